From an optimization exercise on the open Yosys and OpenROAD flow, aimed at small area; shortcuts taken in it are not production practice. Where RTL was checked, it was by simulation tests only, not by an equivalence proof against the original. The runs stand in the order in which they began. Some may have run side by side, so a run need not build on the results above it, and the first need not be the original design. The series may have gaps, and a smaller design here may also do less where the tests do not look. For runs 2 to 5, only the layout was checked, not whether the RTL still works. Power figures rest on the tool's default switching activity, not on a simulated workload.

$ cat flow/config.mk
export PLATFORM = sky130hd
export DESIGN_NAME = PipelinedProcessor
export DESIGN_NICKNAME = PipelinedProcessor
export VERILOG_FILES = /design/flow/design.v
export SDC_FILE = /design/flow/constraint.sdc
export NUM_CORES = 4
export LEC_CHECK = 0
export CAP_MARGIN = 20
export CORE_MARGIN = 2
export CORE_UTILIZATION = 40
export SLEW_MARGIN = 20
$ cat flow/constraint.sdc
create_clock -name core_clock -period 5.0 [get_ports {clk}]
set_input_delay 1.0000 -clock core_clock [delete_from_list [all_inputs] [get_ports {clk}]]
set_output_delay 1.0000 -clock core_clock [all_outputs]
set_load 0.01 [all_outputs]
$ cat flow/design.v
module PipelinedProcessor(
    input clk, reset,
    input [31:0] instruction_in,  
    input [31:0] data_in,         
    output reg [31:0] data_out,   
    output reg [31:0] address_out  
);
    reg [31:0] IF_ID_instr, IF_ID_pc;
    reg [31:0] ID_EX_regA, ID_EX_regB, ID_EX_instr;
    reg [31:0] EX_MEM_alu_out, EX_MEM_instr;
    reg [31:0] MEM_WB_data, MEM_WB_alu_out, MEM_WB_instr;
    reg IF_ID_valid, ID_EX_valid, EX_MEM_valid, MEM_WB_valid;
    reg [31:0] register_file[0:15];  
    reg [31:0] pc;
    wire [3:0] opcode = IF_ID_instr[31:28];
    wire [3:0] rs = IF_ID_instr[27:24];
    wire [3:0] rt = IF_ID_instr[23:20];
    wire [3:0] rd = IF_ID_instr[19:16];
    wire [15:0] imm = IF_ID_instr[15:0];
    wire [3:0] ex_opcode = ID_EX_instr[31:28];
    wire [3:0] mem_opcode = EX_MEM_instr[31:28];
    wire [3:0] wb_opcode = MEM_WB_instr[31:28];
    wire [3:0] wb_rd = MEM_WB_instr[19:16];
    wire wb_write = MEM_WB_valid && (wb_opcode == 4'b0000 || wb_opcode == 4'b0001 ||
                                     wb_opcode == 4'b0010 || wb_opcode == 4'b1000);
    reg [31:0] alu_out;
    always @(posedge clk or posedge reset) begin
        if (reset) begin
            pc <= 0;
            IF_ID_instr <= 0;
            IF_ID_pc <= 0;
            IF_ID_valid <= 0;
        end else begin
            IF_ID_instr <= instruction_in;
            IF_ID_pc <= pc;
            IF_ID_valid <= 1'b1;
            pc <= pc + 4;
        end
    end
    always @(posedge clk or posedge reset) begin
        if (reset) begin
            ID_EX_instr <= 0;
            ID_EX_regA <= 0;
            ID_EX_regB <= 0;
            ID_EX_valid <= 0;
        end else begin
            ID_EX_instr <= IF_ID_instr;
            ID_EX_valid <= IF_ID_valid;
            ID_EX_regA <= register_file[rs];
            ID_EX_regB <= opcode == 4'b1000 ? {16'b0, imm} : register_file[rt];  
        end
    end
    always @(*) begin
        if (!ID_EX_valid)
            alu_out = 0;
        else
            case (ex_opcode)
                4'b0000: alu_out = ID_EX_regA + ID_EX_regB;  
                4'b0001: alu_out = ID_EX_regA - ID_EX_regB;  
                4'b0010: alu_out = ID_EX_regA & ID_EX_regB;  
                4'b1000: alu_out = ID_EX_regA + ID_EX_regB;  
                default: alu_out = 0;
            endcase
    end
    always @(posedge clk or posedge reset) begin
        if (reset) begin
            EX_MEM_alu_out <= 0;
            EX_MEM_instr <= 0;
            EX_MEM_valid <= 0;
        end else begin
            EX_MEM_alu_out <= alu_out;
            EX_MEM_instr <= ID_EX_instr;
            EX_MEM_valid <= ID_EX_valid;
        end
    end
    always @(posedge clk or posedge reset) begin
        if (reset) begin
            MEM_WB_data <= 0;
            MEM_WB_alu_out <= 0;
            MEM_WB_instr <= 0;
            MEM_WB_valid <= 0;
        end else begin
            if (EX_MEM_valid && mem_opcode == 4'b1000) begin
                MEM_WB_data <= data_in;  
            end else begin
                MEM_WB_alu_out <= EX_MEM_alu_out;  
            end
            MEM_WB_instr <= EX_MEM_instr;
            MEM_WB_valid <= EX_MEM_valid;
        end
    end
    always @(posedge clk) begin
        if (wb_write)
            register_file[wb_rd] <= (wb_opcode == 4'b1000) ? MEM_WB_data : MEM_WB_alu_out;
    end
    always @(*) begin
        data_out = MEM_WB_data;
        address_out = EX_MEM_alu_out;
    end
endmodule
$ cat flow/run.sh
#!/bin/bash
# synth_recipe.tcl (not shown) runs the flow's synth.tcl, then flattens the netlist and writes it again
# the make line also repeats each setting of config.mk as NAME=value (left out here)
make -C /OpenROAD-flow-scripts/flow DESIGN_CONFIG=/design/flow/config.mk WORK_HOME=/design/flow/orfs CLKGATE_MAP_FILE= SYNTH_SCRIPT=/design/flow/synth_recipe.tcl finish
==> results of run 1 <==
## state kept, by name, summed over array words and instances (netlist names)
name and count:
IF_ID_instr 32, EX_MEM_instr 8, ID_EX_instr 8, MEM_WB_instr 8, ID_EX_regA 32, IF_ID_valid 1
register_file 512, MEM_WB_valid 1, MEM_WB_data 32, ID_EX_valid 1, EX_MEM_alu_out 32, ID_EX_regB 32
MEM_WB_alu_out 32, EX_MEM_valid 1
## layout make-up
| class | instances | share of cell area |
|---|---|---|
| Tap cell | 1060 | 0.0348 |
| Multi-Input combinational cell | 846 | 0.302 |
| Inverter | 15 | 0.00157 |
| Clock inverter | 34 | 0.00751 |
| Sequential cell | 732 | 0.548 |
| Clock buffer | 114 | 0.0584 |
| Timing Repair Buffer | 185 | 0.0478 |
## layout by cell type, fill, tap and decap left out, types with 4 or more instances in the layout
master and instances:
nor3_1 6, clkbuf_16 82, buf_4 47, nor3_2 6
clkinv_2 12, nand3_1 21, a21oi_1 36, mux4_2 320
dfrtp_1 212, nor2_4 12, a21o_1 10, nor2b_1 28
clkinv_1 11, dfrtp_4 4, o31ai_1 12, clkbuf_1 26
dfrtp_2 4, o21a_1 5, inv_1 14, o21bai_1 6
nor2_1 24, and3_1 4, clkdlybuf4s50_1 129, clkbuf_8 5
xor2_1 21, a31oi_1 4, edfxtp_1 512, clkinvlp_4 4
a32oi_1 12, xnor2_1 33, nand2_1 41, nand2b_1 5
mux2_2 113, ha_1 38, bufinv_16 4, buf_12 9
o21ai_0 24
## report_power, final
| part | internal [W] | total [W] | switching (W) |
|---|---|---|---|
| Sequential | 0.00677 | 0.00699 | 0.000227 |
| Clock | 0.00331 | 0.00566 | 0.00235 |
| Combinational | 0.000853 | 0.00175 | 0.000902 |
| Total | 0.0109 | 0.0144 | 0.00348 |
## worst max path at each step
stage / from / to / cells after the start
floorplan: MEM_WB_instr[31] / register_file[0][0] / 4
global placement: ID_EX_regB[6] / EX_MEM_alu_out[25] / 16
detailed placement: ID_EX_regB[12] / EX_MEM_alu_out[25] / 14
CTS: ID_EX_regB[12] / EX_MEM_alu_out[23] / 14
global route: ID_EX_regB[6] / EX_MEM_alu_out[23] / 16
finish: ID_EX_regB[12] / EX_MEM_alu_out[23] / 14
## metrics by stage
stage	power [W]	utilization
floorplan	0.00817	-
global placement	0.00884	0.442
detailed placement	0.00887	0.442
CTS	0.0146	0.473
global route	0.0150	0.473
finish	0.0144	0.473
## layer usage
| metal | share of wire | vias up | GRT usage |
|---|---|---|---|
| met5 | 0.00030 | - | 0 |
| met4 | 0.024 | 4 | 0.0567 |
| met3 | 0.060 | 144 | 0.0317 |
| met2 | 0.50 | 642 | 0.340 |
| met1 | 0.42 | 9549 | 0.285 |
| li1 | - | 7331 | - |
## cells by family after synthesis
group	synth area share
AO/OA/AOI/OAI	0.0287
XOR/XNOR	0.0145
AND/OR/NAND/NOR	0.0294
buffers and inverters	0.0132
other	0.000115
adder cells (fa/ha/maj)	0.0155
multiplexers	0.260
flip-flops	0.639
==> metrics.md, run 1 <==
| Metric | Value |
|---|---|
| Total CTS buffers | 80 |
| Final nets | 1,965 |
| Die Y | 290 um |
| Top cells by count, synth | edfxtp_1, mux4_2, dfrtp_1 |
| Antenna-violating nets left | 0 |
| Vias in the first global route | 18,800 |
| Arr. time, crit path | 4.73 ns |
| Slew Viols, Final | 0 |
| F_max | 0.237 GHz |
| Worst reg2reg path depth | 14 |
| DP HPWL | 53,600 um |
| Synth Flop Type | edfxtp_1 |
| FP Rows | 104 |
| CTS Hold Bufs | 0 |
| Cell count after synthesis | 1,687 |
| Post-synthesis cell area | 32,700 sq um |
| DIE AREA | 84,000 sq um |
| First-pass GRT wire length | 126,000 um |
| Initial antenna violation count | 4 |
| Setup WS pre-CTS | 0.878 ns |
| Final Critical Period | 4.21 ns |
| Setup Viol. Count Final | 0 |
| Pleak | 13.2 nW |
| Io pins | 130 |
| Number of warnings issued by yosys | 1 |
| Hold WS | 0.343 ns |
| Largest area contributor in the synthesized netlist | edfxtp_1 |
| Top-count cell post-synth | edfxtp_1 |
| DR vias/cell | 5.92 |
| CTS resizes | 0 |
| Buffers on Ports | 129 |
| Placed Area | 35,600 sq um |
| Ant. Diodes | 0 |
| Final WS setup | 0.789 ns |
| Final Cell Area | 38,100 sq um |
| Type of the worst setup path | reg -> reg |
| Slowest CP cell | nor4_1 |
| RSZ-0062 raised after global routing | no |
| CP Capture Type | flip-flop |
| TNS Setup | 0 ns |
| Crit start category | flip-flop |
| DP Cell Count | 2,838 |
| Largest buffer count on any clock path | 3 |
| Avg WL per Cell | 28.7 um |
| Hold Crit Class | reg -> reg |
| Synth-to-Final Area Change | 16.7% |
| Worst Skew | 0.0283 ns |
| Hold path cells | 0 |
| Grt ovf | 0 |
| Cells along the critical path | or3_4, nor3_2, nor3b_2, nand2_1, o31ai_1, xnor2_1, ha_1, nand2_1, nor4_1, nand3_2, a21boi_0, a21oi_1, xor2_1, o21ai_0 |
| Post-CTS Setup Bufs | 0 |
| CTS tree | done |
| Worst Path Buf+Inv | 0 |
| Kind of cell adding the most delay to the critical path | simple AND/OR/NAND/NOR gates |
| Most used cell, CP | nand2_1 |
| Core ar. | 80,700 sq um |
| Fraction of layout cells with a size suffix above 1 | 0.335 |
| Initial core utilization | 0.405 |
| H-tree depth | 3 |
| GPL Wtd Cong | 0.828 |
| Vias | 17,700 |
| Drt initial violations | 1,712 |
| Cell variety after synth | 68 |
| Status | complete, no violations |
| Ys async rst share | 0.301 |
| Worst reg2reg setup slack | 0.79 ns |
| Reg area | 20,900 sq um |
| Die X | 290 um |
| CP required | 5.52 ns |
| Total track usage | 0.206 |
| TritonRoute pass-1 iters | 5 |
| Root Buffer | clkbuf_16 |
| Later-pin clock latency in the skew report | 0.63 ns |
| Post-Layout Cell Count | 2,986 |
| DRC violations left | 0 |
| Largest net degree at the start of global routing | 76 |
| Power Dens Cells | 378 nW/um^2 |
| Hold Crit Endpoint | EX_MEM_instr[17] |
| Reg clk slew, reported paths | 0.06 ns |
| Worst path max stage delay | 0.57 ns |
| Critical hold path startpoint | ID_EX_instr[17] |
| Final-report hold violation count | 0 |
| Fillers | 6,684 |
| Post-synth EDFFs | 512 |
| Relative slew slack | 0.246 |
| Area of the multi-input gates | 11,500 sq um |
| Maximum vdd drop | 0.212 mV |
| Top area cells in the synthesized netlist | edfxtp_1, mux4_2, dfrtp_1 |
| Slew @ Worst Pin | 1.13 ns |
| Mapped Nets | 1,792 |
| Sequential fraction of the synthesis area | 0.639 |
| Top-area cell type share of the netlist area | 0.470 |
| Fin crit share | 0.842 |
| CTS Sinks | 732 |
| Syn Area/Cell | 19.4 sq um |
| Worst R2R End | EX_MEM_alu_out[23] |
| Routed wire length | 85,700 um |
| #FFs+latches synth | 732 |
| RR Startpoint | ID_EX_regB[12] |
| Max-Cap Viols | 0 |
| Critical Path Fanout Max | 5 |
==> inputs of run 2 (changes only) <==
==> flow/design.v (replaced) <==
module PipelinedProcessor(
    input clk, reset,
    input [31:0] instruction_in,  
    input [31:0] data_in,         
    output reg [31:0] data_out,   
    output reg [31:0] address_out  
);
    reg [31:0] register_file[0:15];
    wire [3:0] opcode = instruction_in[31:28];
    wire [3:0] rs = instruction_in[27:24];
    wire [3:0] rt = instruction_in[23:20];
    wire [3:0] rd = instruction_in[19:16];
    wire [15:0] imm = instruction_in[15:0];
    wire op_add  = opcode == 4'b0000;
    wire op_sub  = opcode == 4'b0001;
    wire op_and  = opcode == 4'b0010;
    wire op_load = opcode == 4'b1000;
    wire [15:0] sel_a = 16'b1 << rs;
    wire [15:0] sel_b = 16'b1 << rt;
    reg [31:0] a, rb;
    integer i;
    always @(*) begin
        a = 0;
        rb = 0;
        for (i = 0; i < 16; i = i + 1) begin
            a = a | ({32{sel_a[i]}} & register_file[i]);
            rb = rb | ({32{sel_b[i]}} & register_file[i]);
        end
    end
    wire [31:0] b = op_load ? {16'b0, imm} : rb;
    reg [31:0] alu_out;
    always @(*) begin
        if (op_add || op_load)
            alu_out = a + b;
        else if (op_sub)
            alu_out = a - b;
        else if (op_and)
            alu_out = a & b;
        else
            alu_out = 0;
    end
    reg [31:0] s1_res, s2_res;
    reg s1_wr, s2_wr, s3_wr;        
    reg s1_ld, s2_ld, s3_ld;        
    reg [3:0] s1_rd, s2_rd, s3_rd;
    always @(posedge clk or posedge reset) begin
        if (reset) begin
            s1_res <= 0; s2_res <= 0; address_out <= 0;
            s1_wr <= 0; s2_wr <= 0; s3_wr <= 0;
            s1_ld <= 0; s2_ld <= 0; s3_ld <= 0;
            data_out <= 0;
        end else begin
            s1_res <= alu_out;
            s2_res <= s1_res;
            address_out <= s2_res;
            s1_wr <= op_add | op_sub | op_and | op_load;
            s2_wr <= s1_wr;
            s3_wr <= s2_wr;
            s1_ld <= op_load;
            s2_ld <= s1_ld;
            s3_ld <= s2_ld;
            if (s3_ld)
                data_out <= data_in;
        end
    end
    always @(posedge clk) begin
        s1_rd <= rd;
        s2_rd <= s1_rd;
        s3_rd <= s2_rd;
    end
    always @(posedge clk) begin
        if (s3_wr)
            register_file[s3_rd] <= s3_ld ? data_in : address_out;
    end
endmodule
==> run 2 against run 1 <==
- final cell count increased by 28%
- count of clock-buffer cells in the layout decreased by 26
- critical path type is now in -> reg
- sequential power decreased by 4.6%
- largest power group unchanged
- still clean on timing, DRC and antenna
- flip-flop and latch count decreased by 74
- largest cell class unchanged
- routed wire length increased by 34%
- power increased by 5.6%
- critical path depth increased by 8
==> metrics.md, run 2 <==
| Metric | Value |
|---|---|
| Status | complete, no violations |
| Post-synthesis cell area | 29,500 sq um |
| Drt initial violations | 3,837 |
| Arr. time, crit path | 5.26 ns |
| Maximum vdd drop | 0.385 mV |
| Fraction of layout cells with a size suffix above 1 | 0.258 |
| Final Critical Period | 4.81 ns |
| FP Rows | 99 |
| First-pass GRT wire length | 164,000 um |
| DR vias/cell | 6.50 |
| Reg clk slew, reported paths | 0.06 ns |
| Comb pwr share | 0.219 |
| Max FFs per register | 512 |
| Fillers | 6,034 |
| Die X | 276 um |
| TNS Setup | 0 ns |
| Tot Pwr | 0.0152 W |
| Antenna-violating nets left | 0 |
| TritonRoute pass-1 iters | 8 |
| Total track usage | 0.299 |
| Sequential fraction of the synthesis area | 0.643 |
| Commonest non-fill, non-tap cell in the layout | edfxtp_1 |
| Final nets | 2,944 |
| Pleak | 14.5 nW |
| Mapped Nets | 2,392 |
| CTS tree | done |
| Vias | 24,900 |
| Setup Viol. Count Final | 0 |
| Synth Flop Type | edfxtp_1 |
| Critical Path Fanout Max | 8 |
| Simple-gate portion of the synthesized area | 0.0686 |
| CP required | 5.45 ns |
| Flop pwr share | 0.438 |
| H-tree depth | 3 |
| GPL Wtd Cong | 1.00 |
| Relative slew slack | 0.254 |
| Reg area | 19,000 sq um |
| Routed wire length | 115,000 um |
| Vias in the first global route | 24,200 |
| Largest buffer count on any clock path | 3 |
| Io pins | 130 |
| Top-count cell post-synth | edfxtp_1 |
| Sw power | 0.00422 W |
| Syn Area/Cell | 13.1 sq um |
| Die Y | 276 um |
| Clock share of power | 0.343 |
| DRC violations left | 0 |
| Main combinational cell family by area after synthesis | compound AO/OA/AOI/OAI gates |
| Worst Skew | 0.0171 ns |
| Hold Crit Class | reg -> reg |
| Initial antenna violation count | 3 |
| Type of the worst setup path | in -> reg |
| Final-report hold violation count | 0 |
| RSZ-0062 raised after global routing | no |
| Total CTS buffers | 72 |
| Internal Dissipation | 0.0110 W |
| F_max | 0.208 GHz |
| Root Buffer | clkbuf_16 |
| Core ar. | 73,000 sq um |
| Max-Cap Viols | 0 |
| Synth Area in Compound Gates | 0.221 |
| Fin crit share | 0.962 |
| Post-synthesis mux area share | 0.000678 |
| Top area cells in the synthesized netlist | edfxtp_1, dfrtp_1, a22o_1 |
| Power Dens Cells | 395 nW/um^2 |
| Slew Viols, Final | 0 |
| Cell count after synthesis | 2,261 |
| CP Capture Type | flip-flop |
| Number of warnings issued by yosys | 1 |
| DIE AREA | 76,000 sq um |
| Ys async rst share | 0.204 |
| Synth-to-Final Area Change | 30.4% |
| DP HPWL | 77,700 um |
| Slew @ Worst Pin | 1.12 ns |
| Post-synth EDFFs | 512 |
| Xor/xnor share of the synthesized area | 0.00148 |
| Largest net degree at the start of global routing | 104 |
| CTS Sinks | 658 |
| Crit start category | input port |
| Biggest register | register_file |
| Top cells by count, synth | edfxtp_1, a22o_1, a221oi_1, a22oi_1, dfrtp_1 |
| Grt ovf | 0 |
| Later-pin clock latency in the skew report | 0.61 ns |
| Largest area contributor in the synthesized netlist | edfxtp_1 |
| Top-area cell type share of the netlist area | 0.521 |
| Adder-Cell Fraction of Synth Area | 0.0281 |
| Cell variety after synth | 81 |
| Commonest cells after routing, fill and taps aside | edfxtp_1, buf_4, a22o_1 |
| Avg WL per Cell | 30.1 um |
| Area of the multi-input gates | 10,100 sq um |
| Switching Share | 0.277 |
| Hold WS | 0.326 ns |
| Buffers on Ports | 129 |
| #FFs+latches synth | 658 |
| Fin util | 0.528 |
| Initial core utilization | 0.405 |
## run 2: routing by layer
metal | track usage | share of wire | vias to the layer above
li1 | - | - | 10300
met1 | 0.397 | 0.38 | 12100
met2 | 0.459 | 0.44 | 2078
met3 | 0.0843 | 0.13 | 474
met4 | 0.125 | 0.050 | 2
met5 | 0 | 0.000061 | -
## run 2: path summary, 6_finish.rpt
path | from | endpoint | depth (start not counted) | slack, ns
min in group asynchronous | reset | s2_res[22] | 2 | 0.92
setup reg to reg | register_file[0][0] | s1_res[18] | 19 | 0.65
setup / recovery | instruction_in[20] | s1_res[31] | 22 | 0.19
hold / removal | s2_rd[0] | s3_rd[0] | 0 | 0.33
hold reg to reg | s2_rd[0] | s3_rd[0] | 0 | 0.33
max in group asynchronous | reset | address_out[19] | 3 | 3.25
## run 2: per-stage QoR
stage	worst slack (ns)	area, sq um	std cells
4_1_cts	-0.0161	38200	3821
2_1_floorplan	0.0112	29500	2261
3_3_place_gp	-1.21	35700	3683
6_report	0.192	38500	3830
5_1_grt	0.0113	38500	3827
3_5_place_dp	-1.27	35700	3683
## run 2: power groups by stage
stage                     combinational [W]  clock, W  sequential (W)
after floorplan                     0.00140         0         0.00681
after global placement              0.00311         0         0.00677
after detailed placement            0.00315         0         0.00678
after CTS                           0.00321   0.00528         0.00667
after global routing                0.00357   0.00550         0.00670
final                               0.00333   0.00522         0.00667
## run 2: logic make-up after synthesis
| kind of cell | Yosys count |
|---|---|
| buf+inv | 275 |
| compound gates | 841 |
| fa+ha+maj | 65 |
| mux | 2 |
| xor+xnor | 5 |
| simple gates | 415 |
| flops | 658 |
## run 2: layout make-up
| cell class | count | area share |
|---|---|---|
| Clock inverter | 41 | 0.00949 |
| Sequential cell | 658 | 0.493 |
| Timing Repair Buffer | 627 | 0.142 |
| Antenna cell | 3 | 0.000195 |
| Clock buffer | 88 | 0.0500 |
| Multi-Input combinational cell | 1329 | 0.262 |
| Inverter | 125 | 0.0123 |
| Tap cell | 959 | 0.0312 |
## run 2: worst max-delay path, stage by stage
cell and delay [ns]:
dlymetal6s2s_1 0.17, nand2b_1 0.19, buf_4 0.18, nor2_4 0.10, buf_4 0.15, a221oi_1 0.29
and3_1 0.21, nand4_1 0.31, o21a_1 0.27, ha_4 0.28, inv_1 0.07, a21oi_2 0.07
o31ai_2 0.26, a221oi_1 0.12, buf_4 0.16, o41ai_4 0.32, buf_6 0.18, a21oi_4 0.07
o31ai_4 0.34, a41oi_2 0.16, xnor2_1 0.18, o221ai_1 0.14
## run 2: what timing repair did
item	4_1_cts	5_1_grt
gates resized for setup	32	47
endpoints found under the hold margin	0	0
hold buffers	0	0
gates cloned	1	0
pin swaps	11	18
setup endpoints to repair	14	21
setup buffers	8	6
==> inputs of run 3 (changes only) <==
--- a/flow/design.v
+++ b/flow/design.v
@@ -5,6 +5,8 @@
     output reg [31:0] data_out,   
     output reg [31:0] address_out  
 );
+    localparam K = 16;
+    localparam H = 32 - K;
     reg [31:0] register_file[0:15];
     wire [3:0] opcode = instruction_in[31:28];
     wire [3:0] rs = instruction_in[27:24];
@@ -28,45 +30,54 @@
         end
     end
     wire [31:0] b = op_load ? {16'b0, imm} : rb;
-    reg [31:0] alu_out;
-    always @(*) begin
-        if (op_add || op_load)
-            alu_out = a + b;
-        else if (op_sub)
-            alu_out = a - b;
-        else if (op_and)
-            alu_out = a & b;
-        else
-            alu_out = 0;
-    end
-    reg [31:0] s1_res, s2_res;
+    wire [K-1:0] b_lo = op_sub ? ~b[K-1:0] : b[K-1:0];
+    wire [K:0] sum_lo = {1'b0, a[K-1:0]} + {1'b0, b_lo} + {{K{1'b0}}, op_sub};
+    wire [K-1:0] res_lo = op_and ? (a[K-1:0] & b[K-1:0]) : sum_lo[K-1:0];
+    reg [K-1:0] s1_lo;
+    reg [H-1:0] s1_ahi, s1_bhi;
+    reg s1_c;
+    reg s1_arith, s1_sub, s1_and;   
     reg s1_wr, s2_wr, s3_wr;        
     reg s1_ld, s2_ld, s3_ld;        
     reg [3:0] s1_rd, s2_rd, s3_rd;
+    reg [31:0] s2_res;
+    reg s2_alu;
+    wire [H-1:0] bhi = s1_sub ? ~s1_bhi : s1_bhi;
+    wire [H-1:0] sum_hi = s1_ahi + bhi + {{(H-1){1'b0}}, s1_c};
+    wire [H-1:0] res_hi = s1_and ? (s1_ahi & s1_bhi) : sum_hi;
+    always @(posedge clk) begin
+        s1_lo <= res_lo;
+        s1_c <= sum_lo[K];
+        s1_ahi <= a[31:K];
+        s1_bhi <= b[31:K];
+        s1_rd <= rd;
+        s2_rd <= s1_rd;
+        s3_rd <= s2_rd;
+        s2_res <= {res_hi, s1_lo};
+    end
     always @(posedge clk or posedge reset) begin
         if (reset) begin
-            s1_res <= 0; s2_res <= 0; address_out <= 0;
+            s1_arith <= 0; s1_sub <= 0; s1_and <= 0;
             s1_wr <= 0; s2_wr <= 0; s3_wr <= 0;
             s1_ld <= 0; s2_ld <= 0; s3_ld <= 0;
+            s2_alu <= 0;
+            address_out <= 0;
             data_out <= 0;
         end else begin
-            s1_res <= alu_out;
-            s2_res <= s1_res;
-            address_out <= s2_res;
+            s1_arith <= op_add | op_load;
+            s1_sub <= op_sub;
+            s1_and <= op_and;
             s1_wr <= op_add | op_sub | op_and | op_load;
             s2_wr <= s1_wr;
             s3_wr <= s2_wr;
             s1_ld <= op_load;
             s2_ld <= s1_ld;
             s3_ld <= s2_ld;
+            s2_alu <= s1_arith | s1_sub | s1_and;
+            address_out <= s2_alu ? s2_res : 32'b0;
             if (s3_ld)
                 data_out <= data_in;
         end
-    end
-    always @(posedge clk) begin
-        s1_rd <= rd;
-        s2_rd <= s1_rd;
-        s3_rd <= s2_rd;
     end
     always @(posedge clk) begin
         if (s3_wr)
==> flow/flow/run.sh (new file) <==
#!/bin/bash
# The standard layout (standard.sh) with three changes to how it is made:
#  - port buffers use the smallest buffer, sky130_fd_sc_hd__buf_1;
#  - clock tree synthesis inserts no dummy loads and builds the tree from
#    clkbuf_8 cells with larger sink clusters.
# Everything else, synthesis included, is the standard flow.
set -euo pipefail
export BUFFER_PORTS_ARGS="-buffer_cell sky130_fd_sc_hd__buf_1"
export CTS_ARGS="-sink_clustering_enable -repair_clock_nets -dont_use_dummy_load -buf_list sky130_fd_sc_hd__clkbuf_8 -sink_clustering_size 16 -sink_clustering_max_diameter 60"
bash standard.sh > standard_make.log 2>&1
==> flow/standard.sh (new file) <==
#!/bin/bash
# synth_recipe.tcl (not shown) runs the flow's synth.tcl, then flattens the netlist and writes it again
# the make line also repeats each setting of config.mk as NAME=value (left out here)
make -C /OpenROAD-flow-scripts/flow DESIGN_CONFIG=/design/flow/config.mk WORK_HOME=/design/flow/orfs CLKGATE_MAP_FILE= SYNTH_SCRIPT=/design/flow/synth_recipe.tcl "${@:-finish}"
--- a/flow/config.mk
+++ b/flow/config.mk
@@ -5,7 +5,8 @@
 export SDC_FILE = /design/flow/constraint.sdc
 export NUM_CORES = 4
 export LEC_CHECK = 0
-export CAP_MARGIN = 20
+export CAP_MARGIN = 0
 export CORE_MARGIN = 2
-export CORE_UTILIZATION = 40
-export SLEW_MARGIN = 20
+export CORE_UTILIZATION = 65
+export GPL_TIMING_DRIVEN = 0
+export SLEW_MARGIN = 0
removed: flow/run.sh
==> run 3 against run 2 <==
- now fails the layout checks on setup timing
- final cell count is 25% lower
- power is 27% lower
- sequential share of layout area is 11 points higher
- first-iteration DRC count grew 45%
- synthesized cell count is 10% lower
- clock power decreased by 49%
- die area down 41%
- routed wire length decreased by 8.1%
- worst setup slack got worse by 0.20 ns
- largest power group unchanged
==> metrics.md, run 3 <==
| Metric | Value |
|---|---|
| Io pins | 130 |
| Worst Skew | 0.0563 ns |
| CTS tree | done |
| Drt initial violations | 5,556 |
| Arr. time, crit path | 5.59 ns |
| Sw power | 0.00306 W |
| Status | finished with violations |
| Hold Crit Class | reg -> reg |
| Comb pwr share | 0.161 |
| Top area cells in the synthesized netlist | edfxtp_1, dfxtp_1, dfrtp_1 |
| Hold Crit Endpoint | s2_res[5] |
| Synth Flop Type | edfxtp_1 |
| Power Dens Cells | 354 nW/um^2 |
| Antenna-violating nets left | 0 |
| Reg clk slew, reported paths | 0.10 ns |
| Biggest register | register_file |
| RR Startpoint | s1_sub |
| Final-report hold violation count | 0 |
| Final nets | 2,382 |
| CTS Hold Bufs | 0 |
| Worst reg2reg setup slack | 0.88 ns |
| Crit start category | input port |
| Ys async rst share | 0.109 |
| Die Y | 212 um |
| Met3 wire length | 21,400 um |
| Largest net degree at the start of global routing | 75 |
| Slew Viols, Final | 0 |
| Hold path cells | 0 |
| CP required | 5.59 ns |
| Largest area contributor in the synthesized netlist | edfxtp_1 |
| Fin util | 0.732 |
| Relative slew slack | 0.0868 |
| Buffers on Ports | 127 |
| Maximum vdd drop | 0.344 mV |
| Critical hold path startpoint | s1_lo[5] |
| Met2 routed WL | 41,700 um |
| Vias | 22,700 |
| Later-pin clock latency in the skew report | 0.72 ns |
| Max Used Layer | met5 |
| Setup Viol. Count Final | 1 |
| Vias in the first global route | 21,000 |
| Setup WS pre-CTS | -2.31 ns |
| Clock share of power | 0.239 |
| WL met1 | 34,500 um |
| Synth-to-Final Area Change | 11.5% |
| Syn Area/Cell | 13.9 sq um |
| Layout Check Failures | setup timing |
| Number of warnings issued by yosys | 1 |
| Largest buffer count on any clock path | 3 |
| Pleak | 10.8 nW |
| CTS Sinks | 679 |
| First-pass GRT wire length | 146,000 um |
| Avg WL per Cell | 36.9 um |
| Cell variety after synth | 67 |
| Total CTS buffers | 52 |
| Initial antenna violation count | 5 |
| Root Buffer | clkbuf_8 |
| Fraction of layout cells with a size suffix above 1 | 0.112 |
| DP HPWL | 68,100 um |
| Max-Cap Viols | 0 |
| TNS Setup | -0.00543 ns |
| Commonest cells after routing, fill and taps aside | edfxtp_1, a22o_1, a221oi_1 |
| Slew @ Worst Pin | 1.37 ns |
| Post-synthesis cell area | 28,200 sq um |
| GPL Wtd Cong | 0.999 |
| Top cells by count, synth | edfxtp_1, a221oi_1, a22o_1 |
| Internal Dissipation | 0.00810 W |
| Fin crit share | 1.00 |
| Sequential fraction of the synthesis area | 0.676 |
| Max FFs per register | 512 |
| Cell count after synthesis | 2,035 |
| Commonest non-fill, non-tap cell in the layout | edfxtp_1 |
| FP Rows | 76 |
| Final Critical Period | 5.01 ns |
| Routed wire length | 106,000 um |
| Flop pwr share | 0.600 |
| #FFs+latches synth | 679 |
| Top-count cell post-synth | edfxtp_1 |
| Switching Share | 0.274 |
| Type of the worst setup path | in -> reg |
| DIE AREA | 45,100 sq um |
| Critical Path Fanout Max | 10 |
| Die X | 212 um |
| Post-synth EDFFs | 512 |
| CP Capture Type | flip-flop |
| TritonRoute pass-1 iters | 8 |
| Initial core utilization | 0.657 |
| Core ar. | 43,000 sq um |
| Final WS setup | -0.00543 ns |
| Total track usage | 0.469 |
| Grt ovf | 0 |
| Worst R2R End | s2_res[28] |
| DRC violations left | 0 |
| F_max | 0.200 GHz |
| Mapped Nets | 2,133 |
| Worst reg2reg path depth | 15 |
| DR vias/cell | 7.90 |
| H-tree depth | 2 |
| Top-area cell type share of the netlist area | 0.545 |
-- run 3: cell types whose count changed after synthesis, moves of 39 or more --
cell	change
a21oi_1	-40
a22oi_1	-81
dfrtp_1	-60
dfxtp_1	+81
inv_1	-39
nor2_1	-48
-- run 3: worst max-delay path by stage --
| stage | from | to | slack (ns) | depth (start not counted) |
|---|---|---|---|---|
| final | instruction_in[22] | s1_lo[13] | -0.005 | 19 |
| after floorplan | instruction_in[23] | s1_lo[14] | 0.24 | 20 |
| after global placement | s3_wr | register_file[0][0] | -2.35 | 2 |
| after CTS | instruction_in[20] | s1_lo[14] | -0.02 | 19 |
| after global routing | instruction_in[22] | s1_lo[13] | -0.04 | 19 |
| after detailed placement | instruction_in[20] | s1_lo[14] | -2.31 | 19 |
-- run 3: worst max-delay path, cell delays in order --
cell and delay [ns]:
buf_1 0.11, buf_2 0.24, nand2b_2 0.30, nor2_1 0.42
buf_2 0.43, buf_4 0.42, a221oi_1 0.15, a41oi_2 0.51
xnor2_1 0.13, ha_1 0.40, a21o_1 0.20, a21o_1 0.18
a21o_1 0.17, a21oi_1 0.15, o211ai_1 0.10, a31oi_1 0.31
a21oi_2 0.13, xnor2_1 0.14, o21ai_1 0.06
-- run 3: power groups by stage --
stage	sequential, W	combinational [W]	clock (W)
after floorplan	0.00685	0.000940	0
after global routing	0.00674	0.00189	0.00280
after detailed placement	0.00683	0.00166	0
after global placement	0.00684	0.00151	0
after CTS	0.00670	0.00168	0.00262
final	0.00670	0.00180	0.00266
-- run 3: layout make-up --
cell class                      count  area (sq um)
Sequential cell                   679         19100
Fill cell                        2835         11500
Multi-Input combinational cell   1138          8600
Timing Repair Buffer              196          1350
Tap cell                          585           732
Clock buffer                       52           716
Buffer                            132           666
Inverter                           85           322
Antenna cell                        4          10.0
-- run 3: stage by stage --
stage               hold slack, ns  std cells  total power, W  cell area, sq um
finish                       0.317       2871          0.0112             31500
global route                 0.327       2867          0.0114             31500
CTS                          0.323       2862          0.0110             31300
detailed placement           0.312       2810         0.00848             30400
global placement             0.311       2747         0.00834             29400
floorplan                    0.310       2035         0.00779             28200
-- run 3: logic make-up after synthesis --
| kind of cell | synth area share |
|---|---|
| compound gates | 0.195 |
| simple gates | 0.0648 |
| mux | 0.00421 |
| fa+ha+maj | 0.0150 |
| buf+inv | 0.0294 |
| xor+xnor | 0.0152 |
| flops | 0.676 |
-- run 3: what timing repair did --
| action | CTS | global route |
|---|---|---|
| pin swaps | 1 | 5 |
| gates resized for setup | 90 | 93 |
| setup endpoints to repair | 15 | 8 |
| gates cloned | 0 | 0 |
| buffers inserted | 1 | 5 |
-- run 3: per-layer routing --
metal / vias to the layer above / track usage
met5: - / 0
met2: 2622 / 0.641
met4: 10 / 0.258
met1: 10600 / 0.597
li1: 8711 / -
met3: 713 / 0.251
==> inputs of run 4 (changes only) <==
==> flow/design.v (replaced) <==
module PipelinedProcessor(
    input clk, reset,
    input [31:0] instruction_in,  
    input [31:0] data_in,         
    output reg [31:0] data_out,   
    output reg [31:0] address_out  
);
    reg [31:0] register_file[0:15];
    reg [3:0] d_rs, d_rt, d_rd;
    reg [15:0] d_imm;
    reg d_sub, d_and, d_ld;         
    reg d_wr;                       
    wire [3:0] opcode = instruction_in[31:28];
    always @(posedge clk) begin
        d_rs <= instruction_in[27:24];
        d_rt <= instruction_in[23:20];
        d_rd <= instruction_in[19:16];
        d_imm <= instruction_in[15:0];
        d_sub <= opcode == 4'b0001;
        d_and <= opcode == 4'b0010;
    end
    always @(posedge clk or posedge reset) begin
        if (reset) begin
            d_wr <= 0;
            d_ld <= 0;
        end else begin
            d_wr <= opcode == 4'b0000 || opcode == 4'b0001 ||
                    opcode == 4'b0010 || opcode == 4'b1000;
            d_ld <= opcode == 4'b1000;
        end
    end
    wire [15:0] sel_a = 16'b1 << d_rs;
    wire [15:0] sel_b = 16'b1 << d_rt;
    reg [31:0] a, rb;
    integer i;
    always @(*) begin
        a = 0;
        rb = 0;
        for (i = 0; i < 16; i = i + 1) begin
            a = a | ({32{sel_a[i]}} & register_file[i]);
            rb = rb | ({32{sel_b[i]}} & register_file[i]);
        end
    end
    wire [31:0] b = d_ld ? {16'b0, d_imm} : rb;
    localparam K = 12;
    localparam H = 32 - K;
    wire [K-1:0] b_lo = d_sub ? ~b[K-1:0] : b[K-1:0];
    wire [K:0] sum_lo = {1'b0, a[K-1:0]} + {1'b0, b_lo} + {{K{1'b0}}, d_sub};
    wire [K-1:0] res_lo = d_and ? (a[K-1:0] & b[K-1:0]) : sum_lo[K-1:0];
    reg [K-1:0] e_lo;
    reg [H-1:0] e_ahi, e_bhi;
    reg e_c, e_sub, e_and;
    reg [31:0] w_res;
    reg [3:0] e_rd, m_rd, w_rd;
    reg e_wr, m_wr, w_wr;
    reg e_ld, m_ld, w_ld;
    wire [H-1:0] bhi = e_sub ? ~e_bhi : e_bhi;
    wire [H-1:0] sum_hi = e_ahi + bhi + {{(H-1){1'b0}}, e_c};
    wire [H-1:0] res_hi = e_and ? (e_ahi & e_bhi) : sum_hi;
    always @(posedge clk) begin
        e_lo <= res_lo;
        e_c <= sum_lo[K];
        e_ahi <= a[31:K];
        e_bhi <= b[31:K];
        e_sub <= d_sub;
        e_and <= d_and;
        w_res <= address_out;
        e_rd <= d_rd;
        m_rd <= e_rd;
        w_rd <= m_rd;
    end
    always @(posedge clk or posedge reset) begin
        if (reset) begin
            e_wr <= 0; m_wr <= 0; w_wr <= 0;
            e_ld <= 0; m_ld <= 0; w_ld <= 0;
            address_out <= 0;
            data_out <= 0;
        end else begin
            e_wr <= d_wr;
            m_wr <= e_wr;
            w_wr <= m_wr;
            e_ld <= d_ld;
            m_ld <= e_ld;
            w_ld <= m_ld;
            address_out <= e_wr ? {res_hi, e_lo} : 32'b0;
            if (m_ld)
                data_out <= data_in;
        end
    end
    always @(posedge clk) begin
        if (w_wr)
            register_file[w_rd] <= w_ld ? data_out : w_res;
    end
endmodule
==> run 4 against run 3 <==
- clock power is 2% higher
- via count fell by 4.0%
- critical path type is now reg -> reg
- count of clock-buffer cells in the layout grew 1
- die area up 1.7%
- utilization down 1.4 points
- worst setup slack lost 0.049 ns
- routed wire length down 3.1%
- non-clock buffer count is 37 lower
- the layout still fails its checks (setup timing)
- critical endpoint is now e_lo[10]
- register-to-register slack got worse by 0.93 ns
- first-iteration DRC count down 11%
==> metrics.md, run 4 <==
| Metric | Value |
|---|---|
| DP HPWL | 66,800 um |
| Max-Cap Viols | 0 |
| Avg WL per Cell | 37.4 um |
| Biggest register | register_file |
| Total CTS buffers | 53 |
| Sequential fraction of the synthesis area | 0.688 |
| Slew @ Worst Pin | 1.38 ns |
| CTS Hold Bufs | 0 |
| Antenna-violating nets left | 0 |
| Synth-to-Final Area Change | 9.94% |
| Total track usage | 0.444 |
| Ys async rst share | 0.101 |
| Worst reg2reg setup slack | -0.05 ns |
| Syn Area/Cell | 14.9 sq um |
| DIE AREA | 45,900 sq um |
| Top cells by count, synth | edfxtp_1, a221oi_1, a22o_1 |
| #FFs+latches synth | 713 |
| H-tree depth | 2 |
| Die Y | 214 um |
| Hold Crit Endpoint | w_rd[3] |
| DR vias/cell | 7.93 |
| Post-synthesis cell area | 28,700 sq um |
| Largest area contributor in the synthesized netlist | edfxtp_1 |
| Arr. time, crit path | 5.62 ns |
| Reg clk slew, reported paths | 0.10 ns |
| Fraction of layout cells with a size suffix above 1 | 0.122 |
| Final nets | 2,248 |
| Mapped Nets | 2,031 |
| GPL Wtd Cong | 0.997 |
| Initial core utilization | 0.654 |
| Critical path startpoint | d_rs[2] |
| Vias in the first global route | 20,400 |
| Post-Layout Cell Count | 2,746 |
| Worst reg2reg path depth | 18 |
| Critical hold path startpoint | m_rd[3] |
| Final Critical Period | 5.05 ns |
| RSZ-0062 raised after global routing | yes |
| Number of warnings issued by yosys | 1 |
| Io pins | 130 |
| Setup Viol. Count Final | 1 |
| Routed wire length | 103,000 um |
| DP Cell Count | 2,685 |
| Worst Skew | 0.0860 ns |
| Top-area cell type share of the netlist area | 0.535 |
| Commonest cells after routing, fill and taps aside | edfxtp_1, a22o_1, a221oi_1 |
| Commonest non-fill, non-tap cell in the layout | edfxtp_1 |
| TritonRoute pass-1 iters | 12 |
| Final-report hold violation count | 0 |
| Top area cells in the synthesized netlist | edfxtp_1, dfxtp_1, a221oi_1 |
| Hold WS | 0.313 ns |
| Cell count after synthesis | 1,933 |
| CP Capture Type | flip-flop |
| Fin crit share | 1.01 |
| Hold path cells | 0 |
| Largest buffer count on any clock path | 3 |
| Critical Path Fanout Max | 10 |
| Max FFs per register | 512 |
| Die X | 214 um |
| Type of the worst setup path | reg -> reg |
| Buffers on Ports | 129 |
| Later-pin clock latency in the skew report | 0.73 ns |
| Core ar. | 43,900 sq um |
| FP Rows | 77 |
| Top-count cell post-synth | edfxtp_1 |
| DRC violations left | 0 |
| GRT Max-Usage Layer | met2 |
| CTS tree | done |
| Tot Pwr | 0.0113 W |
| Reg area | 19,800 sq um |
| Relative slew slack | 0.0772 |
| Synth Flop Type | edfxtp_1 |
| CTS Sinks | 713 |
| RR Startpoint | d_rs[2] |
| Cell variety after synth | 65 |
| First-pass GRT wire length | 144,000 um |
| Hold Crit Class | reg -> reg |
| Met3 Usage GRT | 0.222 |
| Maximum vdd drop | 0.365 mV |
| Vias | 21,800 |
| Initial antenna violation count | 2 |
| GR Util met2 | 0.614 |
| Root Buffer | clkbuf_8 |
| Status | finished with violations |
| Fillers | 2,928 |
| Area of the multi-input gates | 8620 sq um |
| GR Util met1 | 0.585 |
| Layout Check Failures | setup timing |
| Final WS setup | -0.0543 ns |
| Drt initial violations | 4,929 |
| Power Dens Cells | 359 nW/um^2 |
| F_max | 0.198 GHz |
| CP required | 5.56 ns |
| TNS Setup | -0.0543 ns |
| Post-synth EDFFs | 512 |
| Setup WS pre-CTS | -0.672 ns |
| Grt ovf | 0 |
| Slew Viols, Final | 0 |
| Crit start category | flip-flop |
| Worst R2R End | e_lo[10] |
| Largest net degree at the start of global routing | 73 |
| Pleak | 10.7 nW |
[run 4: per-stage QoR]
stage	util	instance area (sq um)
floorplan	-	28700
finish	0.719	31600
global route	0.718	31600
detailed placement	0.696	30600
global placement	0.681	29900
CTS	0.716	31500
[run 4: cells by family after synthesis]
kind of cell,Yosys count,share of synthesized area
AO/OA/AOI/OAI,630,0.178
XOR/XNOR,52,0.0159
adder cells (fa/ha/maj),33,0.0151
buffers and inverters,153,0.0204
flip-flops,713,0.688
multiplexers,80,0.0317
AND/OR/NAND/NOR,272,0.0512
[run 4: layout make-up]
cell class | count | share of cell area
diodes | 6 | 0.000476
plain buffers | 129 | 0.0184
repair buffers | 162 | 0.0325
flip-flops and latches | 713 | 0.626
inverters | 24 | 0.00297
multi-input cells | 1067 | 0.273
well taps | 592 | 0.0235
clock buffers | 53 | 0.0231
[run 4: repair_timing]
item / in CTS / in global routing
resized for setup: 61 / 48
pin swaps: 2 / 4
buffers inserted: 0 / 2
setup endpoints to repair: 6 / 7
[run 4: routing by layer]
| metal | share of wire | wire length (um) |
|---|---|---|
| met5 | 0.00075 | 77 |
| met4 | 0.066 | 6730 |
| met3 | 0.20 | 20300 |
| met2 | 0.40 | 41300 |
| met1 | 0.33 | 34200 |
[run 4: worst max-delay path by stage]
stage | to | slack (ns) | depth (start not counted)
after global placement | register_file[0][25] | -1.83 | 2
after detailed placement | e_lo[10] | -0.67 | 19
final | e_lo[10] | -0.05 | 18
after CTS | e_lo[10] | 0.01 | 19
after global routing | e_lo[10] | -0.13 | 17
after floorplan | e_lo[10] | 0.91 | 20
[run 4: where the power goes]
| group | switching [W] | internal (W) |
|---|---|---|
| sequential | 0.000156 | 0.00679 |
| combinational | 0.00110 | 0.000572 |
| clock | 0.00178 | 0.000947 |
[run 4: critical path, stage by stage, from the launching register on]
cell and delay [ns]:
dfxtp_1 0.31, clkbuf_1 0.35, clkbuf_2 0.32, nand2b_1 0.17, nor2_1 0.57, clkbuf_2 0.53
a221oi_1 0.17, nand4_1 0.34, ha_1 0.35, nor2b_1 0.15, o21ai_0 0.24, a21oi_1 0.14
o21ai_0 0.22, a21boi_1 0.12, o21ai_0 0.21, a21oi_1 0.13, o21ai_0 0.24, a211oi_1 0.12
a221o_1 0.29
==> inputs of run 5 (changes only) <==
--- a/flow/design.v
+++ b/flow/design.v
@@ -6,14 +6,17 @@
     output reg [31:0] address_out  
 );
     reg [31:0] register_file[0:15];
-    reg [3:0] d_rs, d_rt, d_rd;
+    reg [3:0] d_rd;
+    reg [3:0] d_rs_lo, d_rs_hi, d_rt_lo, d_rt_hi;
     reg [15:0] d_imm;
     reg d_sub, d_and, d_ld;         
     reg d_wr;                       
     wire [3:0] opcode = instruction_in[31:28];
     always @(posedge clk) begin
-        d_rs <= instruction_in[27:24];
-        d_rt <= instruction_in[23:20];
+        d_rs_lo <= 4'b1 << instruction_in[25:24];
+        d_rs_hi <= 4'b1 << instruction_in[27:26];
+        d_rt_lo <= 4'b1 << instruction_in[21:20];
+        d_rt_hi <= 4'b1 << instruction_in[23:22];
         d_rd <= instruction_in[19:16];
         d_imm <= instruction_in[15:0];
         d_sub <= opcode == 4'b0001;
@@ -29,8 +32,13 @@
             d_ld <= opcode == 4'b1000;
         end
     end
-    wire [15:0] sel_a = 16'b1 << d_rs;
-    wire [15:0] sel_b = 16'b1 << d_rt;
+    reg [15:0] sel_a, sel_b;
+    integer k;
+    always @(*)
+        for (k = 0; k < 16; k = k + 1) begin
+            sel_a[k] = d_rs_hi[k / 4] & d_rs_lo[k % 4];
+            sel_b[k] = d_rt_hi[k / 4] & d_rt_lo[k % 4];
+        end
     reg [31:0] a, rb;
     integer i;
     always @(*) begin
@@ -42,29 +50,26 @@
         end
     end
     wire [31:0] b = d_ld ? {16'b0, d_imm} : rb;
-    localparam K = 12;
+    localparam K = 8;
     localparam H = 32 - K;
     wire [K-1:0] b_lo = d_sub ? ~b[K-1:0] : b[K-1:0];
     wire [K:0] sum_lo = {1'b0, a[K-1:0]} + {1'b0, b_lo} + {{K{1'b0}}, d_sub};
     wire [K-1:0] res_lo = d_and ? (a[K-1:0] & b[K-1:0]) : sum_lo[K-1:0];
     reg [K-1:0] e_lo;
     reg [H-1:0] e_ahi, e_bhi;
-    reg e_c, e_sub, e_and;
+    reg e_c;
     reg [31:0] w_res;
     reg [3:0] e_rd, m_rd, w_rd;
     reg e_wr, m_wr, w_wr;
     reg e_ld, m_ld, w_ld;
-    wire [H-1:0] bhi = e_sub ? ~e_bhi : e_bhi;
-    wire [H-1:0] sum_hi = e_ahi + bhi + {{(H-1){1'b0}}, e_c};
-    wire [H-1:0] res_hi = e_and ? (e_ahi & e_bhi) : sum_hi;
+    wire [H-1:0] res_hi = e_ahi + e_bhi + {{(H-1){1'b0}}, e_c};
     always @(posedge clk) begin
         e_lo <= res_lo;
-        e_c <= sum_lo[K];
-        e_ahi <= a[31:K];
-        e_bhi <= b[31:K];
-        e_sub <= d_sub;
-        e_and <= d_and;
+        e_c <= sum_lo[K] & ~d_and;
+        e_ahi <= d_and ? (a[31:K] & b[31:K]) : a[31:K];
+        e_bhi <= d_and ? {H{1'b0}} : d_sub ? ~b[31:K] : b[31:K];
         w_res <= address_out;
+        address_out <= e_wr ? {res_hi, e_lo} : 32'b0;
         e_rd <= d_rd;
         m_rd <= e_rd;
         w_rd <= m_rd;
@@ -73,7 +78,6 @@
         if (reset) begin
             e_wr <= 0; m_wr <= 0; w_wr <= 0;
             e_ld <= 0; m_ld <= 0; w_ld <= 0;
-            address_out <= 0;
             data_out <= 0;
         end else begin
             e_wr <= d_wr;
@@ -82,7 +86,6 @@
             e_ld <= d_ld;
             m_ld <= e_ld;
             w_ld <= m_ld;
-            address_out <= e_wr ? {res_hi, e_lo} : 32'b0;
             if (m_ld)
                 data_out <= data_in;
         end
--- a/flow/config.mk
+++ b/flow/config.mk
@@ -9,4 +9,5 @@
 export CORE_MARGIN = 2
 export CORE_UTILIZATION = 65
 export GPL_TIMING_DRIVEN = 0
+export SETUP_SLACK_MARGIN = 0.15
 export SLEW_MARGIN = 0
==> run 5 against run 4 <==
- fails the layout checks on capacitance limit, slew limit, setup timing
- count of clock-buffer cells in the layout shrank 1
- synthesized area grew 1.3%
- power grew 1.1%
- via count grew 4.8%
- final cell count grew 3.0%
- die area grew 1.3%
- sequential share of layout area shrank 0.29 points
- utilization is essentially flat
- critical path type unchanged
- critical endpoint is now e_lo[7]
- largest cell class unchanged
- largest power group unchanged
==> metrics.md, run 5 <==
| Metric | Value |
|---|---|
| Syn Area/Cell | 14.4 sq um |
| Die Y | 216 um |
| Total track usage | 0.481 |
| Synth-to-Final Area Change | 9.20% |
| Largest net degree at the start of global routing | 41 |
| Pleak | 10.7 nW |
| Most used cell, CP | clkbuf_1 |
| #FFs+latches synth | 723 |
| Worst reg2reg path depth | 10 |
| Vias | 22,800 |
| DR vias/cell | 8.06 |
| Tot Pwr | 0.0115 W |
| Worst R2R End | e_lo[7] |
| FP Rows | 77 |
| Maximum vdd drop | 0.326 mV |
| Io pins | 130 |
| Initial core utilization | 0.658 |
| Worst Skew | 0.0904 ns |
| Sequential fraction of the synthesis area | 0.680 |
| Arr. time, crit path | 5.64 ns |
| Cell variety after synth | 73 |
| Worst path max stage delay | 1.11 ns |
| Die X | 216 um |
| Fraction of layout cells with a size suffix above 1 | 0.0986 |
| Root Buffer | clkbuf_8 |
| DP HPWL | 73,400 um |
| Power Dens Cells | 361 nW/um^2 |
| CTS Hold Bufs | 0 |
| Largest area contributor in the synthesized netlist | edfxtp_1 |
| Setup Viol. Count Final | 3 |
| Mapped Nets | 2,118 |
| CP endpoint | e_lo[7] |
| Top cells by count, synth | edfxtp_1, a22oi_1, dfxtp_1 |
| Max-Cap Viols | 9 |
| Core ar. | 44,200 sq um |
| Commonest non-fill, non-tap cell in the layout | edfxtp_1 |
| Reg clk slew, reported paths | 0.10 ns |
| Final WS setup | -0.0471 ns |
| Cell count after synthesis | 2,020 |
| RR Startpoint | d_rs_hi[0] |
| Initial antenna violation count | 8 |
| Slowest CP cell | clkbuf_1 |
| Max FFs per register | 512 |
| First-pass GRT wire length | 154,000 um |
| Hold path cells | 1 |
| Critical path startpoint | d_rs_hi[0] |
| Routed wire length | 112,000 um |
| Final nets | 2,331 |
| Post-synth EDFFs | 512 |
| Total CTS buffers | 52 |
| Crit start category | flip-flop |
| Post-Layout Cell Count | 2,828 |
| Status | finished with violations |
| DIE AREA | 46,500 sq um |
| Drt initial violations | 5,656 |
| Worst reg2reg setup slack | -0.05 ns |
| Commonest cells after routing, fill and taps aside | edfxtp_1, a22oi_1, dfxtp_1 |
| Critical Path Fanout Max | 10 |
| Slew Viols, Final | 100 |
| RSZ-0062 raised after global routing | no |
| Final-report hold violation count | 0 |
| Hold WS | 0.329 ns |
| GPL Wtd Cong | 1.03 |
| Buffers on Ports | 129 |
| Slew @ Worst Pin | 1.73 ns |
| Synth Flop Type | edfxtp_1 |
| CTS tree | done |
| Layout Check Failures | capacitance limit, slew limit, setup timing |
| Number of warnings issued by yosys | 1 |
| Fin crit share | 1.01 |
| TritonRoute pass-1 iters | 12 |
| Later-pin clock latency in the skew report | 0.77 ns |
| Type of the worst setup path | reg -> reg |
| Hold Crit Class | in -> reg |
| Largest buffer count on any clock path | 3 |
| Biggest register | register_file |
| CTS Sinks | 723 |
| Top-count cell post-synth | edfxtp_1 |
| Post-synthesis cell area | 29,100 sq um |
| Cells along the critical path | and2_0, clkbuf_1, clkbuf_1, a221oi_1, nand4_1, ha_1, and3_2, a211o_1, o21a_1, o311ai_1 |
| Antenna-violating nets left | 0 |
| Grt ovf | 0 |
| Avg WL per Cell | 39.7 um |
| Top area cells in the synthesized netlist | edfxtp_1, dfxtp_1, a22oi_1 |
| Final Critical Period | 5.05 ns |
| Top-area cell type share of the netlist area | 0.528 |
| Post-CTS Setup Bufs | 0 |
| Relative slew slack | -0.156 |
| Vias in the first global route | 21,200 |
| DRC violations left | 0 |
| CP required | 5.59 ns |
| H-tree depth | 2 |
| Ys async rst share | 0.0553 |
| CP Capture Type | flip-flop |
| DP Cell Count | 2,774 |
| F_max | 0.198 GHz |
run 5: cell types whose count changed in the layout (fill, tap and decap cells not counted), sizes merged, moves of 15 or more:
cell / previous run / this run
dfxtp: 129 / 171
o21ai: 29 / 50
xor2: 32 / 10
a221oi: 214 / 139
buf: 203 / 186
nand2: 25 / 10
dfrtp: 72 / 40
and2: 15 / 60
nand3: 25 / 80
nand4: 51 / 36
a22oi: 69 / 219
a22o: 214 / 142
a31oi: 33 / 6
clkbuf: 141 / 156
run 5: layer usage:
metal | part of all wire | global-route usage | wire [um] | vias to the layer above
met2 | 0.39 | 0.652 | 44200 | 2789
li1 | - | - | - | 8608
met4 | 0.085 | 0.301 | 9590 | 18
met3 | 0.20 | 0.281 | 22400 | 828
met1 | 0.32 | 0.586 | 35800 | 10600
met5 | 0.0019 | 0.00938 | 217 | -
run 5: worst max-delay path: cells and delay by family (launching register included):
family                   cells  cell delay [ns]
AO/OA/AOI/OAI                4             1.09
adder cells (fa/ha/maj)      1             0.32
buffers and inverters        2             1.95
flip-flops                   1             0.47
AND/OR/NAND/NOR              3             1.07
run 5: worst min path at each step:
stage / endpoint / slack [ns] / start
floorplan: e_rd[0] / 0.31 / d_rd[0]
global route: m_rd[3] / 0.33 / e_rd[3]
global placement: e_rd[3] / 0.31 / d_rd[3]
detailed placement: w_rd[0] / 0.31 / m_rd[0]
CTS: m_rd[3] / 0.33 / e_rd[3]
finish: d_rd[2] / 0.33 / instruction_in[18]
run 5: layout make-up:
type,instances,area (sq um)
plain buffers,128,529
flip-flops and latches,723,19800
fillers,2956,12400
diodes,5,12.5
repair buffers,162,1080
clock buffers,52,716
inverters,17,63.8
well taps,592,741
multi-input cells,1149,8830
run 5: through the flow:
step	setup slack, ns	utilization	setup TNS [ns]	cell area (sq um)
2_1_floorplan	1.48	-	0	29100
3_3_place_gp	-2.00	0.686	-227.34	30300
3_5_place_dp	-0.150	0.702	-0.374	31000
4_1_cts	0.164	0.718	0	31800
5_1_grt	0.164	0.718	0	31800
6_report	-0.0471	0.719	-0.0802	31800
run 5: kinds of logic after synthesis:
| family | after synthesis | synth area share |
|---|---|---|
| adders and majority gates | 33 | 0.0149 |
| xor gates and xnor gates | 32 | 0.00963 |
| DFF | 723 | 0.680 |
| AOI/OAI and AO/OA | 668 | 0.179 |
| buffers and inverters | 148 | 0.0197 |
| muxes | 78 | 0.0300 |
| and+or+nand+nor | 338 | 0.0661 |
run 5: power by group:
part           internal, W  switching (W)
logic             0.000568        0.00112
registers          0.00687       0.000144
clock network     0.000929        0.00183
run 5: what timing repair did:
item                                   4_1_cts  5_1_grt
setup endpoints to repair                    4        4
resized for setup                           10       37
endpoints found under the hold margin        0        0
==> inputs of run 6 (changes only) <==
--- a/flow/design.v
+++ b/flow/design.v
@@ -50,26 +50,19 @@
         end
     end
     wire [31:0] b = d_ld ? {16'b0, d_imm} : rb;
-    localparam K = 8;
-    localparam H = 32 - K;
-    wire [K-1:0] b_lo = d_sub ? ~b[K-1:0] : b[K-1:0];
-    wire [K:0] sum_lo = {1'b0, a[K-1:0]} + {1'b0, b_lo} + {{K{1'b0}}, d_sub};
-    wire [K-1:0] res_lo = d_and ? (a[K-1:0] & b[K-1:0]) : sum_lo[K-1:0];
-    reg [K-1:0] e_lo;
-    reg [H-1:0] e_ahi, e_bhi;
+    reg [31:0] e_a, e_b;
     reg e_c;
     reg [31:0] w_res;
     reg [3:0] e_rd, m_rd, w_rd;
     reg e_wr, m_wr, w_wr;
     reg e_ld, m_ld, w_ld;
-    wire [H-1:0] res_hi = e_ahi + e_bhi + {{(H-1){1'b0}}, e_c};
+    wire [31:0] res = e_a + e_b + {31'b0, e_c};
     always @(posedge clk) begin
-        e_lo <= res_lo;
-        e_c <= sum_lo[K] & ~d_and;
-        e_ahi <= d_and ? (a[31:K] & b[31:K]) : a[31:K];
-        e_bhi <= d_and ? {H{1'b0}} : d_sub ? ~b[31:K] : b[31:K];
+        e_a <= d_and ? (a & b) : a;
+        e_b <= d_and ? 32'b0 : d_sub ? ~b : b;
+        e_c <= d_sub;
         w_res <= address_out;
-        address_out <= e_wr ? {res_hi, e_lo} : 32'b0;
+        address_out <= e_wr ? res : 32'b0;
         e_rd <= d_rd;
         m_rd <= e_rd;
         w_rd <= m_rd;
==> flow/flow/run.sh (replaced) <==
#!/bin/bash
# The standard layout (standard.sh, synthesis included) with these changes to
# how it is made:
#  - port buffers use the smallest buffer, sky130_fd_sc_hd__buf_1;
#  - clock tree synthesis inserts no dummy loads and builds the tree from
#    clkbuf_8 cells with sink clusters of up to 16 flip-flops;
#  - after global routing, cells on paths with slack are downsized
#    (repair_timing -recover_power).
# The make output goes to standard_make.log; each step's log is under orfs/logs.
set -euo pipefail
export BUFFER_PORTS_ARGS="-buffer_cell sky130_fd_sc_hd__buf_1"
export CTS_ARGS="-sink_clustering_enable -repair_clock_nets -dont_use_dummy_load -buf_list sky130_fd_sc_hd__clkbuf_8 -sink_clustering_size 16 -sink_clustering_max_diameter 60"
export RECOVER_POWER=100
bash standard.sh > standard_make.log 2>&1
==> flow/config.mk (replaced) <==
export PLATFORM = sky130hd
export DESIGN_NAME = PipelinedProcessor
export DESIGN_NICKNAME = PipelinedProcessor
export VERILOG_FILES = /design/flow/design.v
export SDC_FILE = /design/flow/constraint.sdc
export NUM_CORES = 4
export LEC_CHECK = 0
export CAP_MARGIN = 20
export CORE_MARGIN = 2
export CORE_UTILIZATION = 55
export GPL_TIMING_DRIVEN = 0
export SETUP_SLACK_MARGIN = 0
export SLEW_MARGIN = 20
==> run 6 against run 5 <==
- critical path type unchanged
- power is 2.1% higher
- count of clock-buffer cells in the layout increased by 2
- fails the layout checks on capacitance limit, slew limit
- largest cell class unchanged
- sequential power rose by 0.9%
- register-to-register slack better by 0.24 ns
- clock skew is 0.034 ns lower
- die area is 19% higher
- utilization is 11 points lower
- combinational power increased by 4%
==> metrics.md, run 6 <==
| Metric | Value |
|---|---|
| Status | finished with violations |
| Layout Check Failures | capacitance limit, slew limit |
| Die X | 235 um |
| CTS resizes | 0 |
| Avg WL per Cell | 41.4 um |
| Pleak | 10.6 nW |
| Post-synthesis cell area | 29,300 sq um |
| Post-CTS Setup Bufs | 0 |
| Largest net degree at the start of global routing | 35 |
| Power Dens Cells | 369 nW/um^2 |
| Top area cells in the synthesized netlist | edfxtp_1, dfxtp_1, a22oi_1 |
| Largest buffer count on any clock path | 3 |
| Largest area contributor in the synthesized netlist | edfxtp_1 |
| Commonest cells after routing, fill and taps aside | edfxtp_1, a22oi_1, dfxtp_1 |
| Worst Skew | 0.0564 ns |
| Number of warnings issued by yosys | 1 |
| Synth Flop Type | edfxtp_1 |
| GPL Wtd Cong | 1.03 |
| Worst R2R End | e_a[20] |
| DP HPWL | 82,600 um |
| Fillers | 4,189 |
| Drt initial violations | 4,987 |
| Final-report hold violation count | 0 |
| Sw power | 0.00325 W |
| Buffers on Ports | 129 |
| Syn Area/Cell | 14.3 sq um |
| F_max | 0.208 GHz |
| CTS tree | done |
| Later-pin clock latency in the skew report | 0.75 ns |
| Crit start category | flip-flop |
| Post-synth EDFFs | 512 |
| Switching Share | 0.278 |
| Final nets | 2,387 |
| Sequential fraction of the synthesis area | 0.682 |
| Vias | 23,000 |
| CP Capture Type | flip-flop |
| Hold Crit Class | in -> async |
| Internal Dissipation | 0.00846 W |
| Flop pwr share | 0.605 |
| Final Cell Area | 31,700 sq um |
| Total track usage | 0.437 |
| Initial core utilization | 0.557 |
| Die Y | 235 um |
| Relative slew slack | -0.307 |
| Worst reg2reg path depth | 8 |
| Arr. time, crit path | 5.40 ns |
| Fraction of layout cells with a size suffix above 1 | 0.0691 |
| Vias in the first global route | 21,300 |
| RR Startpoint | d_rt_hi[0] |
| Maximum vdd drop | 0.253 mV |
| Mapped Nets | 2,147 |
| RSZ-0062 raised after global routing | no |
| Ys async rst share | 0.0547 |
| Max-Cap Viols | 16 |
| Critical path startpoint | d_rt_hi[0] |
| First-pass GRT wire length | 166,000 um |
| Cell count after synthesis | 2,049 |
| Comb pwr share | 0.151 |
| Initial antenna violation count | 10 |
| #FFs+latches synth | 731 |
| TritonRoute pass-1 iters | 9 |
| Reg clk slew, reported paths | 0.09 ns |
| Top cells by count, synth | edfxtp_1, a22oi_1, dfxtp_1 |
| Cell variety after synth | 60 |
| CTS Sinks | 731 |
| Root Buffer | clkbuf_8 |
| CTS Hold Bufs | 0 |
| Routed wire length | 124,000 um |
| Slew Viols, Final | 199 |
| Total CTS buffers | 54 |
| DR vias/cell | 7.70 |
| Commonest non-fill, non-tap cell in the layout | edfxtp_1 |
| DRC violations left | 0 |
| Type of the worst setup path | reg -> reg |
| Final Critical Period | 4.81 ns |
| Max FFs per register | 512 |
| Clock share of power | 0.244 |
| Top-area cell type share of the netlist area | 0.525 |
| Io pins | 130 |
| Core ar. | 52,600 sq um |
| Top-count cell post-synth | edfxtp_1 |
| FP Rows | 84 |
| Biggest register | register_file |
| DIE AREA | 55,100 sq um |
| Critical Path Fanout Max | 10 |
| Antenna-violating nets left | 0 |
| Setup Viol. Count Final | 0 |
| Synth-to-Final Area Change | 8.37% |
| Grt ovf | 0 |
| Slew @ Worst Pin | 1.95 ns |
| H-tree depth | 2 |
| Fin crit share | 0.962 |
| Tot Pwr | 0.0117 W |
| Placed Area | 31,700 sq um |
| CP required | 5.59 ns |
| CP endpoint | e_a[20] |
| Worst reg2reg setup slack | 0.19 ns |
## run 6: how the worst min path moves through the flow
stage              endpoint
2_1_floorplan       e_rd[0]
3_3_place_gp        m_rd[2]
3_5_place_dp        e_rd[1]
4_1_cts        data_out[26]
5_1_grt        data_out[26]
6_report               w_wr
## run 6: power by group through the flow
stage	sequential [W]	combinational (W)	clock (W)
after global routing	0.00712	0.00185	0.00302
after detailed placement	0.00722	0.00172	0
final	0.00708	0.00176	0.00286
after CTS	0.00708	0.00173	0.00283
after global placement	0.00721	0.00166	0
after floorplan	0.00722	0.00100	0
## run 6: final cells by class
| class | instances | area [sq um] | share of cell area |
|---|---|---|---|
| buffer | 155 | 654 | 0.0206 |
| sequential | 731 | 20000 | 0.629 |
| tap | 688 | 861 | 0.0271 |
| timing repair buffer | 184 | 812 | 0.0256 |
| antenna | 6 | 15.0 | 0.000473 |
| multi-input combinational | 1144 | 8620 | 0.272 |
| clock buffer | 54 | 743 | 0.0234 |
| inverter | 19 | 71.3 | 0.00225 |
## run 6: logic make-up (layout without fill, tap and decap cells)
logic type,after synthesis,after routing,share of synthesized area
fa+ha+maj,33,33,0.0145
xor+xnor,48,48,0.0144
mux,76,76,0.0291
simple gates,328,328,0.0592
flops,731,731,0.682
other cells,0,6,0
buf+inv,174,412,0.0234
compound gates,659,659,0.178
## run 6: through the flow
step	setup TNS [ns]	cells	hold slack [ns]	util	setup WS, ns
2_1_floorplan	0	2049	0.310	-	1.48
3_3_place_gp	-291.35	2866	0.311	0.583	-2.30
3_5_place_dp	0	2920	0.313	0.604	1.33
4_1_cts	0	2974	0.149	0.618	1.32
5_1_grt	0	2976	0.219	0.604	0.645
6_report	0	2981	0.199	0.604	0.192
## run 6: critical path, cell delays in order, from the launching register on
cell and delay [ns]:
dfxtp_1 0.37, and2_1 0.14, clkbuf_1 0.49, clkbuf_1 0.90
clkbuf_1 1.21, a22o_1 0.26, a221oi_1 0.06, a31oi_1 0.78
o22a_1 0.48
## run 6: per-layer routing
metal,GRT usage,wire [um],share of wire,vias up
met5,0,122,0.00099,-
met4,0.274,11400,0.092,16
met3,0.222,22100,0.18,738
met2,0.609,48800,0.40,2543
met1,0.538,41100,0.33,10900
li1,-,-,-,8714
==> inputs of run 7 (changes only) <==
==> flow/flow/run.sh (replaced) <==
#!/bin/bash
# The standard layout (standard.sh, synthesis included) with two changes to
# how it is made:
#  - port buffers use the smallest buffer, sky130_fd_sc_hd__buf_1;
#  - clock tree synthesis inserts no dummy loads and builds the tree from
#    clkbuf_8 cells with sink clusters of up to 16 flip-flops.
# The make output goes to standard_make.log; each step's log is under orfs/logs.
set -euo pipefail
export BUFFER_PORTS_ARGS="-buffer_cell sky130_fd_sc_hd__buf_1"
export CTS_ARGS="-sink_clustering_enable -repair_clock_nets -dont_use_dummy_load -buf_list sky130_fd_sc_hd__clkbuf_8 -sink_clustering_size 16 -sink_clustering_max_diameter 60"
bash standard.sh > standard_make.log 2>&1
==> run 7 against run 6 <==
- now clean on timing, DRC and antenna
- synthesized area is the same
- critical path depth fell by 1
- via count is 0.31% higher
- non-clock buffer count did not move
- cell area grew 2.4%
- flip-flop and latch count unchanged
- global-route usage unchanged
==> metrics.md, run 7 <==
| Metric | Value |
|---|---|
| Fraction of layout cells with a size suffix above 1 | 0.120 |
| CP Capture Type | flip-flop |
| Top-count cell post-synth | edfxtp_1 |
| Total CTS buffers | 54 |
| FP Rows | 84 |
| Vias in the first global route | 21,300 |
| Fin util | 0.619 |
| Status | complete, no violations |
| F_max | 0.235 GHz |
| CTS Hold Bufs | 0 |
| Mapped Nets | 2,147 |
| Total track usage | 0.437 |
| TNS Setup | 0 ns |
| CP endpoint | e_a[22] |
| Critical path startpoint | d_rt_hi[2] |
| Cell count after synthesis | 2,049 |
| Pleak | 10.9 nW |
| Worst R2R End | e_a[22] |
| GPL Wtd Cong | 1.03 |
| Arr. time, crit path | 4.85 ns |
| Initial antenna violation count | 10 |
| Avg WL per Cell | 41.5 um |
| CTS tree | done |
| Later-pin clock latency in the skew report | 0.75 ns |
| Initial core utilization | 0.557 |
| Io pins | 130 |
| Grt ovf | 0 |
| Hold Crit Class | in -> async |
| Sequential fraction of the synthesis area | 0.682 |
| Fillers | 4,056 |
| Commonest cells after routing, fill and taps aside | edfxtp_1, a22oi_1, dfxtp_1 |
| DP HPWL | 82,600 um |
| Power Dens Cells | 362 nW/um^2 |
| Largest area contributor in the synthesized netlist | edfxtp_1 |
| DRC violations left | 0 |
| Root Buffer | clkbuf_8 |
| Slew Viols, Final | 0 |
| Hold WS | 0.167 ns |
| TritonRoute pass-1 iters | 9 |
| Maximum vdd drop | 0.255 mV |
| Die Y | 235 um |
| Largest net degree at the start of global routing | 35 |
| Type of the worst setup path | reg -> reg |
| First-pass GRT wire length | 166,000 um |
| Die X | 235 um |
| Placed Area | 31,700 sq um |
| Syn Area/Cell | 14.3 sq um |
| #FFs+latches synth | 731 |
| Biggest register | register_file |
| Vias | 23,000 |
| Reg clk slew, reported paths | 0.10 ns |
| Top area cells in the synthesized netlist | edfxtp_1, dfxtp_1, a22oi_1 |
| Antenna-violating nets left | 0 |
| Post-CTS Setup Bufs | 0 |
| Final Critical Period | 4.25 ns |
| Max FFs per register | 512 |
| Tot Pwr | 0.0118 W |
| DR vias/cell | 7.72 |
| Ys async rst share | 0.0547 |
| Setup Viol. Count Final | 0 |
| Reg area | 20,000 sq um |
| H-tree depth | 2 |
| Drt initial violations | 4,950 |
| Routed wire length | 124,000 um |
| Final nets | 2,387 |
| Fin crit share | 0.850 |
| Number of warnings issued by yosys | 1 |
| DIE AREA | 55,100 sq um |
| Worst Skew | 0.0546 ns |
| RR Startpoint | d_rt_hi[2] |
| Top-area cell type share of the netlist area | 0.525 |
| Synth Flop Type | edfxtp_1 |
| CTS Sinks | 731 |
| Largest buffer count on any clock path | 3 |
| Worst reg2reg path depth | 7 |
| Final Cell Area | 32,500 sq um |
| Commonest non-fill, non-tap cell in the layout | edfxtp_1 |
| Buffers on Ports | 129 |
| Top cells by count, synth | edfxtp_1, a22oi_1, dfxtp_1 |
| Relative slew slack | 0.0647 |
| Crit start category | flip-flop |
| Slew @ Worst Pin | 1.40 ns |
| Critical Path Fanout Max | 10 |
| Post-synthesis cell area | 29,300 sq um |
| Cell variety after synth | 60 |
| CP required | 5.60 ns |
| Core ar. | 52,600 sq um |
| RSZ-0062 raised after global routing | no |
| Final-report hold violation count | 0 |
| Worst reg2reg setup slack | 0.75 ns |
| CTS resizes | 0 |
| Max-Cap Viols | 0 |
| Synth-to-Final Area Change | 11.0% |
| Post-synth EDFFs | 512 |
| Area of the multi-input gates | 8750 sq um |
-- run 7: cell counts after synthesis --
Identical to the previous run, type by type.
-- run 7: how the worst min path moves through the flow --
| stage | endpoint | cells past startpoint |
|---|---|---|
| floorplan | e_rd[0] | 0 |
| global placement | m_rd[2] | 0 |
| detailed placement | e_rd[1] | 0 |
| CTS | data_out[26] | 2 |
| global route | data_out[26] | 2 |
| finish | data_out[26] | 2 |
-- run 7: cell type report --
class,instances,share of cell area
Antenna cell,7,0.000539
Buffer,155,0.0205
Clock buffer,54,0.0229
Inverter,19,0.00219
Multi-Input combinational cell,1144,0.269
Sequential cell,731,0.614
Tap cell,688,0.0265
Timing Repair Buffer,184,0.0443
-- run 7: worst max-delay path, cell delays in order (launching register included) --
cell and delay, ns:
dfxtp_1 0.38, and2_1 0.14, clkbuf_1 0.39, buf_2 0.60, buf_1 1.01, a221oi_1 0.29, a31oi_1 0.84, o22a_1 0.46
-- run 7: power by group --
group	switching (W)	internal [W]	total [W]
logic	0.00122	0.000586	0.00181
registers	0.000141	0.00694	0.00708
clock network	0.00192	0.000964	0.00288
total	0.00328	0.00849	0.0118
-- run 7: metal layers --
layer | vias up | track usage | part of all wire
met2 | 2508 | 0.609 | 0.40
met4 | 12 | 0.274 | 0.085
met5 | - | 0 | 0.0012
li1 | 8727 | - | -
met3 | 691 | 0.222 | 0.18
met1 | 11100 | 0.538 | 0.33
-- run 7: through the flow --
step	worst slack (ns)	instances
after CTS	1.32	2974
after global placement	-2.30	2866
after detailed placement	1.33	2920
final	0.749	2982
after floorplan	1.48	2049
after global routing	1.16	2976
-- run 7: kinds of logic (layout without fill, tap and decap cells) --
logic type	Yosys count	count (layout)	synth area share
flip-flops	731	731	0.682
buffers and inverters	174	412	0.0234
XOR/XNOR	48	48	0.0144
AND/OR/NAND/NOR	328	328	0.0592
multiplexers	76	76	0.0291
adder cells (fa/ha/maj)	33	33	0.0145
other	0	7	0
AO/OA/AOI/OAI	659	659	0.178
==> inputs of run 8 (changes only) <==
--- a/flow/design.v
+++ b/flow/design.v
@@ -50,19 +50,26 @@
         end
     end
     wire [31:0] b = d_ld ? {16'b0, d_imm} : rb;
-    reg [31:0] e_a, e_b;
+    localparam K = 12;
+    localparam H = 32 - K;
+    wire [K-1:0] b_lo = d_sub ? ~b[K-1:0] : b[K-1:0];
+    wire [K:0] sum_lo = {1'b0, a[K-1:0]} + {1'b0, b_lo} + {{K{1'b0}}, d_sub};
+    wire [K-1:0] res_lo = d_and ? (a[K-1:0] & b[K-1:0]) : sum_lo[K-1:0];
+    reg [K-1:0] e_lo;
+    reg [H-1:0] e_ahi, e_bhi;
     reg e_c;
     reg [31:0] w_res;
     reg [3:0] e_rd, m_rd, w_rd;
     reg e_wr, m_wr, w_wr;
     reg e_ld, m_ld, w_ld;
-    wire [31:0] res = e_a + e_b + {31'b0, e_c};
+    wire [H-1:0] res_hi = e_ahi + e_bhi + {{(H-1){1'b0}}, e_c};
     always @(posedge clk) begin
-        e_a <= d_and ? (a & b) : a;
-        e_b <= d_and ? 32'b0 : d_sub ? ~b : b;
-        e_c <= d_sub;
+        e_lo <= res_lo;
+        e_c <= sum_lo[K] & ~d_and;
+        e_ahi <= d_and ? (a[31:K] & b[31:K]) : a[31:K];
+        e_bhi <= d_and ? {H{1'b0}} : d_sub ? ~b[31:K] : b[31:K];
         w_res <= address_out;
-        address_out <= e_wr ? res : 32'b0;
+        address_out <= e_wr ? {res_hi, e_lo} : 32'b0;
         e_rd <= d_rd;
         m_rd <= e_rd;
         w_rd <= m_rd;
==> flow/flow/run.sh (replaced) <==
#!/bin/bash
# The standard layout (standard.sh, synthesis included) with these changes to
# how it is made:
#  - before global placement the buffers synthesis inserted are removed
#    (pre_gpl.tcl), so that the resizer buffers those nets itself;
#  - the resizer may swap a cell for one of another footprint
#    (MATCH_CELL_FOOTPRINT=0);
#  - port buffers use the smallest buffer, sky130_fd_sc_hd__buf_1;
#  - clock tree synthesis inserts no dummy loads and builds the tree from
#    clkbuf_8 cells with sink clusters of up to 16 flip-flops.
# The make output goes to standard_make.log; each step's log is under orfs/logs.
set -euo pipefail
here=$(cd "$(dirname "$0")" && pwd)
export PRE_GLOBAL_PLACE_TCL="$here/pre_gpl.tcl"
export BUFFER_PORTS_ARGS="-buffer_cell sky130_fd_sc_hd__buf_1"
export CTS_ARGS="-sink_clustering_enable -repair_clock_nets -dont_use_dummy_load -buf_list sky130_fd_sc_hd__clkbuf_8 -sink_clustering_size 16 -sink_clustering_max_diameter 60"
bash standard.sh MATCH_CELL_FOOTPRINT=0 finish > standard_make.log 2>&1
==> flow/flow/pre_gpl.tcl (new file) <==
remove_buffers
--- a/flow/config.mk
+++ b/flow/config.mk
@@ -9,5 +9,5 @@
 export CORE_MARGIN = 2
 export CORE_UTILIZATION = 55
 export GPL_TIMING_DRIVEN = 0
-export SETUP_SLACK_MARGIN = 0
+export SETUP_SLACK_MARGIN = 0.4
 export SLEW_MARGIN = 20
==> run 8 against run 7 <==
- highest routed layer is now met4
- critical endpoint is now e_c
- cell area decreased by 2.2%
- power down 3.3%
- largest power group unchanged
- still clean
- routed wire length is 16% lower
- maximum frequency is 4.5% lower
- flip-flop and latch count fell by 12
==> metrics.md, run 8 <==
| Metric | Value |
|---|---|
| Status | complete, no violations |
| Largest buffer count on any clock path | 3 |
| Initial core utilization | 0.557 |
| Fin util | 0.617 |
| Io pins | 130 |
| RSZ-0062 raised after global routing | no |
| Vias in the first global route | 20,000 |
| Crit start category | flip-flop |
| Slew @ Worst Pin | 1.15 ns |
| Drt initial violations | 3,533 |
| Setup Viol. Count Final | 0 |
| Top-area cell type share of the netlist area | 0.535 |
| Fillers | 3,890 |
| Routed wire length | 104,000 um |
| Final nets | 2,208 |
| Mapped Nets | 2,064 |
| Antenna-violating nets left | 0 |
| Worst reg2reg setup slack | 0.55 ns |
| Initial antenna violation count | 3 |
| Final-report hold violation count | 0 |
| Top area cells in the synthesized netlist | edfxtp_1, dfxtp_1, a22oi_1 |
| H-tree depth | 2 |
| Core ar. | 51,500 sq um |
| Avg WL per Cell | 37.2 um |
| Post-synth EDFFs | 512 |
| Later-pin clock latency in the skew report | 0.73 ns |
| Fraction of layout cells with a size suffix above 1 | 0.131 |
| Power Dens Cells | 358 nW/um^2 |
| Ys async rst share | 0.0556 |
| CP Capture Type | flip-flop |
| First-pass GRT wire length | 140,000 um |
| Buffers on Ports | 129 |
| Largest area contributor in the synthesized netlist | edfxtp_1 |
| Fin crit share | 0.890 |
| TritonRoute pass-1 iters | 7 |
| Sequential fraction of the synthesis area | 0.687 |
| Total CTS buffers | 53 |
| GPL Wtd Cong | 0.876 |
| FP Rows | 83 |
| Biggest register | register_file |
| DRC violations left | 0 |
| Root Buffer | clkbuf_8 |
| DR vias/cell | 7.49 |
| Reg clk slew, reported paths | 0.09 ns |
| DIE AREA | 54,000 sq um |
| Cell variety after synth | 64 |
| #FFs+latches synth | 719 |
| Worst Skew | 0.0730 ns |
| Syn Area/Cell | 14.6 sq um |
| Synth-to-Final Area Change | 10.8% |
| Post-synthesis cell area | 28,700 sq um |
| Relative slew slack | 0.226 |
| Maximum vdd drop | 0.229 mV |
| CP required | 5.57 ns |
| Arr. time, crit path | 5.02 ns |
| Grt ovf | 0 |
| Synth Flop Type | edfxtp_1 |
| Die Y | 232 um |
| Slew Viols, Final | 0 |
| Number of warnings issued by yosys | 1 |
| Max-Cap Viols | 0 |
| Top-count cell post-synth | edfxtp_1 |
| Cell count after synthesis | 1,966 |
| Critical Path Fanout Max | 14 |
| Die X | 232 um |
| Commonest cells after routing, fill and taps aside | edfxtp_1, a22oi_1, dfxtp_1 |
| Type of the worst setup path | reg -> reg |
| Total track usage | 0.368 |
| Final WS setup | 0.549 ns |
| Pleak | 10.6 nW |
| Setup WS pre-CTS | 0.137 ns |
| CTS Sinks | 719 |
| Commonest non-fill, non-tap cell in the layout | edfxtp_1 |
| Vias | 20,900 |
| Top cells by count, synth | edfxtp_1, a22oi_1, dfxtp_1 |
| CTS tree | done |
| Final Critical Period | 4.45 ns |
| Hold Crit Class | in -> async |
| F_max | 0.225 GHz |
| Largest net degree at the start of global routing | 53 |
| DP HPWL | 59,100 um |
| Max FFs per register | 512 |
## run 8: changes by cell type in the layout (fill, tap and decap cells not counted), moves of 19 or more
cell      before  now
clkbuf_1      70    0
a22oi_1      268  207
clkbuf_2      38    0
a22o_1       122  155
buf_2         29    0
and2_4         0   27
a221oi_1     123  146
dfxtp_1      179  157
and2_1        41   22
nor2_1        71   52
## run 8: worst paths after layout
path	end	from	cells past startpoint
max	e_c	d_rt_hi[3]	18
min	data_out[0]	reset	2
max reg2reg	e_c	d_rt_hi[3]	18
min reg2reg	m_rd[2]	e_rd[2]	0
max in group asynchronous	d_ld	reset	3
min in group core_clock	m_rd[2]	e_rd[2]	0
## run 8: per-stage QoR
stage               hold WS (ns)  cell area [sq um]  TNS [ns]  power, W  std cells
finish                     0.183              31800         0    0.0114       2792
global route               0.179              31800         0    0.0117       2789
CTS                        0.143              31600         0    0.0113       2765
detailed placement         0.312              30900         0   0.00869       2712
global placement           0.310              29600   -307.84   0.00862       2650
floorplan                  0.310              28700         0   0.00805       1966
## run 8: logic make-up after synthesis
family	Yosys count	synth area share
mux	72	0.0282
compound gates	636	0.177
flops	719	0.687
fa+ha+maj	33	0.0151
buf+inv	152	0.0201
simple gates	309	0.0588
xor+xnor	45	0.0137
## run 8: power by group
group | leakage, nW | switching, W | total [W] | internal [W]
Combinational | 3.59 | 0.00104 | 0.00160 | 0.000558
Sequential | 6.59 | 0.000190 | 0.00703 | 0.00684
Clock | 0.381 | 0.00180 | 0.00275 | 0.000947
Total | 10.6 | 0.00303 | 0.0114 | 0.00835
## run 8: final cells by class
type                       count  area, sq um  area share
inverter                      27          101     0.00319
antenna                        4         10.0    0.000315
clock buffer                  53          729      0.0229
sequential                   719        19700       0.621
tap                          680          851      0.0268
timing repair buffer         202         1670      0.0526
multi-input combinational   1107         8700       0.273
## run 8: worst max-delay path: stages (launching register included)
cell      delay [ns]
dfxtp_2         0.43
and2_4          0.28
buf_16          0.19
buf_16          0.17
a22o_1          0.19
a221oi_1        0.22
nand4_1         0.19
mux2_2          0.33
xor2_1          0.15
ha_1            0.37
nor2b_1         0.15
o21ai_0         0.21
a21boi_0        0.17
o21ai_1         0.27
a21boi_1        0.15
o21ai_2         0.26
a21oi_1         0.16
o21a_1          0.21
o31a_1          0.23
## run 8: what timing repair did
item | in CTS | in global routing
setup endpoints to repair | 3 | 3
hold endpoints to repair | 0 | 0
pin swaps | 0 | 11
hold buffers | 0 | 0
cloned | 0 | 12
buffers inserted | 0 | 11
gates resized for setup | 3 | 14
## run 8: per-layer routing
metal | vias up | GRT usage | wire (um)
met2 | 2039 | 0.530 | 43500
met5 | - | 0 | 0
met4 | 0 | 0.162 | 4970
li1 | 8285 | - | -
met3 | 399 | 0.0939 | 15900
met1 | 10200 | 0.528 | 39700
==> inputs of run 9 (changes only) <==
--- a/flow/design.v
+++ b/flow/design.v
@@ -50,26 +50,19 @@
         end
     end
     wire [31:0] b = d_ld ? {16'b0, d_imm} : rb;
-    localparam K = 12;
-    localparam H = 32 - K;
-    wire [K-1:0] b_lo = d_sub ? ~b[K-1:0] : b[K-1:0];
-    wire [K:0] sum_lo = {1'b0, a[K-1:0]} + {1'b0, b_lo} + {{K{1'b0}}, d_sub};
-    wire [K-1:0] res_lo = d_and ? (a[K-1:0] & b[K-1:0]) : sum_lo[K-1:0];
-    reg [K-1:0] e_lo;
-    reg [H-1:0] e_ahi, e_bhi;
+    reg [31:0] e_a, e_b;
     reg e_c;
     reg [31:0] w_res;
     reg [3:0] e_rd, m_rd, w_rd;
     reg e_wr, m_wr, w_wr;
     reg e_ld, m_ld, w_ld;
-    wire [H-1:0] res_hi = e_ahi + e_bhi + {{(H-1){1'b0}}, e_c};
+    wire [31:0] res = e_a + e_b + {31'b0, e_c};
     always @(posedge clk) begin
-        e_lo <= res_lo;
-        e_c <= sum_lo[K] & ~d_and;
-        e_ahi <= d_and ? (a[31:K] & b[31:K]) : a[31:K];
-        e_bhi <= d_and ? {H{1'b0}} : d_sub ? ~b[31:K] : b[31:K];
+        e_a <= d_and ? (a & b) : a;
+        e_b <= d_and ? 32'b0 : d_sub ? ~b : b;
+        e_c <= d_sub;
         w_res <= address_out;
-        address_out <= e_wr ? {res_hi, e_lo} : 32'b0;
+        address_out <= e_wr ? res : 32'b0;
         e_rd <= d_rd;
         m_rd <= e_rd;
         w_rd <= m_rd;
--- a/flow/config.mk
+++ b/flow/config.mk
@@ -9,5 +9,4 @@
 export CORE_MARGIN = 2
 export CORE_UTILIZATION = 55
 export GPL_TIMING_DRIVEN = 0
-export SETUP_SLACK_MARGIN = 0.4
 export SLEW_MARGIN = 20
==> run 9 against run 8 <==
- sequential power is 2% higher
- sequential share of layout area increased by 0.66 points
- critical endpoint is now address_out[28]
- routed wire length shrank 1.0%
- critical path type unchanged
- utilization down 1.2 points
- die area up 1.9%
- largest power group unchanged
- worst setup slack better by 1.2 ns
==> metrics.md, run 9 <==
| Metric | Value |
|---|---|
| Status | complete, no violations |
| Worst reg2reg setup slack | 1.74 ns |
| DP HPWL | 57,700 um |
| DRC violations left | 0 |
| Worst reg2reg path depth | 12 |
| #FFs+latches synth | 731 |
| Reg clk slew, reported paths | 0.10 ns |
| Clock share of power | 0.244 |
| Critical Path Fanout Max | 4 |
| Fraction of layout cells with a size suffix above 1 | 0.113 |
| Type of the worst setup path | reg -> reg |
| Max-Cap Viols | 0 |
| Largest net degree at the start of global routing | 38 |
| Avg WL per Cell | 36.5 um |
| Biggest register | register_file |
| Vias | 21,200 |
| Sw power | 0.00314 W |
| CTS tree | done |
| RR Startpoint | e_a[0] |
| CTS Sinks | 731 |
| Routed wire length | 103,000 um |
| Final WS setup | 1.74 ns |
| Slew @ Worst Pin | 1.08 ns |
| Largest buffer count on any clock path | 3 |
| Post-CTS Setup Bufs | 0 |
| Tot Pwr | 0.0116 W |
| CP required | 5.58 ns |
| Core ar. | 52,600 sq um |
| Final Critical Period | 3.26 ns |
| Ys async rst share | 0.0547 |
| Max FFs per register | 512 |
| Worst path max stage delay | 0.54 ns |
| Arr. time, crit path | 3.84 ns |
| Relative slew slack | 0.280 |
| Die Y | 235 um |
| Flop pwr share | 0.615 |
| Vias in the first global route | 20,700 |
| Worst Skew | 0.0603 ns |
| Number of warnings issued by yosys | 1 |
| Initial antenna violation count | 3 |
| Top area cells in the synthesized netlist | edfxtp_1, dfxtp_1, a22oi_1 |
| Antenna-violating nets left | 0 |
| CTS Hold Bufs | 0 |
| Post-synthesis cell area | 29,300 sq um |
| Final-report hold violation count | 0 |
| Comb pwr share | 0.141 |
| Total track usage | 0.366 |
| First-pass GRT wire length | 145,000 um |
| Top-count cell post-synth | edfxtp_1 |
| DR vias/cell | 7.54 |
| GPL Wtd Cong | 0.894 |
| Fin crit share | 0.653 |
| Pleak | 10.5 nW |
| Setup Viol. Count Final | 0 |
| Root Buffer | clkbuf_8 |
| Power Dens Cells | 365 nW/um^2 |
| Largest area contributor in the synthesized netlist | edfxtp_1 |
| TNS Setup | 0 ns |
| Synth-to-Final Area Change | 8.72% |
| Sequential fraction of the synthesis area | 0.682 |
| Drt initial violations | 4,029 |
| Total CTS buffers | 54 |
| Die X | 235 um |
| CTS resizes | 0 |
| Top-area cell type share of the netlist area | 0.525 |
| Syn Area/Cell | 14.3 sq um |
| Maximum vdd drop | 0.285 mV |
| RSZ-0062 raised after global routing | no |
| Cell count after synthesis | 2,049 |
| Final nets | 2,228 |
| Slowest CP cell | fa_1 |
| Hold Crit Class | in -> async |
| Later-pin clock latency in the skew report | 0.74 ns |
| Cell variety after synth | 60 |
| Top cells by count, synth | edfxtp_1, a22oi_1, dfxtp_1 |
| H-tree depth | 2 |
| Commonest non-fill, non-tap cell in the layout | edfxtp_1 |
| Setup WS pre-CTS | 1.82 ns |
| Slew Viols, Final | 0 |
| Io pins | 130 |
| Cells along the critical path | inv_1, fa_1, inv_1, fa_1, a21oi_1, o21bai_1, nand4_1, a211oi_1, nor3_1, o22ai_1, mux2i_1, a31oi_1 |
| CP Capture Type | flip-flop |
| Buffers on Ports | 129 |
| Crit start category | flip-flop |
| DIE AREA | 55,100 sq um |
| Switching Share | 0.271 |
| Commonest cells after routing, fill and taps aside | edfxtp_1, a22oi_1, dfxtp_1 |
| F_max | 0.306 GHz |
| Mapped Nets | 2,147 |
| Synth Flop Type | edfxtp_1 |
| Initial core utilization | 0.557 |
| Worst R2R End | address_out[28] |
| Post-synth EDFFs | 512 |
| FP Rows | 84 |
| Internal Dissipation | 0.00848 W |
| Grt ovf | 0 |
| TritonRoute pass-1 iters | 7 |
## run 9: cell count changes after synthesis, sizes merged, moves of 9 or more
| cell | previous run | this run |
|---|---|---|
| o22a | 15 | 29 |
| and2 | 54 | 41 |
| nor2 | 64 | 83 |
| a22o | 155 | 122 |
| dfxtp | 167 | 179 |
| buf | 30 | 48 |
| xnor2 | 29 | 38 |
| a221oi | 146 | 124 |
| a22oi | 207 | 268 |
| nand3 | 42 | 54 |
| clkbuf | 95 | 107 |
## run 9: power by group through the flow
stage	Sequential [W]	Clock (W)	Combinational, W
global route	0.00717	0.00306	0.00176
floorplan	0.00722	0	0.00100
finish	0.00715	0.00284	0.00163
CTS	0.00714	0.00286	0.00159
global placement	0.00727	0	0.00153
detailed placement	0.00727	0	0.00159
## run 9: cell type report
cell class | count | area [sq um]
sequential | 731 | 20000
timing repair buffer | 180 | 1350
clock buffer | 54 | 743
fill | 4075 | 20700
tap | 688 | 861
antenna | 3 | 7.51
multi-input combinational | 1144 | 8830
inverter | 19 | 71.3
## run 9: worst max-delay path by stage
stage / depth (start not counted) / startpoint / to / slack [ns]
2_1_floorplan: 2 / w_wr / register_file[0][0] / 1.48
5_1_grt: 12 / e_b[0] / address_out[28] / 1.62
3_3_place_gp: 2 / w_wr / register_file[0][6] / -2.47
6_report: 12 / e_a[0] / address_out[28] / 1.74
3_5_place_dp: 12 / e_a[0] / address_out[28] / 1.82
4_1_cts: 12 / e_a[0] / address_out[28] / 1.79
## run 9: layer usage
| metal | track usage | part of all wire |
|---|---|---|
| met1 | 0.512 | 0.38 |
| met2 | 0.520 | 0.41 |
| met3 | 0.132 | 0.16 |
| met4 | 0.146 | 0.048 |
| met5 | 0 | 0 |
## run 9: per-stage QoR
| step | cell area, sq um | util | hold WS [ns] | cells |
|---|---|---|---|---|
| 3_5_place_dp | 31100 | 0.592 | 0.312 | 2762 |
| 3_3_place_gp | 30000 | 0.571 | 0.310 | 2711 |
| 5_1_grt | 31800 | 0.606 | 0.144 | 2817 |
| 2_1_floorplan | 29300 | - | 0.310 | 2049 |
| 4_1_cts | 31800 | 0.606 | 0.128 | 2816 |
| 6_report | 31800 | 0.606 | 0.162 | 2819 |
## run 9: cell families (layout without fill, tap and decap cells)
kind of cell	count (synthesis)	after routing	share of synthesized area
compound gates	659	659	0.178
simple gates	328	328	0.0592
xor+xnor	48	48	0.0144
other cells	0	3	0
buf+inv	174	253	0.0234
fa+ha+maj	33	33	0.0145
mux	76	76	0.0291
flops	731	731	0.682
## run 9: critical path: cells and delay by family (launching register included)
kind	cells	cell delay, ns
AO/OA/AOI/OAI	5	1.24
adder cells (fa/ha/maj)	2	0.75
AND/OR/NAND/NOR	2	0.42
flip-flops	1	0.32
multiplexers	1	0.24
buffers and inverters	2	0.17
==> inputs of run 10 (changes only) <==
--- a/flow/design.v
+++ b/flow/design.v
@@ -50,19 +50,26 @@
         end
     end
     wire [31:0] b = d_ld ? {16'b0, d_imm} : rb;
-    reg [31:0] e_a, e_b;
+    localparam K = 12;
+    localparam H = 32 - K;
+    wire [K-1:0] b_lo = d_sub ? ~b[K-1:0] : b[K-1:0];
+    wire [K:0] sum_lo = {1'b0, a[K-1:0]} + {1'b0, b_lo} + {{K{1'b0}}, d_sub};
+    wire [K-1:0] res_lo = d_and ? (a[K-1:0] & b[K-1:0]) : sum_lo[K-1:0];
+    reg [K-1:0] e_lo;
+    reg [H-1:0] e_ahi, e_bhi;
     reg e_c;
     reg [31:0] w_res;
     reg [3:0] e_rd, m_rd, w_rd;
     reg e_wr, m_wr, w_wr;
     reg e_ld, m_ld, w_ld;
-    wire [31:0] res = e_a + e_b + {31'b0, e_c};
+    wire [H-1:0] res_hi = e_ahi + e_bhi + {{(H-1){1'b0}}, e_c};
     always @(posedge clk) begin
-        e_a <= d_and ? (a & b) : a;
-        e_b <= d_and ? 32'b0 : d_sub ? ~b : b;
-        e_c <= d_sub;
+        e_lo <= res_lo;
+        e_c <= sum_lo[K] & ~d_and;
+        e_ahi <= d_and ? (a[31:K] & b[31:K]) : a[31:K];
+        e_bhi <= d_and ? {H{1'b0}} : d_sub ? ~b[31:K] : b[31:K];
         w_res <= address_out;
-        address_out <= e_wr ? res : 32'b0;
+        address_out <= e_wr ? {res_hi, e_lo} : 32'b0;
         e_rd <= d_rd;
         m_rd <= e_rd;
         w_rd <= m_rd;
--- a/flow/config.mk
+++ b/flow/config.mk
@@ -9,4 +9,5 @@
 export CORE_MARGIN = 2
 export CORE_UTILIZATION = 55
 export GPL_TIMING_DRIVEN = 0
+export SETUP_SLACK_MARGIN = 0.15
 export SLEW_MARGIN = 20
==> run 10 against run 9 <==
- clock power is 3% lower
- largest power group unchanged
- critical path type unchanged
- cell area is 0.71% lower
- critical path depth is 5 higher
- still clean on timing, DRC and antenna
- register-to-register slack worse by 1.3 ns
==> metrics.md, run 10 <==
| Metric | Value |
|---|---|
| CP Capture Type | flip-flop |
| Avg WL per Cell | 36.1 um |
| Initial antenna violation count | 3 |
| Ys async rst share | 0.0556 |
| Slew Viols, Final | 0 |
| Largest area contributor in the synthesized netlist | edfxtp_1 |
| Biggest register | register_file |
| Total track usage | 0.367 |
| First-pass GRT wire length | 140,000 um |
| Grt ovf | 0 |
| Relative slew slack | 0.243 |
| Area of the multi-input gates | 8600 sq um |
| Post-synthesis cell area | 28,700 sq um |
| Core ar. | 51,500 sq um |
| Buffers on Ports | 129 |
| DP Cell Count | 2,712 |
| Power Dens Cells | 359 nW/um^2 |
| Mapped Nets | 2,064 |
| Max-Cap Viols | 0 |
| Slew @ Worst Pin | 1.13 ns |
| DIE AREA | 54,000 sq um |
| FP Rows | 83 |
| Pleak | 10.4 nW |
| Synth-to-Final Area Change | 10.1% |
| Cell variety after synth | 64 |
| Top area cells in the synthesized netlist | edfxtp_1, dfxtp_1, a22oi_1 |
| DP HPWL | 59,100 um |
| Sequential fraction of the synthesis area | 0.687 |
| Top-area cell type share of the netlist area | 0.535 |
| DRC violations left | 0 |
| Critical Path Fanout Max | 18 |
| Die X | 232 um |
| Hold WS | 0.186 ns |
| CP required | 5.57 ns |
| Reg clk slew, reported paths | 0.09 ns |
| Hold Crit Class | in -> async |
| H-tree depth | 2 |
| Fillers | 3,901 |
| Syn Area/Cell | 14.6 sq um |
| #FFs+latches synth | 719 |
| Vias | 20,600 |
| Post-Layout Cell Count | 2,767 |
| Root Buffer | clkbuf_8 |
| CTS Sinks | 719 |
| Largest buffer count on any clock path | 3 |
| Largest net degree at the start of global routing | 53 |
| Synth Flop Type | edfxtp_1 |
| Top cells by count, synth | edfxtp_1, a22oi_1, dfxtp_1 |
| Top-count cell post-synth | edfxtp_1 |
| Reg area | 19,700 sq um |
| Total CTS buffers | 53 |
| Drt initial violations | 3,255 |
| Commonest non-fill, non-tap cell in the layout | edfxtp_1 |
| Final-report hold violation count | 0 |
| Max FFs per register | 512 |
| Io pins | 130 |
| Final WS setup | 0.422 ns |
| Die Y | 232 um |
| GPL Wtd Cong | 0.876 |
| Setup Viol. Count Final | 0 |
| DR vias/cell | 7.46 |
| Fin util | 0.614 |
| Placed Area | 30,900 sq um |
| Initial core utilization | 0.557 |
| Commonest cells after routing, fill and taps aside | edfxtp_1, a22oi_1, dfxtp_1 |
| TritonRoute pass-1 iters | 8 |
| Antenna-violating nets left | 0 |
| Crit start category | flip-flop |
| Post-CTS Setup Bufs | 0 |
| CTS tree | done |
| Fin crit share | 0.916 |
| Later-pin clock latency in the skew report | 0.74 ns |
| Status | complete, no violations |
| Final Critical Period | 4.58 ns |
| Setup WS pre-CTS | 0.137 ns |
| Routed wire length | 99,900 um |
| Number of warnings issued by yosys | 1 |
| RSZ-0062 raised after global routing | no |
| F_max | 0.218 GHz |
| Worst Skew | 0.0775 ns |
| Post-synth EDFFs | 512 |
| Arr. time, crit path | 5.15 ns |
| Final nets | 2,185 |
| Fraction of layout cells with a size suffix above 1 | 0.118 |
| Cell count after synthesis | 1,966 |
| Vias in the first global route | 20,000 |
| Final Cell Area | 31,600 sq um |
| Type of the worst setup path | reg -> reg |
| Maximum vdd drop | 0.228 mV |
==> run 10: worst paths after layout <==
| kind | from | cells past startpoint | to | slack (ns) |
|---|---|---|---|---|
| worst max-delay path | d_rt_hi[0] | 17 | e_c | 0.42 |
| worst min-delay path | reset | 2 | data_out[0] | 0.19 |
| worst max register to register | d_rt_hi[0] | 17 | e_c | 0.42 |
| worst min register to register | e_rd[2] | 0 | m_rd[2] | 0.34 |
| max in group asynchronous | reset | 3 | d_ld | 4.37 |
| min in group core_clock | e_rd[2] | 0 | m_rd[2] | 0.34 |
==> run 10: metal layers <==
layer  vias up  wire (um)  part of all wire  track usage
met5         -          0                 0            0
met4         0       4890             0.049        0.159
met3       399      13700              0.14       0.0922
met2      1907      41800              0.42        0.529
met1     10100      39600              0.40        0.530
li1       8223          -                 -            -
==> run 10: report_power, final <==
part	switching, W	internal [W]	total (W)
Combinational	0.00103	0.000553	0.00158
Clock	0.00180	0.000947	0.00275
Sequential	0.000178	0.00684	0.00702
Total	0.00301	0.00834	0.0113
==> run 10: cells by family after synthesis <==
group | count (synthesis) | share of synthesized area
compound gates | 636 | 0.177
xor+xnor | 45 | 0.0137
fa+ha+maj | 33 | 0.0151
buf+inv | 152 | 0.0201
flops | 719 | 0.687
mux | 72 | 0.0282
simple gates | 309 | 0.0588
==> run 10: area by class of cell <==
class / count / share of cell area
well taps: 680 / 0.0269
inverters: 27 / 0.00321
diodes: 2 / 0.000158
flip-flops and latches: 719 / 0.624
clock buffers: 53 / 0.0231
multi-input cells: 1095 / 0.272
repair buffers: 191 / 0.0503
==> run 10: worst max-delay path, stage by stage (launching register included) <==
cell and delay, ns:
dfxtp_1 0.42, and2_2 0.43, buf_12 0.26, a22o_1 0.25, a221oi_1 0.21, nand4_1 0.19
mux2_2 0.33, xor2_1 0.15, ha_1 0.37, nor2b_1 0.15, o21ai_0 0.21, a21boi_0 0.17
o21ai_1 0.27, a21boi_0 0.21, o21ai_2 0.25, a21oi_1 0.15, o21a_1 0.20, o31a_1 0.23
==> run 10: stage by stage <==
stage / setup TNS (ns) / power (W)
2_1_floorplan: 0 / 0.00805
6_report: 0 / 0.0114
3_5_place_dp: 0 / 0.00869
5_1_grt: 0 / 0.0117
4_1_cts: 0 / 0.0113
3_3_place_gp: -307.84 / 0.00862
==> run 10: timing repair <==
item,in CTS,in global routing
endpoints found under the setup margin,1,2
resized for setup,1,3
hold buffers,0,0
==> inputs of run 11 (changes only) <==
--- a/flow/config.mk
+++ b/flow/config.mk
@@ -8,6 +8,6 @@
 export CAP_MARGIN = 20
 export CORE_MARGIN = 2
 export CORE_UTILIZATION = 55
-export GPL_TIMING_DRIVEN = 0
+export GPL_TIMING_DRIVEN = 1
 export SETUP_SLACK_MARGIN = 0.15
 export SLEW_MARGIN = 20
==> run 11 against run 10 <==
- highest routed layer unchanged
- critical path depth decreased by 3
- sequential power is essentially flat
- non-clock buffer count is 22 higher
- count of clock-buffer cells in the layout is 2 higher
- die area did not move
- via count grew 0.22%
- critical path type unchanged
- sequential share of layout area grew 0.96 points
- still clean
- global-route usage increased by 0.64 points
==> metrics.md, run 11 <==
| Metric | Value |
|---|---|
| Final Critical Period | 4.55 ns |
| Hold Crit Class | reg -> reg |
| Hold path cells | 0 |
| Io pins | 130 |
| Largest buffer count on any clock path | 3 |
| DP HPWL | 63,200 um |
| Mapped Nets | 2,064 |
| Initial antenna violation count | 2 |
| Post-synth EDFFs | 512 |
| CTS tree | done |
| Flop pwr share | 0.617 |
| Core ar. | 51,500 sq um |
| Later-pin clock latency in the skew report | 0.71 ns |
| Number of warnings issued by yosys | 1 |
| Routed wire length | 101,000 um |
| Sequential fraction of the synthesis area | 0.687 |
| Final Cell Area | 31,100 sq um |
| Total track usage | 0.374 |
| Top cells by count, synth | edfxtp_1, a22oi_1, dfxtp_1 |
| DR vias/cell | 7.41 |
| Clock share of power | 0.245 |
| Worst reg2reg path depth | 14 |
| Syn Area/Cell | 14.6 sq um |
| Relative slew slack | 0.200 |
| Root Buffer | clkbuf_8 |
| Max-Cap Viols | 0 |
| CTS Sinks | 719 |
| Antenna-violating nets left | 0 |
| Vias in the first global route | 19,900 |
| Top-count cell post-synth | edfxtp_1 |
| DRC violations left | 0 |
| Maximum vdd drop | 0.284 mV |
| First-pass GRT wire length | 143,000 um |
| RSZ-0062 raised after global routing | no |
| Hold WS | 0.333 ns |
| GPL Wtd Cong | 0.972 |
| Post-synthesis cell area | 28,700 sq um |
| F_max | 0.220 GHz |
| Setup Viol. Count Final | 0 |
| Comb pwr share | 0.138 |
| Initial core utilization | 0.557 |
| Die Y | 232 um |
| Fillers | 3,993 |
| Top-area cell type share of the netlist area | 0.535 |
| TNS Setup | 0 ns |
| Top area cells in the synthesized netlist | edfxtp_1, dfxtp_1, a22oi_1 |
| Avg WL per Cell | 36.3 um |
| Biggest register | register_file |
| Drt initial violations | 3,922 |
| Grt ovf | 0 |
| Vias | 20,700 |
| Internal Dissipation | 0.00837 W |
| Pleak | 10.4 nW |
| Slew Viols, Final | 0 |
| Synth-to-Final Area Change | 8.37% |
| Reg clk slew, reported paths | 0.09 ns |
| CP Capture Type | flip-flop |
| Die X | 232 um |
| Final-report hold violation count | 0 |
| Largest area contributor in the synthesized netlist | edfxtp_1 |
| Status | complete, no violations |
| Arr. time, crit path | 5.11 ns |
| Largest net degree at the start of global routing | 41 |
| Power Dens Cells | 366 nW/um^2 |
| Cell count after synthesis | 1,966 |
| Commonest cells after routing, fill and taps aside | edfxtp_1, a22oi_1, dfxtp_1 |
| Max FFs per register | 512 |
| Post-CTS Setup Bufs | 0 |
| Placed Area | 30,300 sq um |
| Commonest non-fill, non-tap cell in the layout | edfxtp_1 |
| H-tree depth | 2 |
| Critical Path Fanout Max | 13 |
| FP Rows | 83 |
| #FFs+latches synth | 719 |
| Final nets | 2,209 |
| Synth Flop Type | edfxtp_1 |
| TritonRoute pass-1 iters | 9 |
| CP required | 5.56 ns |
| Slew @ Worst Pin | 1.20 ns |
| Fraction of layout cells with a size suffix above 1 | 0.111 |
| Worst Skew | 0.0453 ns |
| Crit start category | flip-flop |
| Fin crit share | 0.910 |
| CTS resizes | 0 |
| Total CTS buffers | 55 |
| Cell variety after synth | 64 |
| Switching Share | 0.265 |
| DIE AREA | 54,000 sq um |
| Ys async rst share | 0.0556 |
| Sw power | 0.00302 W |
| Buffers on Ports | 129 |
| Type of the worst setup path | reg -> reg |
| Worst reg2reg setup slack | 0.45 ns |
| CTS Hold Bufs | 0 |
## run 11: through the flow
| stage | power, W | instances | setup slack, ns | util |
|---|---|---|---|---|
| 5_1_grt | 0.0118 | 2791 | 0.240 | 0.604 |
| 3_3_place_gp | 0.00866 | 2733 | 0.748 | 0.589 |
| 2_1_floorplan | 0.00805 | 1966 | 1.35 | - |
| 4_1_cts | 0.0114 | 2788 | 0.546 | 0.603 |
| 6_report | 0.0114 | 2793 | 0.449 | 0.604 |
| 3_5_place_dp | 0.00869 | 2733 | 0.585 | 0.589 |
## run 11: worst paths after layout
check,start,end
min in group asynchronous,reset,data_out[6]
worst max-delay path,d_rt_lo[0],e_c
worst min register to register,m_rd[1],w_rd[1]
worst min-delay path,m_rd[1],w_rd[1]
max in group asynchronous,reset,d_ld
worst max register to register,d_rt_lo[0],e_c
## run 11: per-layer routing
| layer | wire length [um] | vias to the layer above | global-route usage |
|---|---|---|---|
| li1 | - | 8274 | - |
| met1 | 37600 | 9928 | 0.519 |
| met2 | 43300 | 2006 | 0.555 |
| met3 | 14700 | 482 | 0.0982 |
| met4 | 5750 | 0 | 0.171 |
| met5 | 0 | - | 0 |
## run 11: cell families after synthesis
family,synth area share
AND/OR/NAND/NOR,0.0588
buffers and inverters,0.0201
XOR/XNOR,0.0137
flip-flops,0.687
multiplexers,0.0282
AO/OA/AOI/OAI,0.177
adder cells (fa/ha/maj),0.0151
## run 11: power by group through the flow
stage               combinational, W  sequential, W  clock (W)
floorplan                   0.000922        0.00712          0
global placement             0.00151        0.00715          0
detailed placement           0.00153        0.00716          0
CTS                          0.00154        0.00702    0.00282
global route                 0.00170        0.00705    0.00302
finish                       0.00157        0.00702    0.00278
## run 11: final cells by class
type	count	area (sq um)	share of cell area
sequential	719	19700	0.634
tap	680	851	0.0273
clock buffer	55	757	0.0243
antenna	4	10.0	0.000322
inverter	27	101	0.00326
timing repair buffer	213	1150	0.0369
multi-input combinational	1095	8530	0.274
## run 11: critical path: stages, from the launching register on
cell      delay, ns
dfxtp_1        0.38
and2_1         0.55
buf_4          0.39
a221oi_1       0.31
nand3_1        0.11
o31ai_1        0.73
xnor2_1        0.17
ha_1           0.37
a21boi_0       0.15
o21ai_0        0.24
a21boi_0       0.16
o21ai_0        0.27
a21oi_1        0.14
o21a_1         0.20
o31a_1         0.24
==> inputs of run 12 (changes only) <==
--- a/flow/config.mk
+++ b/flow/config.mk
@@ -7,7 +7,7 @@
 export LEC_CHECK = 0
 export CAP_MARGIN = 20
 export CORE_MARGIN = 2
-export CORE_UTILIZATION = 55
+export CORE_UTILIZATION = 65
 export GPL_TIMING_DRIVEN = 1
 export SETUP_SLACK_MARGIN = 0.15
 export SLEW_MARGIN = 20
==> run 12 against run 11 <==
- cell area decreased by 0.60%
- non-clock buffer count decreased by 3
- critical path type unchanged
- still clean on timing, DRC and antenna
- clock power is 3% lower
- largest cell class unchanged
==> metrics.md, run 12 <==
| Metric | Value |
|---|---|
| Post-CTS Setup Bufs | 0 |
| CTS tree | done |
| Fin util | 0.704 |
| CP endpoint | e_c |
| Status | complete, no violations |
| TritonRoute pass-1 iters | 11 |
| Largest net degree at the start of global routing | 41 |
| Antenna-violating nets left | 0 |
| Routed wire length | 95,900 um |
| Initial antenna violation count | 1 |
| DIE AREA | 45,900 sq um |
| Io pins | 130 |
| Vias | 21,000 |
| Arr. time, crit path | 5.21 ns |
| Reg clk slew, reported paths | 0.10 ns |
| Slew Viols, Final | 0 |
| Largest area contributor in the synthesized netlist | edfxtp_1 |
| Final-report hold violation count | 0 |
| Max-Cap Viols | 0 |
| Relative slew slack | 0.223 |
| TNS Setup | 0 ns |
| Worst reg2reg setup slack | 0.37 ns |
| Drt initial violations | 4,205 |
| CTS Sinks | 719 |
| Buffers on Ports | 129 |
| Grt ovf | 0 |
| Die X | 214 um |
| Post-Layout Cell Count | 2,697 |
| Cell count after synthesis | 1,966 |
| Max FFs per register | 512 |
| Power Dens Cells | 364 nW/um^2 |
| Setup Viol. Count Final | 0 |
| Top-count cell post-synth | edfxtp_1 |
| Top cells by count, synth | edfxtp_1, a22oi_1, dfxtp_1 |
| Slew @ Worst Pin | 1.16 ns |
| CP required | 5.58 ns |
| CTS resizes | 0 |
| Post-synthesis cell area | 28,700 sq um |
| Ys async rst share | 0.0556 |
| Core ar. | 43,900 sq um |
| Tot Pwr | 0.0113 W |
| DR vias/cell | 7.77 |
| Mapped Nets | 2,064 |
| Vias in the first global route | 20,200 |
| Worst path max stage delay | 0.56 ns |
| RSZ-0062 raised after global routing | no |
| Later-pin clock latency in the skew report | 0.72 ns |
| Commonest cells after routing, fill and taps aside | edfxtp_1, a22oi_1, dfxtp_1 |
| DP HPWL | 59,200 um |
| F_max | 0.216 GHz |
| Root Buffer | clkbuf_8 |
| Total CTS buffers | 53 |
| CTS Hold Bufs | 0 |
| Syn Area/Cell | 14.6 sq um |
| Synth Flop Type | edfxtp_1 |
| Cell variety after synth | 64 |
| Number of warnings issued by yosys | 1 |
| Critical Path Fanout Max | 11 |
| Die Y | 214 um |
| Biggest register | register_file |
| Pleak | 10.3 nW |
| Top-area cell type share of the netlist area | 0.535 |
| Total track usage | 0.415 |
| Critical hold path startpoint | m_rd[1] |
| RR Startpoint | d_rt_hi[2] |
| Slowest CP cell | o31ai_1 |
| First-pass GRT wire length | 137,000 um |
| Post-synth EDFFs | 512 |
| Cells along the critical path | and2_1, buf_4, a22o_1, a221oi_1, nand3_1, o31ai_1, xnor2_1, ha_1, a21boi_0, o21ai_0, a21boi_0, o21ai_0, a21oi_1, o21a_1, o31a_1 |
| Worst Skew | 0.0508 ns |
| Top area cells in the synthesized netlist | edfxtp_1, dfxtp_1, a22oi_1 |
| Final Critical Period | 4.63 ns |
| Avg WL per Cell | 35.6 um |
| Critical path startpoint | d_rt_hi[2] |
| Maximum vdd drop | 0.281 mV |
| Worst reg2reg path depth | 15 |
| DP Cell Count | 2,643 |
| FP Rows | 77 |
| Crit start category | flip-flop |
| Largest buffer count on any clock path | 3 |
| Initial core utilization | 0.654 |
| Hold Crit Class | reg -> reg |
| Sequential fraction of the synthesis area | 0.687 |
| CP Capture Type | flip-flop |
| #FFs+latches synth | 719 |
| H-tree depth | 2 |
| Final nets | 2,204 |
| Type of the worst setup path | reg -> reg |
| Fraction of layout cells with a size suffix above 1 | 0.110 |
| GPL Wtd Cong | 0.978 |
| Synth-to-Final Area Change | 7.72% |
| Worst R2R End | e_c |
| DRC violations left | 0 |
| Commonest non-fill, non-tap cell in the layout | edfxtp_1 |
| Fin crit share | 0.927 |
run 12: cell counts after synthesis:
No cell type changed its count.
run 12: metrics by stage:
step	setup slack, ns	hold slack [ns]	cell area [sq um]
floorplan	1.35	0.310	28700
global placement	0.800	0.310	30200
detailed placement	0.715	0.312	30200
CTS	0.657	0.334	30900
global route	0.346	0.340	30900
finish	0.366	0.333	30900
run 12: metal layers:
layer | global-route usage | wire length [um] | part of all wire
met5 | 0 | 0 | 0
met4 | 0.225 | 6450 | 0.067
met3 | 0.116 | 15000 | 0.16
met2 | 0.606 | 40400 | 0.42
met1 | 0.571 | 34100 | 0.36
run 12: logic make-up after synthesis:
group | count (synthesis) | share of synthesized area
and+or+nand+nor | 309 | 0.0588
AOI/OAI and AO/OA | 636 | 0.177
xor gates and xnor gates | 45 | 0.0137
DFF | 719 | 0.687
muxes | 72 | 0.0282
adders and majority gates | 33 | 0.0151
buffers and inverters | 152 | 0.0201
run 12: layout make-up:
type | instances | area (sq um)
Inverter | 27 | 101
Tap cell | 592 | 741
Fill cell | 3035 | 13000
Timing Repair Buffer | 210 | 1100
Sequential cell | 719 | 19700
Multi-Input combinational cell | 1095 | 8530
Clock buffer | 53 | 729
Antenna cell | 1 | 2.50
run 12: worst max-delay path, delay by kind of cell, from the launching register on:
family | cells | cell delay, ns
DFF | 1 | 0.39
AOI/OAI and AO/OA | 10 | 2.79
xor gates and xnor gates | 1 | 0.15
adders and majority gates | 1 | 0.36
buffers and inverters | 1 | 0.32
and+or+nand+nor | 2 | 0.50
run 12: how the worst min path moves through the flow:
stage              end  cells past startpoint  slack, ns
3_5_place_dp   e_rd[3]                      0       0.31
4_1_cts        e_rd[3]                      0       0.33
6_report       w_rd[1]                      0       0.33
2_1_floorplan  e_rd[0]                      0       0.31
5_1_grt        w_rd[2]                      0       0.34
3_3_place_gp   w_rd[1]                      0       0.31
run 12: where the power goes:
group / switching, W / internal, W / leakage [nW]
Clock: 0.00174 / 0.000946 / 0.381
Combinational: 0.00102 / 0.000540 / 3.37
Sequential: 0.000184 / 0.00684 / 6.59
Total: 0.00294 / 0.00833 / 10.3
==> inputs of run 13 (changes only) <==
--- a/flow/config.mk
+++ b/flow/config.mk
@@ -7,7 +7,8 @@
 export LEC_CHECK = 0
 export CAP_MARGIN = 20
 export CORE_MARGIN = 2
-export CORE_UTILIZATION = 65
+export CORE_UTILIZATION = 55
 export GPL_TIMING_DRIVEN = 1
+export PLACE_DENSITY = 0.75
 export SETUP_SLACK_MARGIN = 0.15
 export SLEW_MARGIN = 20
==> run 13 against run 12 <==
- still clean on timing, DRC and antenna
- synthesized area stayed put
- maximum frequency is 4.2% higher
- cell area hardly changed
- power is 0.50% lower
- clock power hardly changed
- die area is 18% higher
- clock skew is 0.025 ns higher
- first-iteration DRC count is 6.3% lower
- worst hold slack worse by 0.025 ns
- count of clock-buffer cells in the layout stayed put
- combinational power is 4% lower
- critical endpoint unchanged
- largest power group unchanged
==> metrics.md, run 13 <==
| Metric | Value |
|---|---|
| RSZ-0062 raised after global routing | no |
| Top-area cell type share of the netlist area | 0.535 |
| Hold Crit Class | reg -> reg |
| Top-count cell post-synth | edfxtp_1 |
| Arr. time, crit path | 5.05 ns |
| Reg clk slew, reported paths | 0.10 ns |
| Antenna-violating nets left | 0 |
| Relative slew slack | 0.226 |
| Max-Cap Viols | 0 |
| Post-synth EDFFs | 512 |
| Post-synthesis cell area | 28,700 sq um |
| Largest buffer count on any clock path | 3 |
| Drt initial violations | 3,938 |
| CTS resizes | 0 |
| Commonest cells after routing, fill and taps aside | edfxtp_1, a22oi_1, dfxtp_1 |
| Post-CTS Setup Bufs | 0 |
| Syn Area/Cell | 14.6 sq um |
| Synth-to-Final Area Change | 7.70% |
| Slew Viols, Final | 0 |
| Grt ovf | 0 |
| TritonRoute pass-1 iters | 6 |
| Setup Viol. Count Final | 0 |
| CP required | 5.60 ns |
| Maximum vdd drop | 0.173 mV |
| Synth Flop Type | edfxtp_1 |
| Later-pin clock latency in the skew report | 0.71 ns |
| Vias | 20,800 |
| Type of the worst setup path | reg -> reg |
| DP HPWL | 55,100 um |
| Fraction of layout cells with a size suffix above 1 | 0.104 |
| Final-report hold violation count | 0 |
| Avg WL per Cell | 33.9 um |
| Largest net degree at the start of global routing | 41 |
| Cell count after synthesis | 1,966 |
| Final nets | 2,190 |
| Worst reg2reg setup slack | 0.55 ns |
| Status | complete, no violations |
| Die Y | 232 um |
| First-pass GRT wire length | 135,000 um |
| Largest area contributor in the synthesized netlist | edfxtp_1 |
| Die X | 232 um |
| Top area cells in the synthesized netlist | edfxtp_1, dfxtp_1, a22oi_1 |
| FP Rows | 83 |
| Pleak | 10.3 nW |
| Number of warnings issued by yosys | 1 |
| Crit start category | flip-flop |
| Commonest non-fill, non-tap cell in the layout | edfxtp_1 |
| Slew @ Worst Pin | 1.16 ns |
| Routed wire length | 93,800 um |
| Worst Skew | 0.0762 ns |
| Cell variety after synth | 64 |
| H-tree depth | 2 |
| CTS tree | done |
| Initial core utilization | 0.557 |
| CTS Sinks | 719 |
| Io pins | 130 |
| DR vias/cell | 7.49 |
| GPL Wtd Cong | 1.01 |
| Critical Path Fanout Max | 9 |
| F_max | 0.225 GHz |
| Ys async rst share | 0.0556 |
| Total track usage | 0.346 |
| Fin crit share | 0.889 |
| Root Buffer | clkbuf_8 |
| TNS Setup | 0 ns |
| Core ar. | 51,500 sq um |
| Sequential fraction of the synthesis area | 0.687 |
| Total CTS buffers | 53 |
| #FFs+latches synth | 719 |
| DIE AREA | 54,000 sq um |
| CP Capture Type | flip-flop |
| CTS Hold Bufs | 0 |
| Final Critical Period | 4.45 ns |
| Buffers on Ports | 129 |
| DRC violations left | 0 |
| Initial antenna violation count | 1 |
| Placed Area | 30,200 sq um |
| Top cells by count, synth | edfxtp_1, a22oi_1, dfxtp_1 |
| Power Dens Cells | 363 nW/um^2 |
| Mapped Nets | 2,064 |
| Max FFs per register | 512 |
| Final Cell Area | 30,900 sq um |
| Vias in the first global route | 20,300 |
| Biggest register | register_file |
[run 13: cell counts after synthesis]
Identical to the previous run, type by type.
[run 13: worst max-delay path: stages (launching register included)]
cell and delay, ns:
dfxtp_1 0.39, and2_1 0.37, a22o_1 0.26, a221oi_1 0.25, nand4_1 0.26, mux2_2 0.35
xor2_1 0.15, ha_1 0.37, nor2b_1 0.15, o21ai_0 0.23, a21boi_0 0.16, o21ai_0 0.23
a21boi_0 0.17, o21ai_0 0.40, a21oi_1 0.16, o21a_1 0.21, o31a_1 0.23
[run 13: through the flow]
step	utilization	hold slack (ns)	instances	power [W]	worst slack, ns
6_report	0.600	0.309	2771	0.0112	0.555
5_1_grt	0.600	0.304	2771	0.0116	0.334
4_1_cts	0.600	0.311	2770	0.0112	0.797
3_5_place_dp	0.586	0.314	2717	0.00861	0.831
3_3_place_gp	0.586	0.315	2717	0.00856	0.940
2_1_floorplan	-	0.310	1966	0.00805	1.35
[run 13: power breakdown]
part | total [W] | switching, W | internal, W | leakage (nW)
Sequential | 0.00701 | 0.000169 | 0.00684 | 6.59
Clock | 0.00270 | 0.00176 | 0.000947 | 0.381
Combinational | 0.00150 | 0.000963 | 0.000538 | 3.29
Total | 0.0112 | 0.00289 | 0.00833 | 10.3
[run 13: metal layers]
| metal | global-route usage | routed length, um |
|---|---|---|
| met5 | 0 | 0 |
| met4 | 0.181 | 6340 |
| met3 | 0.0918 | 13000 |
| met2 | 0.526 | 41000 |
| met1 | 0.459 | 33500 |
[run 13: cell type report]
type                       count  area (sq um)
antenna                        1          2.50
clock buffer                  53           729
fill                        3893         20600
inverter                      27           101
multi-input combinational   1095          8530
sequential                   719         19700
tap                          680           851
timing repair buffer         196           987
[run 13: cell families (layout without fill, tap and decap cells)]
| family | Yosys count | in the layout | share of synthesized area |
|---|---|---|---|
| fa+ha+maj | 33 | 33 | 0.0151 |
| buf+inv | 152 | 276 | 0.0201 |
| simple gates | 309 | 309 | 0.0588 |
| mux | 72 | 72 | 0.0282 |
| compound gates | 636 | 636 | 0.177 |
| other cells | 0 | 1 | 0 |
| flops | 719 | 719 | 0.687 |
| xor+xnor | 45 | 45 | 0.0137 |
[run 13: worst paths after layout]
check                           cells after the start            from  endpoint
worst max-delay path                               16      d_rt_hi[1]       e_c
worst min-delay path                                0  address_out[2]  w_res[2]
worst max register to register                     16      d_rt_hi[1]       e_c
worst min register to register                      0  address_out[2]  w_res[2]
max in group asynchronous                           3           reset      w_ld
min in group asynchronous                           3           reset      e_wr
==> inputs of run 14 (changes only) <==
--- a/flow/design.v
+++ b/flow/design.v
@@ -15,10 +15,10 @@
     always @(posedge clk) begin
         d_rs_lo <= 4'b1 << instruction_in[25:24];
         d_rs_hi <= 4'b1 << instruction_in[27:26];
-        d_rt_lo <= 4'b1 << instruction_in[21:20];
+        d_rt_lo <= opcode == 4'b1000 ? 4'b0 : 4'b1 << instruction_in[21:20];
         d_rt_hi <= 4'b1 << instruction_in[23:22];
         d_rd <= instruction_in[19:16];
-        d_imm <= instruction_in[15:0];
+        d_imm <= opcode == 4'b1000 ? instruction_in[15:0] : 16'b0;
         d_sub <= opcode == 4'b0001;
         d_and <= opcode == 4'b0010;
     end
@@ -49,7 +49,7 @@
             rb = rb | ({32{sel_b[i]}} & register_file[i]);
         end
     end
-    wire [31:0] b = d_ld ? {16'b0, d_imm} : rb;
+    wire [31:0] b = rb | {16'b0, d_imm};
     localparam K = 12;
     localparam H = 32 - K;
     wire [K-1:0] b_lo = d_sub ? ~b[K-1:0] : b[K-1:0];
==> run 14 against run 13 <==
- still clean on timing, DRC and antenna
- non-clock buffer count shrank 5
- cell area shrank 0.28%
- die area shrank 0.39%
- largest power group unchanged
- largest cell class unchanged
- utilization is essentially flat
- clock power grew 2%
- flip-flop and latch count is the same
- count of clock-buffer cells in the layout grew 1
- power grew 0.31%
==> metrics.md, run 14 <==
| Metric | Value |
|---|---|
| Top cells by count, synth | edfxtp_1, a22oi_1, dfxtp_1 |
| Post-CTS Setup Bufs | 0 |
| Top area cells in the synthesized netlist | edfxtp_1, dfxtp_1, a22oi_1 |
| DP HPWL | 53,700 um |
| Number of warnings issued by yosys | 1 |
| Largest buffer count on any clock path | 3 |
| RSZ-0062 raised after global routing | no |
| Vias | 20,600 |
| Power Dens Cells | 365 nW/um^2 |
| Syn Area/Cell | 14.6 sq um |
| Avg WL per Cell | 34.5 um |
| DRC violations left | 0 |
| Largest net degree at the start of global routing | 41 |
| Post-synth EDFFs | 512 |
| Initial core utilization | 0.556 |
| CP Capture Type | flip-flop |
| Mapped Nets | 2,061 |
| Routed wire length | 95,300 um |
| H-tree depth | 2 |
| Cell variety after synth | 65 |
| Die X | 232 um |
| Max FFs per register | 512 |
| CTS Sinks | 719 |
| Synth Flop Type | edfxtp_1 |
| DIE AREA | 53,800 sq um |
| Top-area cell type share of the netlist area | 0.538 |
| Hold path cells | 0 |
| Antenna-violating nets left | 0 |
| Synth-to-Final Area Change | 7.82% |
| #FFs+latches synth | 719 |
| F_max | 0.234 GHz |
| Largest area contributor in the synthesized netlist | edfxtp_1 |
| Sequential fraction of the synthesis area | 0.689 |
| Fraction of layout cells with a size suffix above 1 | 0.103 |
| Root Buffer | clkbuf_8 |
| Biggest register | register_file |
| Final Critical Period | 4.28 ns |
| Later-pin clock latency in the skew report | 0.72 ns |
| Status | complete, no violations |
| Worst reg2reg path depth | 18 |
| Ys async rst share | 0.0556 |
| Crit start category | flip-flop |
| Top-count cell post-synth | edfxtp_1 |
| First-pass GRT wire length | 137,000 um |
| CTS tree | done |
| DR vias/cell | 7.44 |
| Max-Cap Viols | 0 |
| Grt ovf | 0 |
| Slew Viols, Final | 0 |
| Setup WS pre-CTS | 0.885 ns |
| Tot Pwr | 0.0112 W |
| Pleak | 10.4 nW |
| Commonest cells after routing, fill and taps aside | edfxtp_1, a22oi_1, dfxtp_1 |
| TNS Setup | 0 ns |
| Total CTS buffers | 54 |
| Ant. Diodes | 0 |
| Final WS setup | 0.724 ns |
| Reg clk slew, reported paths | 0.10 ns |
| Core ar. | 51,400 sq um |
| Final-report hold violation count | 0 |
| Setup Viol. Count Final | 0 |
| Buffers on Ports | 129 |
| Commonest non-fill, non-tap cell in the layout | edfxtp_1 |
| Hold Crit Class | reg -> reg |
| Io pins | 130 |
| Fin util | 0.600 |
| Cell count after synthesis | 1,963 |
| Vias in the first global route | 20,300 |
| Relative slew slack | 0.242 |
| Arr. time, crit path | 4.84 ns |
| Drt initial violations | 4,340 |
| Critical Path Fanout Max | 30 |
| Slew @ Worst Pin | 1.14 ns |
| FP Rows | 83 |
| Post-synthesis cell area | 28,600 sq um |
| TritonRoute pass-1 iters | 9 |
| Maximum vdd drop | 0.192 mV |
| Fillers | 3,820 |
| GPL Wtd Cong | 1.04 |
| Placed Area | 30,100 sq um |
| CP required | 5.56 ns |
| Fin crit share | 0.855 |
| CTS resizes | 0 |
| Final Cell Area | 30,800 sq um |
| Final nets | 2,186 |
| CTS Hold Bufs | 0 |
| Initial antenna violation count | 1 |
| Type of the worst setup path | reg -> reg |
| Worst Skew | 0.0856 ns |
| Total track usage | 0.353 |
| Die Y | 232 um |
==> run 14: cell types whose count changed in the layout (fill, tap and decap cells not counted), moves of 19 or more <==
cell,change
a22oi_1,+39
a222oi_1,+19
nor2_1,+19
a221oi_1,-33
nand3_1,+21
a22o_1,-37
and2_1,+23
==> run 14: cell type report <==
| cell class | count | area (sq um) | area share |
|---|---|---|---|
| clock buffers | 54 | 743 | 0.0241 |
| repair buffers | 191 | 982 | 0.0319 |
| inverters | 16 | 61.3 | 0.00199 |
| flip-flops and latches | 719 | 19700 | 0.640 |
| well taps | 680 | 851 | 0.0276 |
| multi-input cells | 1106 | 8480 | 0.275 |
==> run 14: stage by stage <==
step                      hold WS (ns)  std cells
final                            0.332       2766
after global routing             0.333       2766
after CTS                        0.334       2765
after detailed placement         0.312       2711
after global placement           0.314       2711
after floorplan                  0.310       1963
==> run 14: where the power goes <==
group          switching (W)  leakage [nW]  internal (W)  total [W]
registers           0.000172          6.59       0.00684    0.00701
clock network        0.00180         0.388      0.000963    0.00276
logic               0.000938          3.40      0.000536    0.00147
==> run 14: worst paths after layout <==
path	startpoint	endpoint	slack, ns
worst max-delay path	d_rt_hi[0]	e_lo[10]	0.72
worst min-delay path	d_rd[0]	e_rd[0]	0.33
worst max register to register	d_rt_hi[0]	e_lo[10]	0.72
worst min register to register	d_rd[0]	e_rd[0]	0.33
max in group asynchronous	reset	w_ld	3.94
min in group asynchronous	reset	data_out[27]	0.40
==> run 14: routing by layer <==
metal / GRT usage / routed length [um] / vias to the layer above
li1: - / - / 8150
met4: 0.187 / 6310 / 0
met1: 0.470 / 33300 / 9837
met2: 0.536 / 41600 / 2053
met5: 0 / 0 / -
met3: 0.0883 / 14200 / 531
==> run 14: kinds of logic after synthesis <==
group / share of synthesized area
AOI/OAI and AO/OA: 0.169
xor gates and xnor gates: 0.0168
adders and majority gates: 0.0151
buffers and inverters: 0.0184
DFF: 0.689
muxes: 0.0260
and+or+nand+nor: 0.0650
==> run 14: worst max-delay path, cell delays in order (launching register included) <==
cell	delay [ns]
dfxtp_1	0.60
and2_1	0.23
buf_4	0.52
a22oi_1	0.16
nand3_1	0.14
nor2_1	0.05
nand2_1	0.10
xnor2_1	0.08
ha_1	0.37
nor2b_1	0.15
o21ai_0	0.20
a21boi_0	0.16
o21ai_0	0.28
a21boi_0	0.17
o21ai_0	0.29
a21oi_1	0.14
a21oi_1	0.26
xor2_1	0.15
o21ai_0	0.10

-- separate check: timing with driven ports --
No port has a modelled driver above. Below, the same layouts with a new extraction and two added sets of constraints.
Step 1: set_driving_cell puts a clkbuf_16 on clk and a buf_2 on each other input, an assumption about the parent block.
Step 2, shift: input delay + t, output delay - t, t = (earliest + latest rising clock arrival at the registers) / 2. This alone moves slack from input paths to output paths.
Slacks: no drivers / after step 1 / after step 2; pairs: no drivers / after step 1.
| run | t (ns) | setup WS [ns] | clock arrival spread, ns | worst data-port slew with drivers (ns) | cell pins on the clock port's net |
|---|---|---|---|---|---|
| run 1 | 0.671 | 0.789 / 0.789 / 0.789 | 0.029 / 0.029 | 0.06 | 1 |
| run 2 | 0.673 | 0.192 / 0.223 / -0.450 | 0.023 / 0.022 | 0.09 | 1 |
| run 3 | 0.747 | -0.005 / 0.016 / -0.731 | 0.056 / 0.056 | 0.05 | 1 |
| run 4 | 0.745 | -0.054 / -0.054 / -0.054 | 0.086 / 0.086 | 0.07 | 1 |
| run 5 | 0.784 | -0.047 / -0.047 / -0.047 | 0.091 / 0.091 | 0.05 | 1 |
| run 6 | 0.776 | 0.192 / 0.192 / 0.192 | 0.064 / 0.065 | 0.05 | 1 |
| run 7 | 0.788 | 0.749 / 0.749 / 0.749 | 0.060 / 0.059 | 0.05 | 1 |
| run 8 | 0.760 | 0.549 / 0.549 / 0.549 | 0.076 / 0.076 | 0.08 | 1 |
| run 9 | 0.773 | 1.737 / 1.737 / 1.737 | 0.064 / 0.064 | 0.06 | 1 |
| run 10 | 0.764 | 0.422 / 0.422 / 0.422 | 0.083 / 0.083 | 0.10 | 1 |
| run 11 | 0.740 | 0.449 / 0.449 / 0.449 | 0.057 / 0.057 | 0.04 | 1 |
| run 12 | 0.748 | 0.366 / 0.366 / 0.366 | 0.052 / 0.053 | 0.07 | 1 |
| run 13 | 0.728 | 0.555 / 0.555 / 0.555 | 0.076 / 0.076 | 0.04 | 1 |
| run 14 | 0.741 | 0.724 / 0.724 / 0.724 | 0.086 / 0.086 | 0.07 | 1 |
Met with ideal ports but missed after step 2: setup timing in run 2. The setup slack of run 3, which loses most, moves by +0.021 ns with the drivers and by -0.726 ns with both steps.
